Source: an optimization exercise on an open RTL-to-GDS flow (aim: small area). Production flows keep margins and buffers that such runs may drop. Function was checked by simulation only, so behaviour that the tests miss may differ from the original. The runs stand in the order in which they began. Some may have run side by side, so a run need not build on the results above it, and the first need not be the original design. The series may have gaps, and a smaller design here may also do less where the tests do not look. The clock cells of runs 5 to 9 come from the design's own scripts or RTL, not from TritonCTS. The clock port is modelled as an ideal driver, which makes a skipped or thinned clock tree look cheaper than it is; a real chip needs a root buffer or a tree.

$ cat flow/design.v
`timescale 1ns / 1ps
module metro_istasyonu #(
    parameter [31:0] HALF_PERIOD = 32'd1000,  
    parameter SCAN_BIT = 6                    
)(
    input clk,
    input rst,
    input switch_yon,
    input [5:0] switch_first,
    output dp,
    output [6:0]sseg,
    output [3:0] an, 
    output reg [5:0] leds
    );
    assign dp = 1;
    reg [SCAN_BIT+1:0]count;  
    reg [6:0] sseg_tmp; 
    reg [3:0] an_tmp;  
    reg [6:0] a;        
    reg [83:0] durak_adi; 
    reg saniyelik_clk;  
    reg saniye_tick;
    reg [31:0] clk_sayaci;  
    reg [5:0] durak_sayaci; 
    reg [4:0] saniye_sayaci;    
    reg [5:0]s;  
    reg yon;
    always @(posedge clk) begin
      if (rst) begin
        clk_sayaci=32'd0;
        saniyelik_clk=1'b1;
        saniye_sayaci=0;
        leds=6'b000_000;
        durak_adi = 0;
        durak_adi =~durak_adi;  
        sseg_tmp=7'b1111111;   
        an_tmp=0;
        count=0;
        durak_sayaci=0;
        yon=0;
        s=0;
      end
      else begin
        if(saniye_sayaci<=19)begin  
            case(count[SCAN_BIT+1:SCAN_BIT])
              2'b00 : 
                begin
                sseg_tmp = durak_adi[83:77];
                an_tmp = 4'b1110;
                end
              2'b01:
                begin
                sseg_tmp =durak_adi[76:70]; 
                an_tmp = 4'b1101;
                end
                2'b10:
                begin
                sseg_tmp = durak_adi[69:63];
                an_tmp = 4'b1011;
                end
                2'b11:
                begin
                sseg_tmp = durak_adi[62:56];
                an_tmp = 4'b0111;
                end
            endcase
        end
        else begin
            an_tmp=4'b1111;
            sseg_tmp=7'b1111111;
        end
        count=count+1;
        saniye_tick=1'b0;
        if(clk_sayaci==HALF_PERIOD)begin
            clk_sayaci=32'd1;
            saniyelik_clk=~saniyelik_clk;
            saniye_tick=saniyelik_clk;
        end
            clk_sayaci=clk_sayaci+1;
        if (saniye_tick) begin
        if(switch_first!=s)begin
            durak_sayaci=switch_first;
            yon=switch_yon;
            s=switch_first;
           case(durak_sayaci)
                6'b000_001: durak_adi[83:0] = 84'b0001000_0001001_0001000_1111111_1100000_1111001_0001001_0001000_1111111_1111111_1111111_1111111;
                6'b000_010: durak_adi[83:0] = 84'b1100000_0001000_1001000_0110001_0110000_1111111_1100000_0001000_1001000_0110001_0110000_1111111;
                6'b000_100: durak_adi[83:0] = 84'b0100100_0011000_0000001_1111010_1111111_0100100_0001000_1110001_0000001_0001001_1000001_1111111;
                6'b001_000: durak_adi[83:0] = 84'b0100001_0001000_1111010_0001000_1000011_1111111_0100001_0001000_1111010_0001000_1000011_1111111;
                6'b010_000: durak_adi[83:0] = 84'b1000100_1000010_1100000_1111111_1000100_1000010_1100000_1111111_1000100_1000010_1100000_1111111;
                6'b100_000: durak_adi[83:0] = 84'b1110000_0001001_0001001_1111111_1110000_0001001_0001001_1111111_1110000_0001001_0001001_1111111;
                default: durak_adi[83:0] = 84'b1111111_1111111_1111111_1111111_1111111_1111111_1111111_1111111_1111111_1111111_1111111_1111111;
            endcase
        end
        if(saniye_sayaci!=0 && saniye_sayaci!=23)begin   
            a=durak_adi[83:77];
            durak_adi=durak_adi<<7;
            durak_adi[6:0]=a;
        end
        if(saniye_sayaci<=19 && durak_sayaci!=6'b000_000)begin  
            leds[5:0]=durak_sayaci[5:0];
            saniye_sayaci=saniye_sayaci+1;
        end
        else if(saniye_sayaci>=20 && saniye_sayaci<=22 && durak_sayaci!=6'b000_000)begin    
            leds=6'b000_000;
            saniye_sayaci=saniye_sayaci+1;
        end
        else if(saniye_sayaci==23 && durak_sayaci!=6'b000_000)begin 
            if(durak_sayaci==6'b100_000)begin
                yon=1;
            end
            if(durak_sayaci==6'b000_001)begin
                yon=0;
            end
            if(yon==0)begin
                durak_sayaci=durak_sayaci<<1;
            end
            else begin
                durak_sayaci=durak_sayaci>>1;
            end
            saniye_sayaci=0;
            durak_adi = 0;
            durak_adi =~durak_adi;
            case(durak_sayaci)
                6'b000_001: durak_adi[83:0] = 84'b0001000_0001001_0001000_1111111_1100000_1111001_0001001_0001000_1111111_1111111_1111111_1111111;
                6'b000_010: durak_adi[83:0] = 84'b1100000_0001000_1001000_0110001_0110000_1111111_1100000_0001000_1001000_0110001_0110000_1111111;
                6'b000_100: durak_adi[83:0] = 84'b0100100_0011000_0000001_1111010_1111111_0100100_0001000_1110001_0000001_0001001_1000001_1111111;
                6'b001_000: durak_adi[83:0] = 84'b0100001_0001000_1111010_0001000_1000011_1111111_0100001_0001000_1111010_0001000_1000011_1111111;
                6'b010_000: durak_adi[83:0] = 84'b1000100_1000010_1100000_1111111_1000100_1000010_1100000_1111111_1000100_1000010_1100000_1111111;
                6'b100_000: durak_adi[83:0] = 84'b1110000_0001001_0001001_1111111_1110000_0001001_0001001_1111111_1110000_0001001_0001001_1111111;
                default: durak_adi[83:0] = 84'b1111111_1111111_1111111_1111111_1111111_1111111_1111111_1111111_1111111_1111111_1111111_1111111;
            endcase
        end
        end
      end
    end
    assign an=an_tmp;
    assign sseg=sseg_tmp;
endmodule
$ cat flow/run.sh
#!/bin/bash
# synth_recipe.tcl (not shown) runs the flow's synth.tcl, then flattens the netlist and writes it again
# the make line also repeats each setting of config.mk as NAME=value (left out here)
make -C /OpenROAD-flow-scripts/flow DESIGN_CONFIG=/design/flow/config.mk WORK_HOME=/design/flow/orfs CLKGATE_MAP_FILE= SYNTH_SCRIPT=/design/flow/synth_recipe.tcl finish
$ cat flow/config.mk
export PLATFORM = sky130hd
export DESIGN_NAME = metro_istasyonu
export DESIGN_NICKNAME = metro_istasyonu
export VERILOG_FILES = /design/flow/design.v
export SDC_FILE = /design/flow/constraint.sdc
export NUM_CORES = 4
export LEC_CHECK = 0
export CAP_MARGIN = 20
export CORE_MARGIN = 2
export CORE_UTILIZATION = 40
export SLEW_MARGIN = 20
$ cat flow/constraint.sdc
create_clock -name core_clock -period 10.0 [get_ports {clk}]
set_input_delay 2.0000 -clock core_clock [delete_from_list [all_inputs] [get_ports {clk}]]
set_output_delay 2.0000 -clock core_clock [all_outputs]
set_load 0.01 [all_outputs]
==> reports/results.tsv, run 1 <==
metric	value	unit
synthFlopType	dfxtp_1	
fin_worst_skew	0.0143	ns
gp_congestion	0.945	
drt_iter0_drc	1050	
synth.avg_cell_area	7.48	sq um
core	0.0244	sq mm
cts_resized	0	
synth_edf_count	0	
clkTransAtPathRegs	0.07	ns
wl	34800	um
outcome	timing/DRC/antenna clean	
crit_family	buffers and inverters	
maxCapViolCount	0	
cp.arrival	6.73	ns
vias	10300	
grt_pass1_wl	55400	um
die-area	0.0263	sq mm
synth_warnings	1	
multiInputGateArea	0.00624	sq mm
slew_violations	0	
crit_chain	clkdlybuf4s50_1, xnor2_1, and4_1, nand2_4, buf_4, mux2i_1, a311oi_2, a21oi_2, a221oi_1, a211o_1	
async_reset_ff_share	0	%
cts_setup_buffers	0	
min_period	6.40	ns
seq_area	0.00320	sq mm
drive_above_1_share	7.69	%
synthCells	1336	
die_y	162	um
path_class	in -> reg	
crit_path_max_incr_delay	1.04	ns
worst-path-buf-inv	2	
io_pins	27	
cts_root_buf	clkbuf_16	
layout.nets	1287	
syn_area	0.00999	sq mm
cts.sinks	160	
fp.dieW	162	um
initial_core_util	41.0	%
hold_path.class	reg -> reg	
rsz0062_at_grt	false	
slowest_stage	clkdlybuf4s50_1	
netlist-cell-type-count	93	
clock_latency	0.45	ns
final_common_cell	dfxtp_1	
htree_levels	4	
fill_cells	2536	
grt.overflow.total	0	
final_cell_mix	160 x dfxtp_1, 159 x nand2_1, 140 x nor2_1, 127 x a21oi_1, 103 x o21ai_0	
drt_pass1_iterations	5	
hold_violations	0	
rows	57	
area_growth	8.83	%
synth_seq_cells	160	
startpoint_type	primary input	
drcViolationCount	0	
slew_headroom	35.6	%
cts_tree	yes	
ctsHoldBuffers	0	
hpwl	22700	um
worstPathMaxFanout	55	
seq_area_frac_synth	32.1	%
antenna_found_initial	1	
tightest_slew	0.957	ns
worstPathRequired	10.34	ns
vias_per_cell	6.38	
grt.total_usage	26.6	%
setup_viol	0	
synth_nets	1349	
worstSetupEndpointType	register	
wl_per_cell	21.6	um
grt_pass1_vias	9612	
max_freq	156	MHz
clockBufferDepth	2	
grt_max_degree	88	
antenna_cells	0	
drtAntennaViolNets	0	
port_buffers	25	
cts_buffers	17	
finalSetupTns	0	ns
finalCritPeriodShare	64.0	%
-- per-stage QoR --
step / util (%) / instance area, sq um / instances / hold WS (ns) / setup slack [ns]
after floorplan: - / 9990 / 1336 / 0.413 / 5.67
after global placement: 42.2 / 10300 / 1579 / 0.428 / 3.31
after detailed placement: 42.2 / 10300 / 1579 / 0.442 / 3.18
after CTS: 44.6 / 10900 / 1611 / 0.453 / 3.65
after global routing: 44.6 / 10900 / 1611 / 0.455 / 3.32
final: 44.6 / 10900 / 1611 / 0.451 / 3.60
-- cell usage after synthesis, drive strengths merged (10+ instances only) --
cell type,n,area share (%)
a211o,18,1.7
a211oi,31,2.5
a21oi,129,6.5
a221oi,14,1.3
a31oi,24,1.6
and2,10,0.63
and3,14,0.93
buf,42,2.2
clkbuf,83,3.2
dfxtp,160,32
inv,17,0.64
mux2i,21,2.1
nand2,161,6.1
nand3,55,2.8
nand4,14,1.0
nor2,142,5.3
nor3,43,2.4
nor4,11,0.75
o211ai,17,1.3
o21ai,106,5.3
o22ai,12,0.75
o31ai,18,1.4
or3,16,1.0
xnor2,26,2.3
xor2,22,1.9
-- worst paths after layout --
path / startpoint / to / slack (ns) / cells past startpoint
worst max register to register: s[3]$_SDFFE_PP0P_ / durak_adi[74]$_SDFFE_PP1P_ / 5.90 / 9
worst max-delay path: switch_first[3] / durak_adi[74]$_SDFFE_PP1P_ / 3.60 / 10
worst min-delay path: count[0]$_SDFF_PP0_ / count[0]$_SDFF_PP0_ / 0.45 / 1
worst min register to register: count[0]$_SDFF_PP0_ / count[0]$_SDFF_PP0_ / 0.45 / 1
-- metal layers --
metal	up-vias	wire length, um	global-route usage, %
li1	4787	-	-
met1	4881	15300	37.2
met2	510	15000	39.7
met3	95	3130	6.13
met4	2	1350	10.6
met5	-	13	0
-- area by class of cell --
| type | instances | area share (%) |
|---|---|---|
| Sequential cell | 160 | 29.5 |
| Inverter | 17 | 0.587 |
| Clock inverter | 15 | 1.39 |
| Tap cell | 324 | 3.73 |
| Clock buffer | 17 | 3.91 |
| Timing Repair Buffer | 44 | 3.59 |
| Multi-Input combinational cell | 1034 | 57.3 |
-- cell families (layout without fill, tap and decap cells) --
group | count (synthesis) | count (layout) | share of synthesized area (%)
other | 1 | 1 | 0.0375
XOR/XNOR | 48 | 48 | 4.21
multiplexers | 30 | 30 | 3.94
AO/OA/AOI/OAI | 448 | 448 | 29.5
flip-flops | 160 | 160 | 32.1
adder cells (fa/ha/maj) | 4 | 4 | 0.501
AND/OR/NAND/NOR | 503 | 503 | 23.8
buffers and inverters | 142 | 93 | 5.97
-- sequential cells by signal, indices dropped and copies added, names as in the netlist --
signal / flops
an_tmp: 4
clk_sayaci: 32
count: 8
durak_adi: 84
durak_sayaci: 6
leds: 6
s: 6
saniye_sayaci: 5
saniyelik_clk: 1
sseg_tmp: 7
yon: 1
Power of run 1 is not shown: the default activity estimate is doubtful for this run.
==> run 2: changes to the inputs <==
==> flow/design.v (replaced) <==
`timescale 1ns / 1ps
module metro_istasyonu #(
    parameter [31:0] HALF_PERIOD = 32'd1000,
    parameter SCAN_BIT = 6
)(
    input clk,
    input rst,
    input switch_yon,
    input [5:0] switch_first,
    output dp,
    output [6:0] sseg,
    output [3:0] an,
    output [5:0] leds
    );
    localparam [10:0] DV_LAST = 2*HALF_PERIOD - 1;
    localparam [10:0] DV_LOOP = 2;
    assign dp = 1'b1;
    reg [SCAN_BIT+1:0] count;
    reg [10:0] dv;
    reg [4:0] sec;       
    reg [5:0] s;         
    reg [5:0] st;        
    reg yon;
    reg [3:0] rot;       
    reg [6:0] sseg_r;
    reg [3:0] an_r;
    wire tick = (dv == DV_LAST);
    wire run = (s != 6'd0);
    wire [5:0] durak = run ? st : 6'd0;
    function [6:0] rom(input [6:0] a);
        case (a)
            7'd0: rom = 7'b0001000;
            7'd1: rom = 7'b0001001;
            7'd2: rom = 7'b0001000;
            7'd3: rom = 7'b1111111;
            7'd4: rom = 7'b1100000;
            7'd5: rom = 7'b1111001;
            7'd6: rom = 7'b0001001;
            7'd7: rom = 7'b0001000;
            7'd8: rom = 7'b1111111;
            7'd9: rom = 7'b1111111;
            7'd10: rom = 7'b1111111;
            7'd11: rom = 7'b1111111;
            7'd16: rom = 7'b1100000;
            7'd17: rom = 7'b0001000;
            7'd18: rom = 7'b1001000;
            7'd19: rom = 7'b0110001;
            7'd20: rom = 7'b0110000;
            7'd21: rom = 7'b1111111;
            7'd22: rom = 7'b1100000;
            7'd23: rom = 7'b0001000;
            7'd24: rom = 7'b1001000;
            7'd25: rom = 7'b0110001;
            7'd26: rom = 7'b0110000;
            7'd27: rom = 7'b1111111;
            7'd32: rom = 7'b0100100;
            7'd33: rom = 7'b0011000;
            7'd34: rom = 7'b0000001;
            7'd35: rom = 7'b1111010;
            7'd36: rom = 7'b1111111;
            7'd37: rom = 7'b0100100;
            7'd38: rom = 7'b0001000;
            7'd39: rom = 7'b1110001;
            7'd40: rom = 7'b0000001;
            7'd41: rom = 7'b0001001;
            7'd42: rom = 7'b1000001;
            7'd43: rom = 7'b1111111;
            7'd48: rom = 7'b0100001;
            7'd49: rom = 7'b0001000;
            7'd50: rom = 7'b1111010;
            7'd51: rom = 7'b0001000;
            7'd52: rom = 7'b1000011;
            7'd53: rom = 7'b1111111;
            7'd54: rom = 7'b0100001;
            7'd55: rom = 7'b0001000;
            7'd56: rom = 7'b1111010;
            7'd57: rom = 7'b0001000;
            7'd58: rom = 7'b1000011;
            7'd59: rom = 7'b1111111;
            7'd64: rom = 7'b1000100;
            7'd65: rom = 7'b1000010;
            7'd66: rom = 7'b1100000;
            7'd67: rom = 7'b1111111;
            7'd68: rom = 7'b1000100;
            7'd69: rom = 7'b1000010;
            7'd70: rom = 7'b1100000;
            7'd71: rom = 7'b1111111;
            7'd72: rom = 7'b1000100;
            7'd73: rom = 7'b1000010;
            7'd74: rom = 7'b1100000;
            7'd75: rom = 7'b1111111;
            7'd80: rom = 7'b1110000;
            7'd81: rom = 7'b0001001;
            7'd82: rom = 7'b0001001;
            7'd83: rom = 7'b1111111;
            7'd84: rom = 7'b1110000;
            7'd85: rom = 7'b0001001;
            7'd86: rom = 7'b0001001;
            7'd87: rom = 7'b1111111;
            7'd88: rom = 7'b1110000;
            7'd89: rom = 7'b0001001;
            7'd90: rom = 7'b0001001;
            7'd91: rom = 7'b1111111;
            default: rom = 7'b1111111;
        endcase
    endfunction
    reg [2:0] idx;
    always @* begin
        case (durak)
            6'b000001: idx = 3'd0;
            6'b000010: idx = 3'd1;
            6'b000100: idx = 3'd2;
            6'b001000: idx = 3'd3;
            6'b010000: idx = 3'd4;
            6'b100000: idx = 3'd5;
            default:   idx = 3'd7;
        endcase
    end
    wire [1:0] dig = count[SCAN_BIT+1:SCAN_BIT];
    wire [3:0] pos_s = rot + {2'b00, dig};
    wire [3:0] pos = (pos_s >= 4'd12) ? pos_s - 4'd12 : pos_s;
    wire load = (switch_first != s);
    wire [5:0] dk = load ? switch_first : durak;
    wire nz = (dk != 6'd0);
    wire [3:0] rot_l = load ? 4'd0 : rot;
    wire [3:0] rot_i = (rot_l == 4'd11) ? 4'd0 : rot_l + 4'd1;
    wire yon_l = load ? switch_yon : yon;
    wire yon_n = (dk == 6'b100000) ? 1'b1 : (dk == 6'b000001) ? 1'b0 : yon_l;
    always @(posedge clk) begin
        if (rst) begin
            count <= 0;
            dv <= 11'd0;
            sec <= 5'd0;
            s <= 6'd0;
            sseg_r <= 7'b1111111;
            an_r <= 4'b0000;
        end else begin
            if (sec <= 5'd19) begin
                sseg_r <= rom({idx, pos});
                an_r <= ~(4'b0001 << dig);
            end else begin
                sseg_r <= 7'b1111111;
                an_r <= 4'b1111;
            end
            count <= count + 1'b1;
            dv <= tick ? DV_LOOP : dv + 1'b1;
            if (tick) begin
                s <= switch_first;
                if (load && switch_first != 6'd0) st <= switch_first;
                if (load) yon <= switch_yon;
                if (sec != 5'd0 && sec != 5'd23) rot <= rot_i;
                else rot <= rot_l;
                if (nz) begin
                    if (sec == 5'd23) begin
                        sec <= 5'd0;
                        rot <= 4'd0;
                        yon <= yon_n;
                        st <= yon_n ? {1'b0, dk[5:1]} : {dk[4:0], 1'b0};
                    end else begin
                        sec <= sec + 1'b1;
                    end
                end
            end
        end
    end
    assign sseg = sseg_r;
    assign an = an_r;
    assign leds = (sec != 5'd0 && sec <= 5'd20) ? st : 6'd0;
endmodule
==> reports/results.tsv, run 2 <==
metric	value	unit	change
cts_root_buf	clkbuf_8		was clkbuf_16
outcome	timing/DRC/antenna clean		unchanged
grt_pass1_wl	14600	um	was 55400 um
wl_met3	299	um	was 3130 um
crit-reg2reg-launch	count[6]$_SDFF_PP0_		was s[3]$_SDFFE_PP0P_
cts_tree	yes		unchanged
worstSetupEndpointType	register		unchanged
hold_path.class	reg -> reg		unchanged
min_period	4.58	ns	was 6.40 ns
synth_warnings	1		unchanged
area_growth	10.3	%	was 8.83%
fp.dieW	100	um	was 162 um
worstPathMaxFanout	21		was 55
finalCritPeriodShare	45.8	%	was 64.0%
grt.overflow.total	0		unchanged
clock_latency	0.31	ns	was 0.45 ns
path_class	in -> reg		unchanged
synth_seq_cells	52		was 160
setup_viol	0		unchanged
port_buffers	25		unchanged
largest_reg_flops	11		was 84
hpwl	6320	um	was 22700 um
netlist_top_cells_area	dfxtp_1 22%, edfxtp_1 8.9%, nor2_1 6.1%, ha_1 4.7%, a21oi_1 4.2%		was dfxtp_1 32%, a21oi_1 6.4%, nand2_1 6.0%, nor2_1 5.3%, o21ai_0 5.2%
vias_per_cell	5.79		was 6.38
ff2ff_setup_slack	6.32	ns	was 5.90 ns
seq_area_frac_synth	31.1	%	was 32.1%
drtAntennaViolNets	0		unchanged
cts_buffers	5		was 17
die_y	100	um	was 162 um
finalSetupTns	0	ns	unchanged
syn_area	0.00370	sq mm	was 0.00999 sq mm
netlist-cell-type-count	74		was 93
rsz0062_at_grt	false		unchanged
gp_congestion	0.867		was 0.945
wl_met1	4070	um	was 15300 um
reg2reg_to	sseg_r[1]$_SDFF_PP1_		was durak_adi[74]$_SDFFE_PP1P_
worstPathRequired	10.03	ns	was 10.34 ns
hold_violations	0		unchanged
antenna_found_initial	0		was 1
cts_resized	0		unchanged
final_common_cell	nor2_1		was dfxtp_1
drcViolationCount	0		unchanged
crit_chain	clkdlybuf4s50_1, xnor2_1, nand4_1, or2_1, a22o_2, o21a_1, a221oi_1, a31oi_1		was clkdlybuf4s50_1, xnor2_1, and4_1, nand2_4, buf_4, mux2i_1, a311oi_2, a21oi_2, a221oi_1, a211o_1
max_freq	218	MHz	was 156 MHz
layout.nets	479		was 1287
slowest_stage	clkdlybuf4s50_1		unchanged
slew_violations	0		unchanged
hold_end	count[0]$_SDFF_PP0_		unchanged
startpoint_type	primary input		unchanged
synth_top_area_share	22.2	%	was 32.1%
synth.avg_cell_area	8.23	sq um	was 7.48 sq um
synth_edf_count	11		was 0
grt_pass1_vias	3085		was 9612
final_cell_mix	60 x nor2_1, 41 x dfxtp_1, 31 x a21oi_1, 28 x nand2_1, 25 x clkdlybuf4s50_1		was 160 x dfxtp_1, 159 x nand2_1, 140 x nor2_1, 127 x a21oi_1, 103 x o21ai_0
reg2regPathDepth	12		was 9
io_pins	27		unchanged
cp.arrival	4.61	ns	was 6.73 ns
wl_met2	4310	um	was 15000 um
grt_max_degree	31		was 88
htree_levels	2		was 4
async_reset_ff_share	0	%	unchanged
die-area	0.0100	sq mm	was 0.0263 sq mm
antenna_cells	0		unchanged
drt_pass1_iterations	4		was 5
ctsHoldBuffers	0		unchanged
synthFlopType	dfxtp_1		unchanged
top_layer_used	met4		was met5
synth_area_leader_cell	dfxtp_1		unchanged
hold_path_depth	1		unchanged
core	0.00911	sq mm	was 0.0244 sq mm
cts.sinks	52		was 160
clkTransAtPathRegs	0.10	ns	was 0.07 ns
cts_setup_buffers	0		unchanged
crit_path_max_incr_delay	0.58	ns	was 1.04 ns
maxCapViolCount	0		unchanged
clockBufferDepth	2		unchanged
fin_worst_skew	0.00905	ns	was 0.0143 ns
initial_core_util	40.6	%	was 41.0%
grt.total_usage	17.5	%	was 26.6%
drive_above_1_share	5.26	%	was 7.69%
yosysMostFrequentCell	nor2_1		
critPathLaunch	switch_first[3]		unchanged
rows	35		was 57
slew_headroom	35.7	%	was 35.6%
vias	3281		was 10300
synthCells	450		was 1336
wl	8710	um	was 34800 um
hp-start	count[0]$_SDFF_PP0_		unchanged
wl_per_cell	15.4	um	was 21.6 um
synth_nets	474		was 1349
tightest_slew	0.963	ns	was 0.957 ns
drt_iter0_drc	176		was 1050
synthTopCellsByCount	60 x nor2_1, 41 x dfxtp_1, 31 x a21oi_1		was 160 x dfxtp_1, 160 x nand2_1, 142 x nor2_1
==> run 2: changes by cell type in the layout (fill, tap and decap cells not counted), sizes merged, moves of 15 or more <==
cell    previous run  this run
o31ai             18         1
a21oi            129        32
a211oi            31         5
nor3              43         9
nand3             55        15
a31oi             24         9
dfxtp            160        41
a211o             18         3
o21ai            106        25
buf               20         1
nand2            161        28
nor2             142        60
==> run 2: final cells by class <==
cell class,instances,area (sq um)
clock inverters,1,8.76
repair buffers,26,258
inverters,16,60.1
multi-input cells,354,2370
fillers,905,5020
well taps,111,139
clock buffers,7,97.6
flip-flops and latches,52,1150
==> run 2: how the worst max path moves through the flow <==
| stage | end | slack [ns] | cells past startpoint |
|---|---|---|---|
| 3_5_place_dp | st[4]$_DFFE_PP_ | 5.10 | 8 |
| 3_3_place_gp | st[4]$_DFFE_PP_ | 5.19 | 8 |
| 2_1_floorplan | rot[2]$_DFFE_PP_ | 6.06 | 10 |
| 4_1_cts | st[4]$_DFFE_PP_ | 5.43 | 8 |
| 6_report | st[4]$_DFFE_PP_ | 5.42 | 8 |
| 5_1_grt | st[2]$_DFFE_PP_ | 5.27 | 8 |
==> run 2: kinds of logic after synthesis <==
group                    Yosys count  synth area share [%]
adder cells (fa/ha/maj)           15                  5.27
XOR/XNOR                          31                  7.54
multiplexers                      18                  5.31
AO/OA/AOI/OAI                    130                  24.9
other                              1                 0.101
buffers and inverters             44                  4.87
AND/OR/NAND/NOR                  159                  21.0
flip-flops                        52                  31.1
==> run 2: through the flow <==
stage               hold WS (ns)  instances  utilization, %  setup slack, ns  cell area, sq um
detailed placement         0.432        559            43.7             5.10              3980
floorplan                  0.413        450               -             6.06              3700
finish                     0.440        567            44.8             5.42              4090
global placement           0.426        559            43.7             5.19              3980
CTS                        0.447        567            44.8             5.43              4090
global route               0.486        567            44.8             5.27              4090
==> run 2: per-layer routing <==
metal / track usage [%] / up-vias
met2: 30.6 / 63
met5: 0 / -
met3: 2.30 / 2
li1: - / 1660
met1: 23.6 / 1556
met4: 2.53 / 0
==> run 2: critical path: cells and delay by family <==
kind / cells / cell delay, ns
compound gates: 4 / 1.16
xor+xnor: 1 / 0.16
buf+inv: 1 / 0.58
simple gates: 2 / 0.70
Power of run 2 is not shown: the default activity estimate is doubtful for this run.
==> run 3: changes to the inputs <==
==> flow/design.v (replaced) <==
`timescale 1ns / 1ps
module metro_istasyonu #(
    parameter [31:0] HALF_PERIOD = 32'd1000,
    parameter SCAN_BIT = 6
)(
    input clk,
    input rst,
    input switch_yon,
    input [5:0] switch_first,
    output dp,
    output [6:0] sseg,
    output [3:0] an,
    output [5:0] leds
    );
    assign dp = 1'b1;
    reg [5:0] sc;
    reg [1:0] dig;
    wire sc_z = ~|sc[4:0];
    wire sc_fb = sc[5] ^ sc[4] ^ sc_z;
    wire dig_step = sc[5] & sc_z;           
    reg [10:0] dv;
    localparam [10:0] DV_RST  = 11'b11111101010;    
    localparam [10:0] DV_TICK = 11'b01011000100;    
    localparam [10:0] DV_LOOP = 11'b11110101000;    
    wire tick = (dv == DV_TICK);
    wire [10:0] dv_nx = {dv[9:0], dv[10] ^ dv[8]};
    reg [4:0] sec;       
    reg [5:0] s;         
    reg [5:0] st;        
    reg yon;
    reg [1:0] ra;        
    reg [1:0] rb;        
    reg [6:0] sseg_r;
    reg [3:0] an_r;
    wire run = |s;
    wire onehot = (st == 6'b000001) | (st == 6'b000010) | (st == 6'b000100) |
                  (st == 6'b001000) | (st == 6'b010000) | (st == 6'b100000);
    wire valid = run & onehot;
    wire [2:0] idx;
    assign idx[0] = valid & (st[0] | st[2] | st[5]);
    assign idx[1] = valid & (st[0] | st[1] | st[4] | st[5]);
    assign idx[2] = valid & (st[0] | st[1] | st[3]);
    wire [1:0] pa = ra + dig;
    reg [1:0] pb;
    always @* begin
        case ({rb, dig})
            4'b00_00, 4'b00_11, 4'b01_10, 4'b10_01: pb = 2'd0;
            4'b00_01, 4'b01_00, 4'b01_11, 4'b10_10: pb = 2'd1;
            default: pb = 2'd2;
        endcase
    end
    wire [6:0] rom;
    assign rom[0] = (~idx[0] & ~idx[1] & ~idx[2]) | (~pa[0] & pb[0] & ~idx[1]) | (pa[0] & ~pb[0] & idx[1] & idx[2]) | (~pa[1] & pb[1] & idx[0] & idx[2]) | (pa[0] & pa[1] & idx[1] & ~idx[2]) | (pa[0] & ~pa[1] & idx[0] & idx[1]) | (~pa[0] & pa[1] & ~pb[1] & idx[0] & idx[1]) | (pa[1] & pb[1] & idx[0] & ~idx[2]) | (pa[0] & pb[1] & idx[2]) | (~pa[0] & ~pb[1] & ~idx[0] & ~idx[1]) | (pa[0] & pa[1] & pb[0] & ~idx[2]) | (~pa[0] & pb[1] & idx[0] & ~idx[1]) | (pa[0] & ~pa[1] & ~pb[0] & ~pb[1] & idx[0]);
    assign rom[1] = (~idx[0] & ~idx[1] & ~idx[2]) | (~pa[0] & ~pa[1] & pb[0] & ~idx[1]) | (pa[0] & ~idx[0] & ~idx[2]) | (pa[0] & pa[1] & idx[1] & ~idx[2]) | (pa[0] & pb[1] & ~idx[0]) | (pa[0] & ~pb[0] & ~pb[1] & idx[0] & idx[2]) | (~pa[0] & pa[1] & pb[0] & idx[0] & idx[2]) | (~pa[0] & ~pa[1] & pb[1] & idx[0] & idx[2]) | (pa[0] & pa[1] & ~pb[0] & idx[0]) | (pb[1] & ~idx[0] & ~idx[1]) | (~pa[0] & pb[0] & ~idx[0] & ~idx[1]);
    assign rom[2] = (~idx[0] & ~idx[1] & ~idx[2]) | (pa[0] & pb[1] & ~idx[1]) | (~pa[0] & ~pa[1] & ~idx[0] & ~idx[2]) | (pa[0] & pa[1] & idx[1] & ~idx[2]) | (pa[0] & pb[1] & ~idx[0] & idx[2]) | (pa[0] & ~pb[0] & ~pb[1] & idx[0] & idx[2]) | (~pa[0] & pa[1] & pb[0] & idx[0] & idx[2]) | (~pa[0] & ~pa[1] & pb[1] & idx[0] & idx[2]) | (~pa[0] & ~pa[1] & ~pb[1] & ~idx[1] & ~idx[2]) | (pa[0] & pa[1] & pb[1]);
    assign rom[3] = (~idx[0] & ~idx[1] & ~idx[2]) | (pa[1] & idx[0] & idx[1]) | (pa[0] & idx[0] & idx[1]) | (pa[0] & pb[0] & idx[2]) | (pb[1] & idx[2]) | (~pb[0] & idx[0] & idx[2]) | (pa[0] & ~pb[0] & ~pb[1] & ~idx[1]) | (pa[0] & pa[1] & idx[1] & ~idx[2]) | (~pa[1] & pb[0] & idx[0] & ~idx[1]) | (pa[0] & pa[1] & pb[1]) | (pa[1] & ~pb[0] & ~pb[1] & idx[0]);
    assign rom[4] = (~idx[0] & ~idx[1] & ~idx[2]) | (pa[0] & pa[1] & ~idx[2]) | (~pa[0] & ~pa[1] & idx[0] & idx[1] & ~idx[2]) | (pa[0] & ~pb[0] & idx[1] & idx[2]) | (~pa[0] & pb[0] & ~idx[0] & idx[1] & idx[2]) | (pb[1] & ~idx[0] & ~idx[1]) | (~pa[1] & pb[0] & idx[0] & ~idx[1]) | (~pa[1] & pb[1] & idx[0] & idx[2]) | (~pa[0] & pa[1] & pb[0] & idx[0] & idx[2]);
    assign rom[5] = (~idx[0] & ~idx[1] & ~idx[2]) | (pa[0] & pb[1] & ~idx[1]) | (pa[1] & ~idx[0] & ~idx[2]) | (pa[0] & pa[1] & ~idx[2]) | (pa[0] & ~pb[0] & idx[1] & idx[2]) | (~pa[0] & ~pb[0] & ~idx[0] & ~idx[1]) | (~pa[0] & pb[0] & idx[1] & idx[2]) | (~pa[0] & ~pa[1] & ~pb[1] & idx[0] & ~idx[2]) | (~pa[0] & ~pa[1] & pb[1] & idx[0] & idx[1]) | (~pb[0] & ~pb[1] & ~idx[0] & idx[1] & idx[2]);
    assign rom[6] = (~idx[0] & ~idx[2]) | (~pa[0] & ~pa[1] & idx[1] & ~idx[2]) | (pa[0] & pa[1] & ~idx[2]) | (~pa[0] & pb[0] & ~idx[1]) | (~pa[0] & ~pb[0] & ~idx[0] & idx[1]) | (pa[0] & ~pb[0] & idx[0] & idx[2]) | (~pa[0] & pb[0] & idx[0] & idx[2]) | (pb[1] & ~idx[0]) | (~pa[1] & pb[1] & idx[2]);
    wire load = (switch_first != s);
    wire [5:0] dk = load ? switch_first : (run ? st : 6'd0);
    wire nz = |dk;
    wire wrap = nz & (sec == 5'd23);
    wire roll = (sec != 5'd0) & (sec != 5'd23);
    wire yon_l = load ? switch_yon : yon;
    wire yon_n = (dk == 6'b100000) ? 1'b1 : (dk == 6'b000001) ? 1'b0 : yon_l;
    wire [1:0] ra_l = load ? 2'd0 : ra;
    wire [1:0] rb_l = load ? 2'd0 : rb;
    wire disp = ~(sec[4] & sec[2]);           
    always @(posedge clk) begin
        if (rst) begin
            sc <= 6'd0;
            dig <= 2'd0;
            dv <= DV_RST;
            sec <= 5'd0;
            s <= 6'd0;
            sseg_r <= 7'b1111111;
            an_r <= 4'b0000;
        end else begin
            sseg_r <= disp ? rom : 7'b1111111;
            an_r <= disp ? ~(4'b0001 << dig) : 4'b1111;
            sc <= {sc[4:0], sc_fb};
            if (dig_step) dig <= dig + 1'b1;
            dv <= tick ? DV_LOOP : dv_nx;
            if (tick) begin
                s <= switch_first;
                if (nz) sec <= wrap ? 5'd0 : sec + 1'b1;
            end
        end
        if (tick) begin
            if (load && switch_first != 6'd0) st <= switch_first;
            yon <= yon_l;
            ra <= ra_l;
            rb <= rb_l;
            if (roll) begin
                ra <= ra_l + 1'b1;
                rb <= (rb_l == 2'd2) ? 2'd0 : rb_l + 1'b1;
            end
            if (wrap) begin
                ra <= 2'd0;
                rb <= 2'd0;
                yon <= yon_n;
                st <= yon_n ? {1'b0, dk[5:1]} : {dk[4:0], 1'b0};
            end
        end
    end
    assign sseg = sseg_r;
    assign an = an_r;
    assign leds = (sec != 5'd0 && sec <= 5'd20) ? st : 6'd0;
endmodule
==> reports/results.tsv, run 3 <==
metric	value	unit	change
clkTransAtPathRegs	0.10	ns	about the same
outcome	timing/DRC/antenna clean		unchanged
io_pins	27		unchanged
worstPathRequired	8.00	ns	was 10.03 ns
wl	8000	um	was 8710 um
cp.arrival	2.39	ns	was 4.61 ns
finalCritPeriodShare	43.9	%	was 45.8%
final_cell_mix	41 x dfxtp_1, 39 x nand2_1, 34 x a21oi_1, 27 x nor2_1, 25 x clkdlybuf4s50_1		was 60 x nor2_1, 41 x dfxtp_1, 31 x a21oi_1, 28 x nand2_1, 25 x clkdlybuf4s50_1
cts_buffers	5		unchanged
final_util	45.2	%	was 44.8%
hold_slack	0.440	ns	about the same
synthCells	398		was 450
setup_viol	0		unchanged
drt_pass1_iterations	4		unchanged
htree_levels	2		unchanged
rsz0062_at_grt	false		unchanged
min_period	4.39	ns	was 4.58 ns
ff2ff_setup_slack	7.33	ns	was 6.32 ns
cts_tree	yes		unchanged
drtAntennaViolNets	0		unchanged
reg2reg_to	sseg_r[2]$_SDFF_PP1_		was sseg_r[1]$_SDFF_PP1_
wl_met3	389	um	was 299 um
synthFlopType	dfxtp_1		unchanged
reg2regPathDepth	6		was 12
antenna_found_initial	0		unchanged
synth_warnings	1		unchanged
grt_max_degree	36		was 31
rows	33		was 35
cts.sinks	52		unchanged
layout.nets	424		was 479
synth_nets	414		was 474
startpoint_type	register		was primary input
hpwl	5820	um	was 6320 um
synth_seq_cells	52		unchanged
ctsHoldBuffers	0		unchanged
cts_resized	0		unchanged
maxCapViolCount	0		unchanged
fin_worst_skew	0.0109	ns	was 0.00905 ns
worstSetupEndpointType	output port		was register
clock_latency	0.32	ns	was 0.31 ns
largest_reg_flops	11		unchanged
seq_area_frac_synth	34.8	%	was 31.1%
final_common_cell	dfxtp_1		was nor2_1
netlist-cell-type-count	70		was 74
hold_end	dv[7]$_SDFF_PP1_		was count[0]$_SDFF_PP0_
grt_pass1_vias	2753		was 3085
hold_path.class	reg -> reg		unchanged
grt_pass1_wl	13500	um	was 14600 um
crit-reg2reg-launch	s[0]$_SDFFE_PP0P_		was count[6]$_SDFF_PP0_
worstPathMaxFanout	6		was 21
fp.dieW	95.0	um	was 100 um
die-area	0.00902	sq mm	was 0.0100 sq mm
die_y	95.0	um	was 100 um
tightest_slew	0.855	ns	was 0.963 ns
port_buffers	25		unchanged
antenna_cells	0		unchanged
core	0.00813	sq mm	was 0.00911 sq mm
cts_root_buf	clkbuf_8		unchanged
wl_met1	3780	um	was 4070 um
grt.total_usage	18.8	%	was 17.5%
finalSetupTns	0	ns	unchanged
area_growth	11.1	%	was 10.3%
hold_path_depth	1		unchanged
top_layer_used	met4		unchanged
cts_setup_buffers	0		unchanged
critPathLaunch	sec[0]$_SDFFE_PP0P_		was switch_first[3]
drt_iter0_drc	192		was 176
netlist_top_cells_area	dfxtp_1 25%, edfxtp_1 10%, a21oi_1 5.1%, nand2_1 4.4%, xnor2_1 3.7%		was dfxtp_1 22%, edfxtp_1 8.9%, nor2_1 6.1%, ha_1 4.7%, a21oi_1 4.2%
drive_above_1_share	6.85	%	was 5.26%
async_reset_ff_share	0	%	unchanged
slew_headroom	42.4	%	was 35.7%
wl_per_cell	15.6	um	was 15.4 um
vias_per_cell	5.86		was 5.79
hold_violations	0		unchanged
wl_met2	3720	um	was 4310 um
synth_edf_count	11		unchanged
max_freq	228	MHz	was 218 MHz
drcViolationCount	0		unchanged
initial_core_util	40.7	%	was 40.6%
grt.overflow.total	0		unchanged
synth_top_area_share	24.8	%	was 22.2%
slew_violations	0		unchanged
synth_area_leader_cell	dfxtp_1		unchanged
synthTopCellsByCount	41 x dfxtp_1, 39 x nand2_1, 34 x a21oi_1		was 60 x nor2_1, 41 x dfxtp_1, 31 x a21oi_1
vias	3013		was 3281
yosysMostFrequentCell	dfxtp_1		was nor2_1
synth.avg_cell_area	8.32	sq um	was 8.23 sq um
clockBufferDepth	2		unchanged
syn_area	0.00331	sq mm	was 0.00370 sq mm
path_class	reg -> out		was in -> reg
hp-start	dv[6]$_SDFF_PP1_		was count[0]$_SDFF_PP0_
gp_congestion	0.918		was 0.867
-- run 3: cell count changes in the layout (fill, tap and decap cells not counted), moves of 6 or more --
cell / delta
a22o_1: -6
a22oi_1: -6
ha_1: -7
mux2i_1: -7
nand2_1: +11
nor2_1: -33
nor2b_1: +6
nor4_1: +9
o31ai_1: +6
xor2_1: -13
-- run 3: layout make-up --
cell class	count	area [sq um]
clock inverters	3	25.0
flip-flops and latches	52	1150
repair buffers	27	265
inverters	13	48.8
multi-input cells	309	1990
fillers	798	4460
well taps	105	131
clock buffers	5	68.8
-- run 3: worst max-delay path, stage by stage (launching register included) --
cell and delay [ns]:
dfxtp_1 0.43, inv_1 0.07, ha_1 0.21, inv_1 0.08
nor4_1 0.05, a21oi_1 0.50, and2_1 0.20, clkdlybuf4s50_1 0.55
-- run 3: cell families (layout without fill, tap and decap cells) --
family                   Yosys count  after routing  share of synthesized area (%)
multiplexers                       8              8                           2.46
adder cells (fa/ha/maj)            7              7                           2.65
other                              1              1                          0.113
flip-flops                        52             52                           34.8
AO/OA/AOI/OAI                    110            110                           22.8
AND/OR/NAND/NOR                  166            166                           26.9
buffers and inverters             37             48                           5.18
XOR/XNOR                          17             17                           5.18
-- run 3: worst max path at each step --
stage                     depth (start not counted)         endpoint  slack (ns)
after floorplan                                   7  st[0]$_DFFE_PP_        6.10
after global placement                            6  st[0]$_DFFE_PP_        5.45
after detailed placement                          6  st[0]$_DFFE_PP_        5.36
after CTS                                         7          leds[2]        5.57
after global routing                              7          leds[0]        5.46
final                                             7          leds[3]        5.61
-- run 3: metrics by stage --
stage	instances	instance area, sq um	setup WS (ns)
3_5_place_dp	506	3580	5.36
3_3_place_gp	506	3580	5.45
6_report	514	3680	5.61
5_1_grt	514	3680	5.46
2_1_floorplan	398	3310	6.10
4_1_cts	514	3680	5.57
-- run 3: routing by layer --
metal / GRT usage (%) / vias to the layer above
met5: 0 / -
met4: 4.83 / 0
met3: 3.91 / 10
met2: 29.1 / 93
met1: 26.8 / 1416
li1: - / 1494
Power of run 3 is not shown: the default activity estimate is doubtful for this run.
==> run 4: changes to the inputs <==
==> flow/flow/run.sh (new file) <==
#!/bin/bash
# Own layout flow: the standard flow, with two changes.
#  1. Synthesis runs the standard synthesis script unchanged, but with ABC's
#     area script replaced by a deeper area-oriented one (&deepsyn), so only
#     the combinational mapping differs; registers keep their names and cells.
#  2. Ports are buffered with sky130_fd_sc_hd__buf_1 instead of the default
#     delay-buffer cell.
# Each step's full output goes to a log file of its own in this folder.
set -euo pipefail
here=$(pwd)
rm -rf "$here/scripts_mod"
cp -r "$FLOW_HOME/scripts" "$here/scripts_mod"
cp "$here/flow/abc_deep.script" "$here/scripts_mod/abc_area.script"

SCRIPTS_DIR="$here/scripts_mod" ABC_AREA=1 bash standard.sh synth > "$here/log_synth.txt" 2>&1
BUFFER_PORTS_ARGS="-buffer_cell sky130_fd_sc_hd__buf_1" bash standard.sh > "$here/log_layout.txt" 2>&1
ls -l out/final.def
==> flow/flow/abc_deep.script (new file) <==
&get -n
&st
&deepsyn -T 60
&nf -R 1000
&put
==> flow/standard.sh (new file) <==
#!/bin/bash
# synth_recipe.tcl (not shown) runs the flow's synth.tcl, then flattens the netlist and writes it again
# the make line also repeats each setting of config.mk as NAME=value (left out here)
make -C /OpenROAD-flow-scripts/flow DESIGN_CONFIG=/design/flow/config.mk WORK_HOME=/design/flow/orfs CLKGATE_MAP_FILE= SYNTH_SCRIPT=/design/flow/synth_recipe.tcl "${@:-finish}"
--- a/flow/config.mk
+++ b/flow/config.mk
@@ -7,2 +7,3 @@
 export LEC_CHECK = 0
+export ABC_AREA = 1
 export CAP_MARGIN = 20
removed: flow/run.sh
==> reports/results.tsv, run 4 <==
metric	value	unit	change
outcome	timing/DRC/antenna clean		unchanged
grt_max_degree	32		was 36
crit_path_max_incr_delay	0.45	ns	was 0.55 ns
wl	5480	um	was 8000 um
clock_latency	0.31	ns	was 0.32 ns
reg2regPathDepth	11		was 6
drive_above_1_share	2.85	%	was 6.85%
synthTopCellsByCount	41 x dfxtp_1, 31 x nor2_1, 28 x nand2_1		was 41 x dfxtp_1, 39 x nand2_1, 34 x a21oi_1
cp.depth	14		was 7
cp.arrival	5.15	ns	was 2.39 ns
die-area	0.00697	sq mm	was 0.00902 sq mm
seq_area	0.00115	sq mm	unchanged
grt.overflow.total	0		unchanged
syn_area	0.00253	sq mm	was 0.00331 sq mm
seq_area_frac_synth	45.5	%	was 34.8%
core	0.00603	sq mm	was 0.00813 sq mm
drcViolationCount	0		unchanged
initial_core_util	42.0	%	was 40.7%
final_common_cell	dfxtp_1		unchanged
layout.nets	331		was 424
maxCapViolCount	0		unchanged
ctsHoldBuffers	0		unchanged
crit-reg2reg-launch	s[2]$_SDFFE_PP0P_		was s[0]$_SDFFE_PP0P_
multiInputGateArea	0.00132	sq mm	was 0.00199 sq mm
slew_headroom	43.1	%	was 42.4%
vias_per_cell	5.47		was 5.86
io_pins	27		unchanged
htree_levels	2		unchanged
finalSetupTns	0	ns	unchanged
setup_viol	0		unchanged
gp_congestion	0.842		was 0.918
crit_family	simple AND/OR/NAND/NOR gates		was buffers and inverters
crit_chain	buf_1, clkinv_1, a222oi_1, and4_1, o21ai_0, or2_0, mux2i_1, and4_1, nand2_1, and2_0, nand2_1, nor2_1, a21oi_1, o21ai_0		was inv_1, ha_1, inv_1, nor4_1, a21oi_1, and2_1, clkdlybuf4s50_1
synth_compound_area_share	17.9	%	was 22.8%
reg2reg_to	yon$_DFFE_PP_		was sseg_r[2]$_SDFF_PP1_
worstPathRequired	10.05	ns	was 8.00 ns
yosysMostFrequentCell	dfxtp_1		unchanged
synthAdderAreaFrac	3.46	%	was 2.65%
cts_setup_buffers	0		unchanged
antenna_cells	0		unchanged
netlist-cell-type-count	47		was 70
synth-simple-area-share	25.6	%	was 26.9%
vias	2140		was 3013
synth_top_family_by_area	simple AND/OR/NAND/NOR gates		unchanged
rows	28		was 33
drt_iter0_drc	161		was 192
drt_pass1_iterations	4		unchanged
cts_buffers	5		unchanged
fp.dieW	83.5	um	was 95.0 um
post-route-worst-setup-slack	4.90	ns	was 5.61 ns
synth_area_leader_cell	dfxtp_1		unchanged
path_class	in -> reg		was reg -> out
synth_edf_count	11		unchanged
critPathLaunch	switch_first[2]		was sec[0]$_SDFFE_PP0P_
cts.sinks	52		unchanged
worstPathMaxFanout	8		was 6
rsz0062_at_grt	false		unchanged
clkTransAtPathRegs	0.09	ns	was 0.10 ns
cts_root_buf	clkbuf_8		unchanged
final_cell_mix	41 x dfxtp_1, 31 x nor2_1, 28 x nand2_1, 25 x buf_1		was 41 x dfxtp_1, 39 x nand2_1, 34 x a21oi_1, 27 x nor2_1, 25 x clkdlybuf4s50_1
drtAntennaViolNets	0		unchanged
wl_per_cell	14.0	um	was 15.6 um
startpoint_type	primary input		was register
clockBufferDepth	2		unchanged
synthFlopType	dfxtp_1		unchanged
antenna_found_initial	0		unchanged
cts_tree	yes		unchanged
fill_cells	627		was 798
max_freq	196	MHz	was 228 MHz
slew_violations	0		unchanged
finalCritPeriodShare	51.0	%	was 43.9%
crit_path_end	yon$_DFFE_PP_		was leds[3]
tightest_slew	0.847	ns	was 0.855 ns
largest_reg_flops	11		unchanged
hold_violations	0		unchanged
synth_top_area_share	32.5	%	was 24.8%
cts_resized	0		unchanged
fin_worst_skew	0.00460	ns	was 0.0109 ns
slowest_stage	or2_0		was clkdlybuf4s50_1
synth.avg_cell_area	8.97	sq um	was 8.32 sq um
hpwl	3840	um	was 5820 um
grt_pass1_vias	1914		was 2753
hold_path.class	reg -> reg		unchanged
min_period	5.10	ns	was 4.39 ns
worstSetupEndpointType	register		was output port
ff2ff_setup_slack	6.41	ns	was 7.33 ns
synthXorXnorAreaFrac	2.77	%	was 5.18%
worst-path-buf-inv	2		was 3
dpl_worst_slack	4.69	ns	was 5.36 ns
area_growth	12.0	%	was 11.1%
synth_warnings	1		unchanged
stdcell_count	391		was 514
placed_cells	383		was 506
grt_pass1_wl	9090	um	was 13500 um
synth_seq_cells	52		unchanged
grt.total_usage	15.8	%	was 18.8%
synthCells	282		was 398
synth_nets	298		was 414
die_y	83.5	um	was 95.0 um
netlist_top_cells_area	dfxtp_1 32%, edfxtp_1 13%, nor2_1 4.6%, nand2_1 4.2%, ha_1 3.5%		was dfxtp_1 25%, edfxtp_1 10%, a21oi_1 5.1%, nand2_1 4.4%, xnor2_1 3.7%
async_reset_ff_share	0	%	unchanged
final_util	47.0	%	was 45.2%
synthMuxAreaShare	2.38	%	was 2.46%
port_buffers	25		unchanged
[run 4: logic make-up (layout without fill, tap and decap cells)]
family,after synthesis,in the layout
AND/OR/NAND/NOR,128,128
other,1,1
XOR/XNOR,8,8
flip-flops,52,52
multiplexers,6,6
AO/OA/AOI/OAI,66,66
buffers and inverters,14,48
adder cells (fa/ha/maj),7,7
[run 4: final cells by class]
type,count,share of cell area (%)
clock inverter,2,1.24
multi-input combinational,216,46.7
tap,75,3.31
clock buffer,6,2.56
sequential,52,40.7
timing repair buffer,27,3.84
inverter,13,1.72
[run 4: worst register-to-register path: cells and delay by family (launching register included)]
| family | cells | cell delay, ns |
|---|---|---|
| and+or+nand+nor | 8 | 2.26 |
| AOI/OAI and AO/OA | 2 | 0.38 |
| DFF | 1 | 0.35 |
| muxes | 1 | 0.36 |
[run 4: worst min-delay path by stage]
stage / slack, ns / cells after the start / to / start
2_1_floorplan: 0.41 / 1 / dv[3]$_SDFF_PP1_ / dv[2]$_SDFF_PP0_
3_3_place_gp: 0.42 / 1 / dv[3]$_SDFF_PP1_ / dv[2]$_SDFF_PP0_
3_5_place_dp: 0.43 / 1 / dv[3]$_SDFF_PP1_ / dv[2]$_SDFF_PP0_
4_1_cts: 0.45 / 1 / dv[3]$_SDFF_PP1_ / dv[2]$_SDFF_PP0_
5_1_grt: 0.48 / 1 / dv[10]$_SDFF_PP1_ / dv[9]$_SDFF_PP1_
6_report: 0.45 / 1 / dv[3]$_SDFF_PP1_ / dv[2]$_SDFF_PP0_
[run 4: metal layers]
layer / wire length (um) / part of all wire (%) / up-vias / track usage (%)
met5: 0 / 0 / - / 0
met4: 48 / 0.88 / 0 / 3.96
met3: 239 / 4.4 / 6 / 3.96
met2: 2450 / 45 / 43 / 25.4
met1: 2740 / 50 / 1001 / 21.4
li1: - / - / 1090 / -
[run 4: per-stage QoR]
step                area [sq um]  hold WS [ns]
CTS                         2830         0.450
global route                2830         0.483
floorplan                   2530         0.410
detailed placement          2720         0.428
global placement            2720         0.422
finish                      2830         0.448
Power of run 4 is not shown: the default activity estimate is doubtful for this run.
==> run 5: changes to the inputs <==
==> flow/design.v (replaced) <==
`timescale 1ns / 1ps
module metro_istasyonu #(
    parameter [31:0] HALF_PERIOD = 32'd1000,
    parameter SCAN_BIT = 6
)(
    input clk,
    input rst,
    input switch_yon,
    input [5:0] switch_first,
    output dp,
    output [6:0] sseg,
    output [3:0] an,
    output [5:0] leds
    );
    assign dp = 1'b1;
    reg rst_d;                   
    reg [5:0] sw_d;              
    reg yon_d;
    reg [5:0] sc;
    reg [1:0] dig;
    wire sc_z = ~|sc[4:0];
    wire sc_fb = sc[5] ^ sc[4] ^ sc_z;
    wire dig_step = sc[5] & sc_z;           
    reg [10:0] dv;
    localparam [10:0] DV_RST  = 11'b10110010011;
    localparam [10:0] DV_TICK = 11'b00011001101;    
    localparam [10:0] DV_LOOP = 11'b10010011011;    
    wire tick = (dv == DV_TICK);
    wire [10:0] dv_nx = {dv[9:0], dv[10] ^ dv[8]};
    reg [4:0] sec;       
    reg [5:0] s;         
    reg [5:0] st;        
    reg yon;
    reg [1:0] ra;        
    reg [1:0] rb;        
    wire run = |s;
    wire onehot = (st == 6'b000001) | (st == 6'b000010) | (st == 6'b000100) |
                  (st == 6'b001000) | (st == 6'b010000) | (st == 6'b100000);
    wire valid = run & onehot;
    wire [1:0] pa = ra + dig;
    reg [1:0] pb;
    always @* begin
        case ({rb, dig})
            4'b00_00, 4'b00_11, 4'b01_10, 4'b10_01: pb = 2'd0;
            4'b00_01, 4'b01_00, 4'b01_11, 4'b10_10: pb = 2'd1;
            default: pb = 2'd2;
        endcase
    end
    wire [6:0] rom;
    reg [6:0] r0;
    always @* case ({pb, pa})
        4'b0000: r0 = ~7'b0001000;
        4'b0001: r0 = ~7'b1111111;
        4'b0010: r0 = ~7'b0001001;
        4'b0011: r0 = ~7'b1111111;
        4'b0100: r0 = ~7'b1100000;
        4'b0101: r0 = ~7'b0001001;
        4'b0110: r0 = ~7'b1111111;
        4'b0111: r0 = ~7'b0001000;
        4'b1000: r0 = ~7'b1111111;
        4'b1001: r0 = ~7'b1111001;
        4'b1010: r0 = ~7'b0001000;
        4'b1011: r0 = ~7'b1111111;
        default: r0 = 7'b0000000;
    endcase
    reg [6:0] r1;
    always @* case ({pb, pa})
        4'b0000: r1 = ~7'b1100000;
        4'b0001: r1 = ~7'b0110001;
        4'b0010: r1 = ~7'b1100000;
        4'b0011: r1 = ~7'b0110001;
        4'b0100: r1 = ~7'b0110000;
        4'b0101: r1 = ~7'b0001000;
        4'b0110: r1 = ~7'b0110000;
        4'b0111: r1 = ~7'b0001000;
        4'b1000: r1 = ~7'b1001000;
        4'b1001: r1 = ~7'b1111111;
        4'b1010: r1 = ~7'b1001000;
        4'b1011: r1 = ~7'b1111111;
        default: r1 = 7'b0000000;
    endcase
    reg [6:0] r2;
    always @* case ({pb, pa})
        4'b0000: r2 = ~7'b0100100;
        4'b0001: r2 = ~7'b0001001;
        4'b0010: r2 = ~7'b0001000;
        4'b0011: r2 = ~7'b1111010;
        4'b0100: r2 = ~7'b1111111;
        4'b0101: r2 = ~7'b0011000;
        4'b0110: r2 = ~7'b1000001;
        4'b0111: r2 = ~7'b1110001;
        4'b1000: r2 = ~7'b0000001;
        4'b1001: r2 = ~7'b0100100;
        4'b1010: r2 = ~7'b0000001;
        4'b1011: r2 = ~7'b1111111;
        default: r2 = 7'b0000000;
    endcase
    reg [6:0] r3;
    always @* case ({pb, pa})
        4'b0000: r3 = ~7'b0100001;
        4'b0001: r3 = ~7'b0001000;
        4'b0010: r3 = ~7'b0100001;
        4'b0011: r3 = ~7'b0001000;
        4'b0100: r3 = ~7'b1000011;
        4'b0101: r3 = ~7'b0001000;
        4'b0110: r3 = ~7'b1000011;
        4'b0111: r3 = ~7'b0001000;
        4'b1000: r3 = ~7'b1111010;
        4'b1001: r3 = ~7'b1111111;
        4'b1010: r3 = ~7'b1111010;
        4'b1011: r3 = ~7'b1111111;
        default: r3 = 7'b0000000;
    endcase
    reg [6:0] r4;
    always @* case ({pb, pa})
        4'b0000: r4 = ~7'b1000100;
        4'b0001: r4 = ~7'b1000010;
        4'b0010: r4 = ~7'b1100000;
        4'b0011: r4 = ~7'b1111111;
        4'b0100: r4 = ~7'b1000100;
        4'b0101: r4 = ~7'b1000010;
        4'b0110: r4 = ~7'b1100000;
        4'b0111: r4 = ~7'b1111111;
        4'b1000: r4 = ~7'b1000100;
        4'b1001: r4 = ~7'b1000010;
        4'b1010: r4 = ~7'b1100000;
        4'b1011: r4 = ~7'b1111111;
        default: r4 = 7'b0000000;
    endcase
    reg [6:0] r5;
    always @* case ({pb, pa})
        4'b0000: r5 = ~7'b1110000;
        4'b0001: r5 = ~7'b0001001;
        4'b0010: r5 = ~7'b0001001;
        4'b0011: r5 = ~7'b1111111;
        4'b0100: r5 = ~7'b1110000;
        4'b0101: r5 = ~7'b0001001;
        4'b0110: r5 = ~7'b0001001;
        4'b0111: r5 = ~7'b1111111;
        4'b1000: r5 = ~7'b1110000;
        4'b1001: r5 = ~7'b0001001;
        4'b1010: r5 = ~7'b0001001;
        4'b1011: r5 = ~7'b1111111;
        default: r5 = 7'b0000000;
    endcase
    assign rom = ~(({7{st[0]}} & r0) | ({7{st[1]}} & r1) | ({7{st[2]}} & r2) | ({7{st[3]}} & r3) | ({7{st[4]}} & r4) | ({7{st[5]}} & r5)) | {7{~valid}};
    wire load = (sw_d != s);
    wire newst = load & (|sw_d);
    wire [5:0] dk = load ? sw_d : (run ? st : 6'd0);
    wire nz = |dk;
    wire wrap = nz & (sec == 5'd23);
    wire roll = (sec != 5'd0) & (sec != 5'd23);
    wire yon_l = load ? yon_d : yon;
    wire yon_n = (dk == 6'b100000) ? 1'b1 : (dk == 6'b000001) ? 1'b0 : yon_l;
    wire [1:0] ra_l = load ? 2'd0 : ra;
    wire [1:0] rb_l = load ? 2'd0 : rb;
    reg [4:0] sec_n;
    reg [5:0] st_n;
    always @* begin
        sec_n = sec;
        st_n = st;
        if (tick) begin
            if (newst) st_n = sw_d;
            if (nz) sec_n = wrap ? 5'd0 : sec + 1'b1;
            if (wrap) st_n = yon_n ? {1'b0, dk[5:1]} : {dk[4:0], 1'b0};
        end
    end
    always @(posedge clk) begin
        rst_d <= rst;
        sw_d <= switch_first;
        yon_d <= switch_yon;
        if (rst) begin
            sc <= 6'b100000;
            dig <= 2'd3;
            dv <= DV_RST;
            sec <= 5'd0;
            s <= 6'd0;
        end else begin
            sc <= {sc[4:0], sc_fb};
            if (dig_step) dig <= dig + 1'b1;
            dv <= tick ? DV_LOOP : dv_nx;
            sec <= sec_n;
            if (tick) s <= sw_d;
        end
        st <= st_n;
        if (tick) begin
            yon <= yon_l;
            ra <= ra_l;
            rb <= rb_l;
            if (roll) begin
                ra <= ra_l + 1'b1;
                rb <= (rb_l == 2'd2) ? 2'd0 : rb_l + 1'b1;
            end
            if (wrap) begin
                ra <= 2'd0;
                rb <= 2'd0;
                yon <= yon_n;
            end
        end
    end
    wire disp = ~rst_d & ~(sec[4] & sec[2]);           
    assign sseg = disp ? rom : 7'b1111111;
    assign an = rst_d ? 4'b0000 : ~sec[4] | ~sec[2] ? ~(4'b0001 << dig) : 4'b1111;
    assign leds = (sec_n != 5'd0 && sec_n <= 5'd20) ? st_n : 6'd0;
endmodule
==> flow/flow/run.sh (replaced) <==
#!/bin/bash
# Own layout flow: the standard flow (standard.sh, ORFS), run with a copy
# of ORFS's scripts in which three things differ:
#  1. Synthesis runs the standard synthesis script unchanged, but ABC's area
#     script is replaced by a deeper area-oriented one (&deepsyn), so only
#     the combinational mapping differs; registers keep their names and cells.
#  2. Ports are buffered with sky130_fd_sc_hd__buf_1 instead of the default
#     delay-buffer cell.
#  3. The clock tree is three clkbuf_8 buffers driven from the clock port, each
#     driving the registers of one placement cluster (manual_cts.tcl), in
#     place of TritonCTS's five-buffer H-tree with dummy loads.
# Each step's full output goes to a log file of its own in this folder.
set -euo pipefail
here=$(pwd)
rm -rf "$here/scripts_mod"
cp -r "$FLOW_HOME/scripts" "$here/scripts_mod"
cp "$here/flow/abc_deep.script" "$here/scripts_mod/abc_area.script"
cp "$here/flow/manual_cts.tcl" "$here/scripts_mod/manual_cts.tcl"
sed -i 's|^log_cmd clock_tree_synthesis {\*}$cts_args$|source $::env(SCRIPTS_DIR)/manual_cts.tcl\nmanual_cts 3 sky130_fd_sc_hd__clkbuf_8|' "$here/scripts_mod/cts.tcl"
grep -q "manual_cts 3" "$here/scripts_mod/cts.tcl"
export SCRIPTS_DIR="$here/scripts_mod"
export BUFFER_PORTS_ARGS="-buffer_cell sky130_fd_sc_hd__buf_1"
bash standard.sh synth > "$here/log_synth.txt" 2>&1
bash standard.sh > "$here/log_layout.txt" 2>&1
ls -l out/final.def
==> flow/flow/manual_cts.tcl (new file) <==
# Clock tree of a few buffers driven straight from the clock port: the
# registers are split into groups by position (k-means), and each group is
# driven by one clock buffer placed at its centre.
proc manual_cts { nbuf cell } {
  set block [ord::get_db_block]
  set clknet [[$block findBTerm clk] getNet]
  set master [[ord::get_db] findMaster $cell]
  set sinks {}
  foreach it [$clknet getITerms] {
    set inst [$it getInst]
    set bb [$inst getBBox]
    lappend sinks [list $it [expr ([$bb xMin]+[$bb xMax])/2.0] [expr ([$bb yMin]+[$bb yMax])/2.0]]
  }
  set sinks [lsort -real -index 1 $sinks]
  set n [llength $sinks]
  # initial centres: spread along x
  set cx {}; set cy {}
  for {set k 0} {$k < $nbuf} {incr k} {
    set s [lindex $sinks [expr int(($k + 0.5) * $n / $nbuf)]]
    lappend cx [lindex $s 1]; lappend cy [lindex $s 2]
  }
  for {set iter 0} {$iter < 30} {incr iter} {
    set assign {}
    foreach s $sinks {
      set best 0; set bd 1e30
      for {set k 0} {$k < $nbuf} {incr k} {
        set d [expr abs([lindex $s 1]-[lindex $cx $k]) + abs([lindex $s 2]-[lindex $cy $k])]
        if {$d < $bd} { set bd $d; set best $k }
      }
      lappend assign $best
    }
    set ncx {}; set ncy {}
    for {set k 0} {$k < $nbuf} {incr k} {
      set sx 0; set sy 0; set c 0
      foreach s $sinks a $assign { if {$a == $k} { set sx [expr $sx+[lindex $s 1]]; set sy [expr $sy+[lindex $s 2]]; incr c } }
      if {$c > 0} { lappend ncx [expr $sx/$c]; lappend ncy [expr $sy/$c] } else { lappend ncx [lindex $cx $k]; lappend ncy [lindex $cy $k] }
    }
    set cx $ncx; set cy $ncy
  }
  for {set k 0} {$k < $nbuf} {incr k} {
    set inst [odb::dbInst_create $block $master "clkbuf_m_$k"]
    set net [odb::dbNet_create $block "clknet_m_$k"]
    $net setSigType CLOCK
    [$inst findITerm A] connect $clknet
    [$inst findITerm X] connect $net
    $inst setLocation [expr int([lindex $cx $k])] [expr int([lindex $cy $k])]
    $inst setPlacementStatus PLACED
    foreach s $sinks a $assign { if {$a == $k} { set it [lindex $s 0]; $it disconnect; $it connect $net } }
  }
  set_propagated_clock [all_clocks]
}
--- a/flow/config.mk
+++ b/flow/config.mk
@@ -10,3 +10,3 @@
 export CORE_MARGIN = 2
-export CORE_UTILIZATION = 40
+export CORE_UTILIZATION = 70
 export SLEW_MARGIN = 20
==> reports/results.tsv, run 5 <==
metric	value	unit	change
outcome	timing/DRC/antenna clean		unchanged
io_pins	27		unchanged
worstSetupEndpointType	output port		was register
area_growth	7.77	%	was 12.0%
worst-path-buf-inv	2		unchanged
finalCritPeriodShare	61.7	%	was 51.0%
synth_seq_cells	49		was 52
async_reset_ff_share	0	%	unchanged
netlist_top_cells_area	dfxtp_1 32%, ha_1 9.2%, edfxtp_1 5.5%, nand2_1 4.4%, clkinv_1 3.4%		was dfxtp_1 32%, edfxtp_1 13%, nor2_1 4.6%, nand2_1 4.2%, ha_1 3.5%
critPathLaunch	sw_d[0]$_DFF_P_		was switch_first[2]
synthFlopType	dfxtp_1		unchanged
yosysMostFrequentCell	dfxtp_1		unchanged
finalSetupTns	0	ns	unchanged
vias_per_cell	6.14		was 5.47
grt_pass1_wl	9930	um	was 9090 um
largest_reg_flops	11		unchanged
cts_resized	0		unchanged
maxCapViolCount	0		unchanged
crit-reg2reg-launch	sw_d[0]$_DFF_P_		was s[2]$_SDFFE_PP0P_
setup_viol	0		unchanged
cts_setup_buffers	0		unchanged
crit_chain	clkinv_1, a22oi_1, nor2b_1, o2111ai_1, a21oi_1, nand2b_1, mux2i_1, and4_1, and3_1, nor2_1, nand2_1, a2111oi_0, a221oi_1, and2_0, buf_1		was buf_1, clkinv_1, a222oi_1, and4_1, o21ai_0, or2_0, mux2i_1, and4_1, nand2_1, and2_0, nand2_1, nor2_1, a21oi_1, o21ai_0
path_class	reg -> out		was in -> reg
startpoint_type	register		was primary input
port_buffers	25		unchanged
rsz0062_at_grt	false		unchanged
synthTopCellsByCount	44 x dfxtp_1, 32 x nand2_1, 25 x clkinv_1		was 41 x dfxtp_1, 31 x nor2_1, 28 x nand2_1
met2_usage	52.1	%	was 25.4%
fp.dieW	66.3	um	was 83.5 um
synth_warnings	1		unchanged
fill_cells	266		was 627
antenna_found_initial	0		unchanged
crit_path_max_incr_delay	0.63	ns	was 0.45 ns
drcViolationCount	0		unchanged
gr-usage-met3	1.19	%	was 3.96%
layout.nets	375		was 331
slew_violations	0		unchanged
gr-max-usage-layer	met2		unchanged
slowest_stage	a2111oi_0		was or2_0
clock_latency	0.17	ns	was 0.31 ns
seq_area_frac_synth	37.9	%	was 45.5%
crit_family	simple AND/OR/NAND/NOR gates		unchanged
fin_worst_skew	0.0319	ns	was 0.00460 ns
synth_area_leader_cell	dfxtp_1		unchanged
die-area	0.00440	sq mm	was 0.00697 sq mm
synth.avg_cell_area	8.66	sq um	was 8.97 sq um
met1_usage	36.5	%	was 21.4%
post-route-worst-setup-slack	3.83	ns	was 4.90 ns
final_util	79.5	%	was 47.0%
grt.total_usage	28.1	%	was 15.8%
hold_violations	0		unchanged
drtAntennaViolNets	0		unchanged
final_cell_mix	44 x dfxtp_1, 32 x nand2_1, 25 x clkinv_1, 25 x buf_1, 23 x nor2_1		was 41 x dfxtp_1, 31 x nor2_1, 28 x nand2_1, 25 x buf_1
grt.overflow.total	0		unchanged
hold_path_depth	1		unchanged
synthCells	314		was 282
dpl_worst_slack	4.10	ns	was 4.69 ns
max_freq	162	MHz	was 196 MHz
hold_slack	0.432	ns	was 0.448 ns
ctsHoldBuffers	0		unchanged
wl	6010	um	was 5480 um
final_common_cell	dfxtp_1		unchanged
grt_max_degree	27		was 32
ff2ff_setup_slack	6.12	ns	was 6.41 ns
worstPathRequired	8.00	ns	was 10.05 ns
min_period	6.17	ns	was 5.10 ns
synth_edf_count	5		was 11
antenna_cells	0		unchanged
tightest_slew	1.04	ns	was 0.847 ns
cp.arrival	4.17	ns	was 5.15 ns
synth_nets	343		was 298
hp-start	dv[4]$_SDFF_PP1_		was dv[2]$_SDFF_PP0_
die_y	66.3	um	was 83.5 um
drt_pass1_iterations	4		unchanged
drt_iter0_drc	341		was 161
worstPathMaxFanout	9		was 8
initial_core_util	73.7	%	was 42.0%
vias	2406		was 2140
netlist-cell-type-count	51		was 47
grt_pass1_vias	2205		was 1914
rows	22		was 28
slew_headroom	30.6	%	was 43.1%
syn_area	0.00272	sq mm	was 0.00253 sq mm
gp_congestion	0.990		was 0.842
synth_top_area_share	32.4	%	was 32.5%
hpwl	4510	um	was 3840 um
hold_end	dv[5]$_SDFF_PP0_		was dv[3]$_SDFF_PP1_
wl_per_cell	15.3	um	was 14.0 um
clkTransAtPathRegs	0.12	ns	was 0.09 ns
drive_above_1_share	1.74	%	was 2.85%
reg2regPathDepth	13		was 11
reg2reg_to	st[1]$_DFF_P_		was yon$_DFFE_PP_
hold_path.class	reg -> reg		unchanged
core	0.00369	sq mm	was 0.00603 sq mm
==> run 5: routing by layer <==
metal  vias to the layer above  share of wire (%)  wire length [um]
met3                        10                5.1               306
met5                         -                  0                 0
met2                        78                 49              2970
met4                         0                1.5                88
li1                       1206                  -                 -
met1                      1112                 44              2640
==> run 5: cells by family after synthesis <==
group                    synth area share (%)
adder cells (fa/ha/maj)                  9.20
buffers and inverters                    3.73
flip-flops                               37.9
AND/OR/NAND/NOR                          23.4
AO/OA/AOI/OAI                            20.4
XOR/XNOR                                 1.93
other                                   0.138
multiplexers                             3.36
==> run 5: stage by stage <==
step	cells	instance area (sq um)
3_5_place_dp	389	2890
6_report	392	2930
5_1_grt	392	2930
2_1_floorplan	314	2720
3_3_place_gp	389	2890
4_1_cts	392	2930
==> run 5: area by class of cell <==
| cell class | instances | area [sq um] | share of cell area, % |
|---|---|---|---|
| sequential | 49 | 1030 | 35.2 |
| inverter | 25 | 93.8 | 3.20 |
| multi-input combinational | 239 | 1590 | 54.2 |
| buffer | 3 | 41.3 | 1.41 |
| timing repair buffer | 28 | 116 | 3.97 |
| tap | 48 | 60.1 | 2.05 |
==> run 5: worst max path at each step <==
stage / endpoint / cells past startpoint
6_report: leds[1] / 15
5_1_grt: leds[2] / 17
4_1_cts: leds[1] / 15
3_5_place_dp: leds[1] / 14
3_3_place_gp: leds[1] / 14
2_1_floorplan: leds[0] / 14
Power of run 5 is not shown: the default activity estimate is doubtful for this run.
==> run 6: changes to the inputs <==
==> flow/design.v (replaced) <==
`timescale 1ns / 1ps
module metro_istasyonu #(
    parameter [31:0] HALF_PERIOD = 32'd1000,
    parameter SCAN_BIT = 6
)(
    input clk,
    input rst,
    input switch_yon,
    input [5:0] switch_first,
    output dp,
    output [6:0] sseg,
    output [3:0] an,
    output [5:0] leds
    );
    assign dp = 1'b1;
    reg rst_d;                   
    reg [5:0] sw_d;              
    reg yon_d;
    reg [5:0] sc;
    reg [1:0] dig;
    wire sc_z = ~|sc[4:0];
    wire sc_fb = sc[5] ^ sc[4] ^ sc_z;
    wire dig_step = sc[5] & sc_z;           
    reg [10:0] dv;
    localparam [10:0] DV_RST  = 11'b10110010011;
    localparam [10:0] DV_TICK = 11'b00011001101;    
    localparam [10:0] DV_LOOP = 11'b10010011011;    
    wire tick = (dv == DV_TICK);
    wire [10:0] dv_nx = {dv[9:0], dv[10] ^ dv[8]};
    reg [4:0] sec;       
    reg [5:0] s;         
    reg [5:0] st;        
    reg yon;
    reg [1:0] ra;        
    reg [1:0] rb;        
    wire run = |s;
    wire onehot = (st == 6'b000001) | (st == 6'b000010) | (st == 6'b000100) |
                  (st == 6'b001000) | (st == 6'b010000) | (st == 6'b100000);
    wire valid = run & onehot;
    wire [2:0] idx;
    assign idx[0] = valid & (st[0] | st[2] | st[5]);
    assign idx[1] = valid & (st[0] | st[1] | st[4] | st[5]);
    assign idx[2] = valid & (st[0] | st[1] | st[3]);
    wire [1:0] pa = ra + dig;
    reg [1:0] pb;
    always @* begin
        case ({rb, dig})
            4'b00_00, 4'b00_11, 4'b01_10, 4'b10_01: pb = 2'd0;
            4'b00_01, 4'b01_00, 4'b01_11, 4'b10_10: pb = 2'd1;
            default: pb = 2'd2;
        endcase
    end
    wire [6:0] rom;
    assign rom[0] = (~idx[0] & ~idx[1] & ~idx[2]) | (~pa[0] & pb[0] & ~idx[1]) | (pa[0] & ~pb[0] & idx[1] & idx[2]) | (~pa[1] & pb[1] & idx[0] & idx[2]) | (pa[0] & pa[1] & idx[1] & ~idx[2]) | (pa[0] & ~pa[1] & idx[0] & idx[1]) | (~pa[0] & pa[1] & ~pb[1] & idx[0] & idx[1]) | (pa[1] & pb[1] & idx[0] & ~idx[2]) | (pa[0] & pb[1] & idx[2]) | (~pa[0] & ~pb[1] & ~idx[0] & ~idx[1]) | (pa[0] & pa[1] & pb[0] & ~idx[2]) | (~pa[0] & pb[1] & idx[0] & ~idx[1]) | (pa[0] & ~pa[1] & ~pb[0] & ~pb[1] & idx[0]);
    assign rom[1] = (~idx[0] & ~idx[1] & ~idx[2]) | (~pa[0] & ~pa[1] & pb[0] & ~idx[1]) | (pa[0] & ~idx[0] & ~idx[2]) | (pa[0] & pa[1] & idx[1] & ~idx[2]) | (pa[0] & pb[1] & ~idx[0]) | (pa[0] & ~pb[0] & ~pb[1] & idx[0] & idx[2]) | (~pa[0] & pa[1] & pb[0] & idx[0] & idx[2]) | (~pa[0] & ~pa[1] & pb[1] & idx[0] & idx[2]) | (pa[0] & pa[1] & ~pb[0] & idx[0]) | (pb[1] & ~idx[0] & ~idx[1]) | (~pa[0] & pb[0] & ~idx[0] & ~idx[1]);
    assign rom[2] = (~idx[0] & ~idx[1] & ~idx[2]) | (pa[0] & pb[1] & ~idx[1]) | (~pa[0] & ~pa[1] & ~idx[0] & ~idx[2]) | (pa[0] & pa[1] & idx[1] & ~idx[2]) | (pa[0] & pb[1] & ~idx[0] & idx[2]) | (pa[0] & ~pb[0] & ~pb[1] & idx[0] & idx[2]) | (~pa[0] & pa[1] & pb[0] & idx[0] & idx[2]) | (~pa[0] & ~pa[1] & pb[1] & idx[0] & idx[2]) | (~pa[0] & ~pa[1] & ~pb[1] & ~idx[1] & ~idx[2]) | (pa[0] & pa[1] & pb[1]);
    assign rom[3] = (~idx[0] & ~idx[1] & ~idx[2]) | (pa[1] & idx[0] & idx[1]) | (pa[0] & idx[0] & idx[1]) | (pa[0] & pb[0] & idx[2]) | (pb[1] & idx[2]) | (~pb[0] & idx[0] & idx[2]) | (pa[0] & ~pb[0] & ~pb[1] & ~idx[1]) | (pa[0] & pa[1] & idx[1] & ~idx[2]) | (~pa[1] & pb[0] & idx[0] & ~idx[1]) | (pa[0] & pa[1] & pb[1]) | (pa[1] & ~pb[0] & ~pb[1] & idx[0]);
    assign rom[4] = (~idx[0] & ~idx[1] & ~idx[2]) | (pa[0] & pa[1] & ~idx[2]) | (~pa[0] & ~pa[1] & idx[0] & idx[1] & ~idx[2]) | (pa[0] & ~pb[0] & idx[1] & idx[2]) | (~pa[0] & pb[0] & ~idx[0] & idx[1] & idx[2]) | (pb[1] & ~idx[0] & ~idx[1]) | (~pa[1] & pb[0] & idx[0] & ~idx[1]) | (~pa[1] & pb[1] & idx[0] & idx[2]) | (~pa[0] & pa[1] & pb[0] & idx[0] & idx[2]);
    assign rom[5] = (~idx[0] & ~idx[1] & ~idx[2]) | (pa[0] & pb[1] & ~idx[1]) | (pa[1] & ~idx[0] & ~idx[2]) | (pa[0] & pa[1] & ~idx[2]) | (pa[0] & ~pb[0] & idx[1] & idx[2]) | (~pa[0] & ~pb[0] & ~idx[0] & ~idx[1]) | (~pa[0] & pb[0] & idx[1] & idx[2]) | (~pa[0] & ~pa[1] & ~pb[1] & idx[0] & ~idx[2]) | (~pa[0] & ~pa[1] & pb[1] & idx[0] & idx[1]) | (~pb[0] & ~pb[1] & ~idx[0] & idx[1] & idx[2]);
    assign rom[6] = (~idx[0] & ~idx[2]) | (~pa[0] & ~pa[1] & idx[1] & ~idx[2]) | (pa[0] & pa[1] & ~idx[2]) | (~pa[0] & pb[0] & ~idx[1]) | (~pa[0] & ~pb[0] & ~idx[0] & idx[1]) | (pa[0] & ~pb[0] & idx[0] & idx[2]) | (~pa[0] & pb[0] & idx[0] & idx[2]) | (pb[1] & ~idx[0]) | (~pa[1] & pb[1] & idx[2]);
    wire load = (sw_d != s);
    wire newst = load & (|sw_d);
    wire [5:0] dk = load ? sw_d : (run ? st : 6'd0);
    wire nz = |dk;
    wire wrap = nz & (sec == 5'd23);
    wire roll = (sec != 5'd0) & (sec != 5'd23);
    wire yon_l = load ? yon_d : yon;
    wire yon_n = (dk == 6'b100000) ? 1'b1 : (dk == 6'b000001) ? 1'b0 : yon_l;
    wire [1:0] ra_l = load ? 2'd0 : ra;
    wire [1:0] rb_l = load ? 2'd0 : rb;
    reg [4:0] sec_n;
    reg [5:0] st_n;
    always @* begin
        sec_n = sec;
        st_n = st;
        if (tick) begin
            if (newst) st_n = sw_d;
            if (nz) sec_n = wrap ? 5'd0 : sec + 1'b1;
            if (wrap) st_n = yon_n ? {1'b0, dk[5:1]} : {dk[4:0], 1'b0};
        end
    end
    always @(posedge clk) begin
        rst_d <= rst;
        sw_d <= switch_first;
        yon_d <= switch_yon;
        if (rst) begin
            sc <= 6'b100000;
            dig <= 2'd3;
            dv <= DV_RST;
            sec <= 5'd0;
            s <= 6'd0;
        end else begin
            sc <= {sc[4:0], sc_fb};
            if (dig_step) dig <= dig + 1'b1;
            dv <= tick ? DV_LOOP : dv_nx;
            sec <= sec_n;
            if (tick) s <= sw_d;
        end
        st <= st_n;
        if (tick) begin
            yon <= yon_l;
            ra <= ra_l;
            rb <= rb_l;
            if (roll) begin
                ra <= ra_l + 1'b1;
                rb <= (rb_l == 2'd2) ? 2'd0 : rb_l + 1'b1;
            end
            if (wrap) begin
                ra <= 2'd0;
                rb <= 2'd0;
                yon <= yon_n;
            end
        end
    end
    wire disp = ~rst_d & ~(sec[4] & sec[2]);           
    assign sseg = disp ? rom : 7'b1111111;
    assign an = rst_d ? 4'b0000 : ~sec[4] | ~sec[2] ? ~(4'b0001 << dig) : 4'b1111;
    assign leds = (sec_n != 5'd0 && sec_n <= 5'd20) ? st_n : 6'd0;
endmodule
==> reports/results.tsv, run 6 <==
metric	value	unit	change
antenna_cells	0		unchanged
wl	5440	um	was 6010 um
syn_area	0.00252	sq mm	was 0.00272 sq mm
hold_path.class	reg -> reg		unchanged
crit_chain	clkinv_1, a221oi_1, o2111ai_1, a21oi_1, nand2_1, mux2i_1, nand4_1, nor2b_1, nand2_1, nand2_1, clkinv_1, nand4_1, mux2i_1, nand4_1, mux2i_1, nor2b_1, buf_1		was clkinv_1, a22oi_1, nor2b_1, o2111ai_1, a21oi_1, nand2b_1, mux2i_1, and4_1, and3_1, nor2_1, nand2_1, a2111oi_0, a221oi_1, and2_0, buf_1
wl_per_cell	15.1	um	was 15.3 um
synth_area_leader_cell	dfxtp_1		unchanged
wl_met1	2430	um	was 2640 um
finalSetupTns	0	ns	unchanged
hpwl	4040	um	was 4510 um
hold_violations	0		unchanged
worstPathMaxFanout	7		was 9
antenna_found_initial	0		unchanged
top_layer_used	met4		unchanged
vias_per_cell	6.29		was 6.14
crit_path_max_incr_delay	0.48	ns	was 0.63 ns
core	0.00339	sq mm	was 0.00369 sq mm
synthFlopType	dfxtp_1		unchanged
max_freq	156	MHz	was 162 MHz
fin_worst_skew	0.00634	ns	was 0.0319 ns
grt_pass1_wl	9410	um	was 9930 um
path_class	reg -> out		unchanged
crit_family	simple AND/OR/NAND/NOR gates		unchanged
wl_met3	257	um	was 306 um
setup_viol	0		unchanged
slowest_stage	mux2i_1		was a2111oi_0
drtAntennaViolNets	0		unchanged
drt_iter0_drc	202		was 341
multiInputGateArea	0.00143	sq mm	was 0.00159 sq mm
yosysMostFrequentCell	dfxtp_1		unchanged
worstPathRequired	8.00	ns	about the same
outcome	timing/DRC/antenna clean		unchanged
min_period	6.40	ns	was 6.17 ns
slew_headroom	35.5	%	was 30.6%
area_growth	7.35	%	was 7.77%
final_common_cell	dfxtp_1		unchanged
synth.avg_cell_area	8.75	sq um	was 8.66 sq um
wl_met2	2670	um	was 2970 um
synth_nets	304		was 343
cp.arrival	4.40	ns	was 4.17 ns
layout.nets	333		was 375
grt_max_degree	27		unchanged
vias	2272		was 2406
synth_seq_cells	49		unchanged
clkTransAtPathRegs	0.09	ns	was 0.12 ns
ctsHoldBuffers	0		unchanged
initial_core_util	74.3	%	was 73.7%
gp_congestion	0.922		was 0.990
fill_cells	260		was 266
startpoint_type	register		unchanged
rsz0062_at_grt	false		unchanged
clock_latency	0.16	ns	was 0.17 ns
cts_setup_buffers	0		unchanged
seq_area_frac_synth	40.9	%	was 37.9%
async_reset_ff_share	0	%	unchanged
grt.overflow.total	0		unchanged
maxCapViolCount	0		unchanged
finalCritPeriodShare	64.0	%	was 61.7%
cts_resized	0		unchanged
drcViolationCount	0		unchanged
io_pins	27		unchanged
fp.dieW	64	um	was 66.3 um
largest_reg_flops	11		unchanged
netlist_top_cells_area	dfxtp_1 35%, edfxtp_1 6.0%, nor2_1 4.8%, nor2b_1 4.5%, a21oi_1 4.0%		was dfxtp_1 32%, ha_1 9.2%, edfxtp_1 5.5%, nand2_1 4.4%, clkinv_1 3.4%
die-area	0.00410	sq mm	was 0.00440 sq mm
die_y	64	um	was 66.3 um
seq_area	0.00103	sq mm	unchanged
grt.total_usage	27.5	%	was 28.1%
port_buffers	25		unchanged
grt_pass1_vias	2196		was 2205
worst-path-buf-inv	3		was 2
tightest_slew	0.967	ns	was 1.04 ns
worstSetupEndpointType	output port		unchanged
synthTopCellsByCount	44 x dfxtp_1, 32 x nor2_1, 24 x nand2_1		was 44 x dfxtp_1, 32 x nand2_1, 25 x clkinv_1
final_cell_mix	44 x dfxtp_1, 32 x nor2_1, 25 x buf_1, 24 x nand2_1, 20 x a21oi_1		was 44 x dfxtp_1, 32 x nand2_1, 25 x clkinv_1, 25 x buf_1, 23 x nor2_1
netlist-cell-type-count	50		was 51
synth_warnings	1		unchanged
slew_violations	0		unchanged
rows	21		was 22
synthCells	288		was 314
drive_above_1_share	0.952	%	was 1.74%
synth_edf_count	5		unchanged
synth_top_area_share	35.0	%	was 32.4%
drt_pass1_iterations	4		unchanged
run 6: metal layers:
layer,track usage (%),vias to the layer above
li1,-,1130
met1,34.9,1048
met2,50.3,84
met3,1.94,10
met4,7.07,0
met5,0,-
run 6: cell families (layout without fill, tap and decap cells):
group,Yosys count,count (layout),share of synthesized area [%]
other cells,1,1,0.149
simple gates,113,113,23.0
flops,49,49,40.9
mux,9,9,3.58
fa+ha+maj,7,7,3.48
buf+inv,15,42,2.38
xor+xnor,10,10,3.48
compound gates,84,84,23.0
run 6: cell type report:
class,count,share of cell area (%)
tap,46,2.13
multi-input combinational,224,52.8
timing repair buffer,25,3.47
inverter,14,1.94
sequential,49,38.1
buffer,3,1.53
run 6: path summary, 6_finish.rpt:
path,startpoint,depth (start not counted),endpoint,slack [ns]
worst max-delay path,sw_d[5]$_DFF_P_,17,leds[2],3.60
worst min-delay path,dv[3]$_SDFF_PP0_,1,dv[4]$_SDFF_PP1_,0.45
worst max register to register,sw_d[5]$_DFF_P_,14,st[4]$_DFF_P_,6.02
worst min register to register,dv[3]$_SDFF_PP0_,1,dv[4]$_SDFF_PP1_,0.45
run 6: per-stage QoR:
stage               utilization, %  hold slack [ns]  cells  setup WS [ns]  area [sq um]
finish                        79.8            0.449    361           3.60          2710
global route                  79.8            0.476    361           3.19          2710
CTS                           79.8            0.455    361           3.65          2710
detailed placement            78.6            0.433    358           3.94          2660
global placement              78.6            0.420    358           4.12          2660
floorplan                        -            0.409    288           4.72          2520
Power of run 6 is not shown: the default activity estimate is doubtful for this run.
==> run 7: changes to the inputs <==
==> flow/design.v: back to that of run 5 <==
--- a/flow/flow/run.sh
+++ b/flow/flow/run.sh
@@ -6,2 +6,4 @@
 #     the combinational mapping differs; registers keep their names and cells.
+#     Adders are left to ABC too (no ADDER_MAP_FILE), instead of being mapped
+#     to half- and full-adder cells before it.
 #  2. Ports are buffered with sky130_fd_sc_hd__buf_1 instead of the default
@@ -22,3 +24,3 @@
 export BUFFER_PORTS_ARGS="-buffer_cell sky130_fd_sc_hd__buf_1"
-bash standard.sh synth > "$here/log_synth.txt" 2>&1
+ADDER_MAP_FILE= bash standard.sh synth > "$here/log_synth.txt" 2>&1
 bash standard.sh > "$here/log_layout.txt" 2>&1
==> reports/results.tsv, run 7 <==
metric	value	unit	change
syn_area	0.00239	sq mm	was 0.00252 sq mm
clock_latency	0.16	ns	about the same
core	0.00331	sq mm	was 0.00339 sq mm
io_pins	27		unchanged
slew_violations	0		unchanged
vias	2165		was 2272
port_buffers	25		unchanged
max_freq	171	MHz	was 156 MHz
final_cell_mix	44 x dfxtp_1, 26 x nand2_1, 25 x buf_1, 22 x nor2_1, 19 x a21oi_1		was 44 x dfxtp_1, 32 x nor2_1, 25 x buf_1, 24 x nand2_1, 20 x a21oi_1
grt_pass1_wl	8960	um	was 9410 um
drcViolationCount	0		unchanged
tightest_slew	0.988	ns	was 0.967 ns
rows	21		unchanged
grt.overflow.total	0		unchanged
synth_nets	288		was 304
drt_iter0_drc	295		was 202
fp.dieW	62.4	um	was 64 um
fin_worst_skew	0.0114	ns	was 0.00634 ns
drtAntennaViolNets	0		unchanged
antenna_found_initial	0		unchanged
synth_edf_count	5		unchanged
synthCells	279		was 288
synth_area_leader_cell	dfxtp_1		unchanged
setup_viol	0		unchanged
hold_path.class	reg -> reg		unchanged
finalCritPeriodShare	58.4	%	was 64.0%
synthFlopType	dfxtp_1		unchanged
finalSetupTns	0	ns	unchanged
drt_pass1_iterations	6		was 4
ff2ff_setup_slack	6.47	ns	was 6.02 ns
area_growth	7.75	%	was 7.35%
cts_setup_buffers	0		unchanged
startpoint_type	register		unchanged
largest_reg_flops	11		unchanged
grt_pass1_vias	2026		was 2196
maxCapViolCount	0		unchanged
final_common_cell	dfxtp_1		unchanged
cp.arrival	3.84	ns	was 4.40 ns
hpwl	3870	um	was 4040 um
crit_family	simple AND/OR/NAND/NOR gates		unchanged
worstSetupEndpointType	output port		unchanged
crit_chain	clkinv_1, a222oi_1, nand4_1, o21bai_1, nand2b_1, a21oi_1, nand4_1, nor2b_1, and2_0, or2_0, nand2b_1, nor2b_1, and2_0, a221o_1, and2_0, buf_1		was clkinv_1, a221oi_1, o2111ai_1, a21oi_1, nand2_1, mux2i_1, nand4_1, nor2b_1, nand2_1, nand2_1, clkinv_1, nand4_1, mux2i_1, nand4_1, mux2i_1, nor2b_1, buf_1
ctsHoldBuffers	0		unchanged
worstPathRequired	8.00	ns	about the same
vias_per_cell	6.15		was 6.29
slowest_stage	dfxtp_1		was mux2i_1
async_reset_ff_share	0	%	unchanged
rsz0062_at_grt	false		unchanged
wl_per_cell	14.5	um	was 15.1 um
die-area	0.00390	sq mm	was 0.00410 sq mm
path_class	reg -> out		unchanged
outcome	timing/DRC/antenna clean		unchanged
crit_path_max_incr_delay	0.34	ns	was 0.48 ns
antenna_cells	0		unchanged
die_y	62.4	um	was 64 um
wl	5100	um	was 5440 um
hold_violations	0		unchanged
yosysMostFrequentCell	dfxtp_1		unchanged
synth.avg_cell_area	8.57	sq um	was 8.75 sq um
synth_top_area_share	36.9	%	was 35.0%
synth_warnings	1		unchanged
grt.total_usage	27.0	%	was 27.5%
cts_resized	0		unchanged
clkTransAtPathRegs	0.09	ns	about the same
worst-path-buf-inv	2		was 3
cpMostUsedCell	and2_0		
drive_above_1_share	0.980	%	was 0.952%
synth_seq_cells	49		unchanged
gp_congestion	0.944		was 0.922
grt_max_degree	27		unchanged
seq_area_frac_synth	43.1	%	was 40.9%
worstPathMaxFanout	7		unchanged
slew_headroom	34.1	%	was 35.5%
netlist_top_cells_area	dfxtp_1 37%, edfxtp_1 6.3%, nand2_1 4.1%, a21oi_1 4.0%, nor2b_1 3.7%		was dfxtp_1 35%, edfxtp_1 6.0%, nor2_1 4.8%, nor2b_1 4.5%, a21oi_1 4.0%
layout.nets	317		was 333
synthTopCellsByCount	44 x dfxtp_1, 26 x nand2_1, 22 x nor2_1		was 44 x dfxtp_1, 32 x nor2_1, 24 x nand2_1
netlist-cell-type-count	46		was 50
min_period	5.84	ns	was 6.40 ns
initial_core_util	72.2	%	was 74.3%
==> run 7: changes by cell type in the layout (fill, tap and decap cells not counted), moves of 3 or more <==
cell and delta:
and2_0 +9, ha_1 -7, o21a_1 +3, o2111ai_1 -3, nand3_1 +3, nor3_1 +3, nor2b_1 -4, nor2_1 -10
mux2i_1 -5
==> run 7: metal layers <==
| metal | global-route usage [%] | share of wire, % | wire length [um] |
|---|---|---|---|
| met1 | 38.4 | 45 | 2300 |
| met2 | 46.0 | 48 | 2430 |
| met3 | 2.16 | 5.7 | 290 |
| met4 | 5.00 | 1.5 | 78 |
| met5 | 0 | 0 | 0 |
==> run 7: kinds of logic (layout without fill, tap and decap cells) <==
group / count (synthesis) / count (layout) / synth area share [%]
other: 1 / 1 / 0.157
DFF: 49 / 49 / 43.1
adders and majority gates: 1 / 1 / 0.419
xor gates and xnor gates: 11 / 11 / 4.03
and+or+nand+nor: 116 / 116 / 25.2
AOI/OAI and AO/OA: 79 / 79 / 22.1
muxes: 5 / 5 / 2.15
buffers and inverters: 17 / 44 / 2.83
==> run 7: final cells by class <==
cell class	instances	area, sq um
repair buffers	25	93.8
well taps	46	57.6
plain buffers	3	41.3
fillers	261	736
flip-flops and latches	49	1030
multi-input cells	213	1290
inverters	16	60.1
==> run 7: final timing paths <==
path,cells after the start,endpoint,start
hold / removal,1,dv[10]$_SDFF_PP1_,dv[9]$_SDFF_PP0_
setup / recovery,16,leds[5],s[2]$_SDFFE_PP0N_
hold reg to reg,1,dv[10]$_SDFF_PP1_,dv[9]$_SDFF_PP0_
setup reg to reg,14,st[5]$_DFF_P_,s[2]$_SDFFE_PP0N_
==> run 7: per-stage QoR <==
| stage | hold slack (ns) | area (sq um) | setup slack (ns) | utilization, % | cells |
|---|---|---|---|---|---|
| after global placement | 0.426 | 2530 | 4.50 | 76.5 | 349 |
| after detailed placement | 0.444 | 2530 | 4.41 | 76.5 | 349 |
| after floorplan | 0.409 | 2390 | 4.90 | - | 279 |
| after CTS | 0.464 | 2570 | 4.23 | 77.8 | 352 |
| after global routing | 0.486 | 2570 | 3.80 | 77.8 | 352 |
| final | 0.466 | 2570 | 4.16 | 77.8 | 352 |
Power of run 7 is not shown: the default activity estimate is doubtful for this run.
==> run 8: changes to the inputs <==
--- a/flow/design.v
+++ b/flow/design.v
@@ -15,5 +15,5 @@
     assign dp = 1'b1;
-    reg rst_d;                   
-    reg [5:0] sw_d;              
-    reg yon_d;
+    wire rst_d;
+    reg load_d;                  
+    reg z;                       
     reg [5:0] sc;
@@ -27,3 +27,6 @@
     localparam [10:0] DV_LOOP = 11'b10010011011;    
+    localparam [10:0] DV_PRE  = 11'b10001100110;    
     wire tick = (dv == DV_TICK);
+    wire ptick = (dv == DV_PRE);
+    assign rst_d = (dv == DV_RST);
     wire [10:0] dv_nx = {dv[9:0], dv[10] ^ dv[8]};
@@ -35,3 +38,3 @@
     reg [1:0] rb;        
-    wire run = |s;
+    wire run = z;
     wire onehot = (st == 6'b000001) | (st == 6'b000010) | (st == 6'b000100) |
@@ -43,5 +46,15 @@
         case ({rb, dig})
-            4'b00_00, 4'b00_11, 4'b01_10, 4'b10_01: pb = 2'd0;
-            4'b00_01, 4'b01_00, 4'b01_11, 4'b10_10: pb = 2'd1;
-            default: pb = 2'd2;
+            4'b00_00: pb = 2'd0;
+            4'b00_01: pb = 2'd2;
+            4'b00_10: pb = 2'd1;
+            4'b00_11: pb = 2'd0;
+            4'b10_00: pb = 2'd2;
+            4'b10_01: pb = 2'd1;
+            4'b10_10: pb = 2'd0;
+            4'b10_11: pb = 2'd2;
+            4'b01_00: pb = 2'd1;
+            4'b01_01: pb = 2'd0;
+            4'b01_10: pb = 2'd2;
+            4'b01_11: pb = 2'd1;
+            default: pb = 2'd0;
         endcase
@@ -55,10 +68,10 @@
         4'b0011: r0 = ~7'b1111111;
-        4'b0100: r0 = ~7'b1100000;
-        4'b0101: r0 = ~7'b0001001;
-        4'b0110: r0 = ~7'b1111111;
-        4'b0111: r0 = ~7'b0001000;
-        4'b1000: r0 = ~7'b1111111;
-        4'b1001: r0 = ~7'b1111001;
-        4'b1010: r0 = ~7'b0001000;
-        4'b1011: r0 = ~7'b1111111;
+        4'b1000: r0 = ~7'b1100000;
+        4'b1001: r0 = ~7'b0001001;
+        4'b1010: r0 = ~7'b1111111;
+        4'b1011: r0 = ~7'b0001000;
+        4'b0100: r0 = ~7'b1111111;
+        4'b0101: r0 = ~7'b1111001;
+        4'b0110: r0 = ~7'b0001000;
+        4'b0111: r0 = ~7'b1111111;
         default: r0 = 7'b0000000;
@@ -71,10 +84,10 @@
         4'b0011: r1 = ~7'b0110001;
-        4'b0100: r1 = ~7'b0110000;
-        4'b0101: r1 = ~7'b0001000;
-        4'b0110: r1 = ~7'b0110000;
-        4'b0111: r1 = ~7'b0001000;
-        4'b1000: r1 = ~7'b1001000;
-        4'b1001: r1 = ~7'b1111111;
-        4'b1010: r1 = ~7'b1001000;
-        4'b1011: r1 = ~7'b1111111;
+        4'b1000: r1 = ~7'b0110000;
+        4'b1001: r1 = ~7'b0001000;
+        4'b1010: r1 = ~7'b0110000;
+        4'b1011: r1 = ~7'b0001000;
+        4'b0100: r1 = ~7'b1001000;
+        4'b0101: r1 = ~7'b1111111;
+        4'b0110: r1 = ~7'b1001000;
+        4'b0111: r1 = ~7'b1111111;
         default: r1 = 7'b0000000;
@@ -87,10 +100,10 @@
         4'b0011: r2 = ~7'b1111010;
-        4'b0100: r2 = ~7'b1111111;
-        4'b0101: r2 = ~7'b0011000;
-        4'b0110: r2 = ~7'b1000001;
-        4'b0111: r2 = ~7'b1110001;
-        4'b1000: r2 = ~7'b0000001;
-        4'b1001: r2 = ~7'b0100100;
-        4'b1010: r2 = ~7'b0000001;
-        4'b1011: r2 = ~7'b1111111;
+        4'b1000: r2 = ~7'b1111111;
+        4'b1001: r2 = ~7'b0011000;
+        4'b1010: r2 = ~7'b1000001;
+        4'b1011: r2 = ~7'b1110001;
+        4'b0100: r2 = ~7'b0000001;
+        4'b0101: r2 = ~7'b0100100;
+        4'b0110: r2 = ~7'b0000001;
+        4'b0111: r2 = ~7'b1111111;
         default: r2 = 7'b0000000;
@@ -103,10 +116,10 @@
         4'b0011: r3 = ~7'b0001000;
-        4'b0100: r3 = ~7'b1000011;
-        4'b0101: r3 = ~7'b0001000;
-        4'b0110: r3 = ~7'b1000011;
-        4'b0111: r3 = ~7'b0001000;
-        4'b1000: r3 = ~7'b1111010;
-        4'b1001: r3 = ~7'b1111111;
-        4'b1010: r3 = ~7'b1111010;
-        4'b1011: r3 = ~7'b1111111;
+        4'b1000: r3 = ~7'b1000011;
+        4'b1001: r3 = ~7'b0001000;
+        4'b1010: r3 = ~7'b1000011;
+        4'b1011: r3 = ~7'b0001000;
+        4'b0100: r3 = ~7'b1111010;
+        4'b0101: r3 = ~7'b1111111;
+        4'b0110: r3 = ~7'b1111010;
+        4'b0111: r3 = ~7'b1111111;
         default: r3 = 7'b0000000;
@@ -119,2 +132,6 @@
         4'b0011: r4 = ~7'b1111111;
+        4'b1000: r4 = ~7'b1000100;
+        4'b1001: r4 = ~7'b1000010;
+        4'b1010: r4 = ~7'b1100000;
+        4'b1011: r4 = ~7'b1111111;
         4'b0100: r4 = ~7'b1000100;
@@ -123,6 +140,2 @@
         4'b0111: r4 = ~7'b1111111;
-        4'b1000: r4 = ~7'b1000100;
-        4'b1001: r4 = ~7'b1000010;
-        4'b1010: r4 = ~7'b1100000;
-        4'b1011: r4 = ~7'b1111111;
         default: r4 = 7'b0000000;
@@ -135,2 +148,6 @@
         4'b0011: r5 = ~7'b1111111;
+        4'b1000: r5 = ~7'b1110000;
+        4'b1001: r5 = ~7'b0001001;
+        4'b1010: r5 = ~7'b0001001;
+        4'b1011: r5 = ~7'b1111111;
         4'b0100: r5 = ~7'b1110000;
@@ -139,6 +156,2 @@
         4'b0111: r5 = ~7'b1111111;
-        4'b1000: r5 = ~7'b1110000;
-        4'b1001: r5 = ~7'b0001001;
-        4'b1010: r5 = ~7'b0001001;
-        4'b1011: r5 = ~7'b1111111;
         default: r5 = 7'b0000000;
@@ -146,5 +159,5 @@
     assign rom = ~(({7{st[0]}} & r0) | ({7{st[1]}} & r1) | ({7{st[2]}} & r2) | ({7{st[3]}} & r3) | ({7{st[4]}} & r4) | ({7{st[5]}} & r5)) | {7{~valid}};
-    wire load = (sw_d != s);
-    wire newst = load & (|sw_d);
-    wire [5:0] dk = load ? sw_d : (run ? st : 6'd0);
+    wire load = load_d;
+    wire newst = load & (|s);
+    wire [5:0] dk = load ? s : (run ? st : 6'd0);
     wire nz = |dk;
@@ -152,3 +165,3 @@
     wire roll = (sec != 5'd0) & (sec != 5'd23);
-    wire yon_l = load ? yon_d : yon;
+    wire yon_l = yon;
     wire yon_n = (dk == 6'b100000) ? 1'b1 : (dk == 6'b000001) ? 1'b0 : yon_l;
@@ -162,3 +175,3 @@
         if (tick) begin
-            if (newst) st_n = sw_d;
+            if (newst) st_n = s;
             if (nz) sec_n = wrap ? 5'd0 : sec + 1'b1;
@@ -168,6 +181,6 @@
     always @(posedge clk) begin
-        rst_d <= rst;
-        sw_d <= switch_first;
-        yon_d <= switch_yon;
+        load_d <= ~rst & ptick & (switch_first != s);
+        if (ptick & (switch_first != s)) yon <= switch_yon;
         if (rst) begin
+            z <= 1'b0;
             sc <= 6'b100000;
@@ -182,3 +195,4 @@
             sec <= sec_n;
-            if (tick) s <= sw_d;
+            if (ptick) s <= switch_first;
+            if (tick) z <= |s;
         end
@@ -186,3 +200,2 @@
         if (tick) begin
-            yon <= yon_l;
             ra <= ra_l;
@@ -191,3 +204,3 @@
                 ra <= ra_l + 1'b1;
-                rb <= (rb_l == 2'd2) ? 2'd0 : rb_l + 1'b1;
+                rb <= (rb_l == 2'd0) ? 2'd2 : (rb_l == 2'd2) ? 2'd1 : 2'd0;
             end
==> reports/results.tsv, run 8 <==
metric	value	unit	change
finalCritPeriodShare	52.9	%	was 58.4%
initial_core_util	74.3	%	was 72.2%
min_period	5.29	ns	was 5.84 ns
synthFlopType	dfxtp_1		unchanged
final_util	80.4	%	was 77.8%
drt_iter0_drc	270		was 295
worstSetupEndpointType	output port		unchanged
die_y	61.1	um	was 62.4 um
netlist_top_cells_area	dfxtp_1 34%, edfxtp_1 5.3%, nor2_1 4.9%, nor2b_1 4.9%, a21oi_1 3.9%		was dfxtp_1 37%, edfxtp_1 6.3%, nand2_1 4.1%, a21oi_1 4.0%, nor2b_1 3.7%
outcome	timing/DRC/antenna clean		unchanged
vias	2168		was 2165
cts_setup_buffers	0		unchanged
cts_resized	0		unchanged
clkTransAtPathRegs	0.10	ns	was 0.09 ns
wl	4970	um	was 5100 um
synth.avg_cell_area	8.44	sq um	was 8.57 sq um
synth_top_area_share	34.2	%	was 36.9%
startpoint_type	register		unchanged
dpl_worst_slack	4.97	ns	was 4.41 ns
antenna_found_initial	0		unchanged
drtAntennaViolNets	0		unchanged
yosysMostFrequentCell	dfxtp_1		unchanged
rows	20		was 21
max_freq	189	MHz	was 171 MHz
setup_viol	0		unchanged
rsz0062_at_grt	false		unchanged
multiInputGateArea	0.00132	sq mm	was 0.00129 sq mm
fin_worst_skew	0.0318	ns	was 0.0114 ns
fp.dieW	61.1	um	was 62.4 um
synth_warnings	1		unchanged
layout.nets	310		was 317
core	0.00308	sq mm	was 0.00331 sq mm
final_common_cell	dfxtp_1		unchanged
io_pins	27		unchanged
synth_edf_count	4		was 5
path_class	reg -> out		unchanged
grt_pass1_vias	1835		was 2026
drive_above_1_share	1.34	%	was 0.980%
async_reset_ff_share	0	%	unchanged
port_buffers	25		unchanged
seq_area	901	sq um	was 0.00103 sq mm
clock_latency	0.16	ns	about the same
wl_per_cell	14.5	um	about the same
synthCells	271		was 279
maxCapViolCount	0		unchanged
final_cell_mix	39 x dfxtp_1, 30 x nor2_1, 25 x buf_1		was 44 x dfxtp_1, 26 x nand2_1, 25 x buf_1, 22 x nor2_1, 19 x a21oi_1
vias_per_cell	6.32		was 6.15
synthTopCellsByCount	39 x dfxtp_1, 30 x nor2_1, 18 x a21oi_1, 18 x nor2b_1, 18 x o21ai_0		was 44 x dfxtp_1, 26 x nand2_1, 22 x nor2_1
antenna_cells	0		unchanged
seq_area_frac_synth	39.4	%	was 43.1%
hold_path.class	reg -> reg		unchanged
gp_congestion	1.05		was 0.944
slew_headroom	31.4	%	was 34.1%
netlist-cell-type-count	50		was 46
grt.total_usage	27.6	%	was 27.0%
synth_seq_cells	43		was 49
post-route-worst-setup-slack	4.71	ns	was 4.16 ns
worstPathRequired	8.00	ns	about the same
grt_max_degree	28		was 27
largest_reg_flops	11		unchanged
drcViolationCount	0		unchanged
grt_pass1_wl	8080	um	was 8960 um
cp.arrival	3.29	ns	was 3.84 ns
drt_pass1_iterations	7		was 6
hold_violations	0		unchanged
slew_violations	0		unchanged
hpwl	3660	um	was 3870 um
ctsHoldBuffers	0		unchanged
synth_area_leader_cell	dfxtp_1		unchanged
worstPathMaxFanout	14		was 7
area_growth	8.32	%	was 7.75%
synth_nets	280		was 288
tightest_slew	1.02	ns	was 0.988 ns
fill_cells	230		was 261
syn_area	0.00229	sq mm	was 0.00239 sq mm
grt.overflow.total	0		unchanged
finalSetupTns	0	ns	unchanged
die-area	0.00374	sq mm	was 0.00390 sq mm
==> run 8: kinds of logic after synthesis <==
| logic type | count (synthesis) | share of synthesized area (%) |
|---|---|---|
| other | 1 | 0.164 |
| XOR/XNOR | 12 | 4.60 |
| AO/OA/AOI/OAI | 83 | 24.6 |
| buffers and inverters | 17 | 2.96 |
| multiplexers | 6 | 2.74 |
| AND/OR/NAND/NOR | 109 | 25.5 |
| flip-flops | 43 | 39.4 |
==> run 8: worst paths after layout <==
path                           end  slack, ns  depth (start not counted)             start
setup reg to reg     st[4]$_DFF_P_       7.08                          9    load_d$_DFF_P_
hold reg to reg   sc[4]$_SDFF_PP0_       0.47                          1  sc[3]$_SDFF_PP0_
setup / recovery           leds[4]       4.71                         11    load_d$_DFF_P_
hold / removal    sc[4]$_SDFF_PP0_       0.47                          1  sc[3]$_SDFF_PP0_
==> run 8: area by class of cell <==
| class | count | area share, % |
|---|---|---|
| sequential | 43 | 36.4 |
| multi-input combinational | 211 | 53.2 |
| timing repair buffer | 26 | 4.09 |
| inverter | 16 | 2.43 |
| buffer | 3 | 1.67 |
| tap | 44 | 2.22 |
==> run 8: stage by stage <==
stage          hold WS [ns]  instance area [sq um]  std cells
6_report              0.469                   2480        343
5_1_grt               0.487                   2480        343
4_1_cts               0.471                   2480        343
3_5_place_dp          0.459                   2430        340
3_3_place_gp          0.450                   2430        340
2_1_floorplan         0.428                   2290        271
==> run 8: layer usage <==
metal | global-route usage (%) | vias up | routed length [um]
met2 | 47.3 | 101 | 2360
met5 | 0 | - | 0
li1 | - | 1054 | -
met4 | 5.59 | 0 | 44
met1 | 38.0 | 1009 | 2180
met3 | 2.73 | 4 | 373
==> run 8: critical path, stage by stage (launching register included) <==
cell      delay, ns
dfxtp_1        0.67
nor2_1         0.13
a22oi_1        0.23
nand2b_1       0.20
o22a_1         0.21
and2_0         0.25
clkinv_1       0.12
nor3b_1        0.63
a22oi_1        0.21
o221ai_1       0.14
nor2b_1        0.17
buf_1          0.17
Power of run 8 is not shown: the default activity estimate is doubtful for this run.
==> run 9: changes to the inputs <==
--- a/flow/flow/run.sh
+++ b/flow/flow/run.sh
@@ -10,3 +10,3 @@
 #     delay-buffer cell.
-#  3. The clock tree is three clkbuf_8 buffers driven from the clock port, each
+#  3. The clock tree is three buf_6 buffers driven from the clock port, each
 #     driving the registers of one placement cluster (manual_cts.tcl), in
@@ -20,3 +20,3 @@
 cp "$here/flow/manual_cts.tcl" "$here/scripts_mod/manual_cts.tcl"
-sed -i 's|^log_cmd clock_tree_synthesis {\*}$cts_args$|source $::env(SCRIPTS_DIR)/manual_cts.tcl\nmanual_cts 3 sky130_fd_sc_hd__clkbuf_8|' "$here/scripts_mod/cts.tcl"
+sed -i 's|^log_cmd clock_tree_synthesis {\*}$cts_args$|source $::env(SCRIPTS_DIR)/manual_cts.tcl\nmanual_cts 3 sky130_fd_sc_hd__buf_6|' "$here/scripts_mod/cts.tcl"
 grep -q "manual_cts 3" "$here/scripts_mod/cts.tcl"
==> reports/results.tsv, run 9 <==
metric	value	unit	change
outcome	timing/DRC/antenna clean		unchanged
worstSetupEndpointType	output port		unchanged
min_period	5.24	ns	was 5.29 ns
largest_reg_flops	11		unchanged
rsz0062_at_grt	false		unchanged
port_buffers	25		unchanged
grt_pass1_vias	1829		was 1835
rows	20		unchanged
synth_area_leader_cell	dfxtp_1		unchanged
setup_viol	0		unchanged
hold_violations	0		unchanged
drive_above_1_share	1.34	%	unchanged
synthCells	271		unchanged
grt.total_usage	27.2	%	was 27.6%
hold_slack	0.470	ns	was 0.469 ns
drt_pass1_iterations	5		was 7
synth_nets	280		unchanged
syn_area	0.00229	sq mm	unchanged
drt_iter0_drc	240		was 270
synthFlopType	dfxtp_1		unchanged
initial_core_util	74.3	%	unchanged
hold_path.class	reg -> reg		unchanged
synth.avg_cell_area	8.44	sq um	unchanged
synth_top_area_share	34.2	%	unchanged
yosysMostFrequentCell	dfxtp_1		unchanged
grt.overflow.total	0		unchanged
hpwl	3660	um	unchanged
fp.dieW	61.1	um	unchanged
async_reset_ff_share	0	%	unchanged
vias	2168		unchanged
drcViolationCount	0		unchanged
final_common_cell	dfxtp_1		unchanged
path_class	reg -> out		unchanged
wl	4920	um	was 4970 um
wl_per_cell	14.4	um	was 14.5 um
worstPathRequired	8.00	ns	about the same
clock_latency	0.14	ns	was 0.16 ns
netlist_top_cells_area	dfxtp_1 34%, edfxtp_1 5.3%, nor2_1 4.9%, nor2b_1 4.9%, a21oi_1 3.9%		unchanged
slew_headroom	31.7	%	was 31.4%
antenna_cells	0		unchanged
tightest_slew	1.01	ns	was 1.02 ns
post-route-worst-setup-slack	4.76	ns	was 4.71 ns
synth_edf_count	4		unchanged
slew_violations	0		unchanged
final_cell_mix	39 x dfxtp_1, 30 x nor2_1, 25 x buf_1		unchanged
netlist-cell-type-count	50		unchanged
vias_per_cell	6.32		unchanged
grt_pass1_wl	7990	um	was 8080 um
die_y	61.1	um	unchanged
finalCritPeriodShare	52.4	%	was 52.9%
max_freq	191	MHz	was 189 MHz
area_growth	7.99	%	was 8.32%
cp.arrival	3.24	ns	was 3.29 ns
synth_warnings	1		unchanged
seq_area_frac_synth	39.4	%	unchanged
synthTopCellsByCount	39 x dfxtp_1, 30 x nor2_1, 18 x a21oi_1, 18 x nor2b_1, 18 x o21ai_0		unchanged
drtAntennaViolNets	0		unchanged
gp_congestion	1.05		unchanged
finalSetupTns	0	ns	unchanged
synth_seq_cells	43		unchanged
core	0.00308	sq mm	unchanged
cts_setup_buffers	0		unchanged
clkTransAtPathRegs	0.11	ns	was 0.10 ns
grt_max_degree	28		unchanged
fin_worst_skew	0.0356	ns	was 0.0318 ns
die-area	0.00374	sq mm	unchanged
cts_resized	0		unchanged
dpl_worst_slack	4.97	ns	unchanged
antenna_found_initial	0		unchanged
maxCapViolCount	0		unchanged
io_pins	27		unchanged
ctsHoldBuffers	0		unchanged
worstPathMaxFanout	14		unchanged
startpoint_type	register		unchanged
layout.nets	310		unchanged
==> run 9: critical path: stages, from the launching register on <==
cell and delay [ns]:
dfxtp_1 0.67, nor2_1 0.13, a22oi_1 0.23, nand2b_1 0.20
o22a_1 0.21, and2_0 0.25, clkinv_1 0.12, nor3b_1 0.61
a22oi_1 0.21, o221ai_1 0.14, nor2b_1 0.17, buf_1 0.17
==> run 9: kinds of logic after synthesis <==
kind of cell / count (synthesis) / share of synthesized area, %
and+or+nand+nor: 109 / 25.5
DFF: 43 / 39.4
muxes: 6 / 2.74
AOI/OAI and AO/OA: 83 / 24.6
xor gates and xnor gates: 12 / 4.60
buffers and inverters: 17 / 2.96
other: 1 / 0.164
==> run 9: area by class of cell <==
| class | instances | area [sq um] |
|---|---|---|
| buffer | 3 | 33.8 |
| timing repair buffer | 26 | 101 |
| sequential | 43 | 901 |
| multi-input combinational | 211 | 1320 |
| fill | 232 | 609 |
| inverter | 16 | 60.1 |
| tap | 44 | 55.1 |
==> run 9: final timing paths <==
kind | from | end | slack, ns | depth (start not counted)
worst max-delay path | load_d$_DFF_P_ | leds[4] | 4.76 | 11
worst min-delay path | sc[3]$_SDFF_PP0_ | sc[4]$_SDFF_PP0_ | 0.47 | 1
worst max register to register | load_d$_DFF_P_ | st[4]$_DFF_P_ | 7.11 | 9
worst min register to register | sc[3]$_SDFF_PP0_ | sc[4]$_SDFF_PP0_ | 0.47 | 1
==> run 9: per-layer routing <==
layer	routed length, um	global-route usage (%)	vias to the layer above
li1	-	-	1056
met1	2230	37.6	1010
met2	2330	47.1	90
met3	295	2.31	12
met4	66	4.66	0
met5	0	0	-
==> run 9: stage by stage <==
step	utilization [%]	cell area [sq um]	cells
after detailed placement	79.1	2430	340
after CTS	80.2	2470	343
after global placement	79.1	2430	340
after global routing	80.2	2470	343
after floorplan	-	2290	271
final	80.2	2470	343
Power of run 9 is not shown: the default activity estimate is doubtful for this run.

static timing again, ports no longer ideal:
Ports are ideal in the flow. The routed layouts listed here were re-timed in OpenROAD.
Step 1 assumes that a clkbuf_16 drives the clock port and a buf_2 every other input.
Step 2 moves the port delays by t, midway between the first and last clock arrival at a register: inputs arrive t later, outputs are due t later. That takes back most of the time a late clock gives input paths.
Slacks: no drivers / after step 1 / after step 2; pairs: no drivers / after step 1.
run	t (ns)	setup slack, ns	latest minus earliest clock arrival (ns)	worst data-port slew with drivers (ns)
run 1	0.489	3.603 / 3.629 / 3.139	0.015 / 0.015	0.03
run 2	0.334	5.418 / 5.427 / 5.093	0.009 / 0.009	0.03
run 3	0.341	5.613 / 5.582 / 5.330	0.011 / 0.011	0.03
run 4	0.332	4.902 / 4.908 / 4.576	0.004 / 0.005	0.03
run 5	0.202	3.834 / 3.787 / 3.989	0.032 / 0.032	0.03
run 6	0.198	3.596 / 3.551 / 3.749	0.006 / 0.006	0.03
run 7	0.196	4.158 / 4.112 / 4.308	0.012 / 0.011	0.03
run 8	0.186	4.706 / 4.662 / 4.848	0.032 / 0.032	0.03
run 9	0.164	4.761 / 4.715 / 4.879	0.036 / 0.036	0.03
After both steps setup and hold are still met in every run listed. For run 1, which loses most, drivers alone change the setup slack by +0.026 ns; drivers and shift together by -0.464 ns.
